Context: an optimization exercise on an open-source flow, tuned for small area, a short achievable clock period and few clock cycles per item. The choices shown serve that exercise and are no tape-out recipe.
Function was checked by simulation only, so behaviour that the tests miss may differ from the original.
Runs are listed by start time; runs that overlapped did not see each other's results, and the first one shown may already differ from the original design.
Some runs may be left out. An edit can pass the tests and still lose a function that they never use.
Power is estimated from default activity; no workload was simulated.

File: design/flow/design.v
module sw_cell (
    input  wire [1:0] letter1,
    input  wire [1:0] letter2,
    input  wire [7:0] up_val,
    input  wire [7:0] left_val,
    input  wire [7:0] diagonal_val,
    output reg  [1:0] arrow,
    output reg  [7:0] val
);
reg [7:0] result_down, result_right, result_diag;
always @* begin
    if (up_val > 1)
        result_down = up_val - 8'd1;
    else
        result_down = 8'd0;
    if (left_val > 1)
        result_right = left_val - 8'd1;
    else
        result_right = 8'd0;
    if (letter1 == letter2)
        result_diag = diagonal_val + 8'd2;
    else if (diagonal_val > 1)
        result_diag = diagonal_val - 8'd1;
    else
        result_diag = 8'd0;
    if (result_down == 0 && result_right == 0 && result_diag == 0) begin
        val   = 8'd0;
        arrow = 2'b00;
    end else if (result_down > result_right) begin
        if (result_down > result_diag) begin
            val   = result_down;
            arrow = 2'b01;
        end else begin
            val   = result_diag;
            arrow = 2'b11;
        end
    end else begin
        if (result_right > result_diag) begin
            val   = result_right;
            arrow = 2'b10;
        end else begin
            val   = result_diag;
            arrow = 2'b11;
        end
    end
end
endmodule
module sw_tile16 (
    input  wire         clk,
    input  wire         rst,
    input  wire         start,
    input  wire [31:0]  seqA,           
    input  wire [31:0]  seqB,           
    input  wire [127:0] firstRow,       
    input  wire [127:0] firstCol,       
    input  wire [7:0]   diagonalCell,   
    output reg          done,
    output wire [7:0]   max_score,
    output wire [3:0]   max_row,
    output wire [3:0]   max_col,
    output wire [511:0] traceback,      
    output wire [127:0] lastRow,        
    output wire [127:0] lastCol         
);
    localparam N = 16;
    reg        busy;
    reg  [4:0] t;
    reg  [7:0]  v    [0:N-1];    
    reg  [7:0]  d    [0:N-1];    
    reg  [1:0]  b    [0:N-1];    
    reg  [31:0] arw  [0:N-1];    
    reg  [7:0]  rmax [0:N-1];    
    reg  [3:0]  rcol [0:N-1];    
    reg  [3:0]  rrow [0:N-1];    
    reg  [127:0] lrow;
    wire [7:0] cval [0:N-1];
    wire [1:0] carw [0:N-1];
    wire [7:0] up0 = firstRow[t[3:0]*8 +: 8];
    genvar g;
    generate
        for (g = 0; g < N; g = g + 1) begin : pe
            sw_cell u_cell (
                .letter1     (seqA[2*g +: 2]),
                .letter2     (b[g]),
                .up_val      ((g == 0) ? up0 : v[(g == 0) ? 0 : g - 1]),
                .left_val    (v[g]),
                .diagonal_val(d[g]),
                .arrow       (carw[g]),
                .val         (cval[g])
            );
            assign lastCol[8*g +: 8] = v[g];
            assign traceback[32*g +: 32] = arw[g];
        end
    endgenerate
    assign lastRow   = lrow;
    assign max_score = rmax[N-1];
    assign max_row   = rrow[N-1];
    assign max_col   = rcol[N-1];
    integer i;
    always @(posedge clk) begin
        if (rst) begin
            busy <= 1'b0;
            done <= 1'b0;
            t    <= 5'd0;
        end else if (start && !busy) begin
            busy <= 1'b1;
            done <= 1'b0;
            t    <= 5'd0;
            for (i = 0; i < N; i = i + 1) begin
                v[i]    <= firstCol[8*i +: 8];
                rmax[i] <= 8'd0;
                rcol[i] <= 4'd0;
                rrow[i] <= i[3:0];
            end
            d[0] <= diagonalCell;
            b[0] <= seqB[1:0];
        end else if (busy) begin
            t <= t + 5'd1;
            if (t == 5'd31) begin
                busy <= 1'b0;
                done <= 1'b1;
            end
            d[0] <= up0;
            b[0] <= seqB[(t[3:0] + 4'd1)*2 +: 2];
            for (i = 1; i < N; i = i + 1) begin
                d[i] <= v[i-1];
                b[i] <= b[i-1];
            end
            for (i = 0; i < N; i = i + 1) begin
                if ({27'd0, t} >= i && {27'd0, t} <= i + 15) begin
                    v[i]   <= cval[i];
                    arw[i] <= {carw[i], arw[i][31:2]};
                    if (cval[i] > rmax[i]) begin
                        rmax[i] <= cval[i];
                        rcol[i] <= t[3:0] - i[3:0];
                    end
                end else if (i > 0 && {27'd0, t} == i + 16) begin
                    if (rmax[i-1] >= rmax[i]) begin
                        rmax[i] <= rmax[i-1];
                        rrow[i] <= rrow[i-1];
                        rcol[i] <= rcol[i-1];
                    end
                end
            end
            if (t >= 5'd15 && t <= 5'd30)
                lrow <= {cval[N-1], lrow[127:8]};
        end
    end
endmodule
File: design/flow/run.sh
#!/bin/bash
# synth_recipe.tcl (not shown) runs the flow's synth.tcl, then flattens the netlist and writes it again
# the make line also repeats each setting of config.mk as NAME=value (left out here)
make -C /OpenROAD-flow-scripts/flow DESIGN_CONFIG=/design/flow/config.mk WORK_HOME=/design/flow/orfs CLKGATE_MAP_FILE= SYNTH_SCRIPT=/design/flow/synth_recipe.tcl finish
File: design/flow/config.mk
export PLATFORM = sky130hd
export DESIGN_NAME = sw_tile16
export DESIGN_NICKNAME = sw_tile16
export VERILOG_FILES = /design/flow/design.v
export SDC_FILE = /design/flow/constraint.sdc
export NUM_CORES = 4
export LEC_CHECK = 0
export CAP_MARGIN = 20
export CORE_MARGIN = 2
export CORE_UTILIZATION = 40
export SLEW_MARGIN = 20
File: design/flow/constraint.sdc
create_clock -name core_clock -period 6.5 [get_ports {clk}]
set_input_delay 1.3000 -clock core_clock [delete_from_list [all_inputs] [get_ports {clk}]]
set_output_delay 1.3000 -clock core_clock [all_outputs]
set_load 0.01 [all_outputs]
==> results.py, run 1 <==
metrics = {
    "route": {
        "drc": 0,
        "wirelength_um": 239000,
        "first_pass_iters": 8,
        "vias": 56534,
        "ant_nets": 0,
        "wl_per_cell_um": 23.4,
        "drt_iter0_markers": 4385,
        "vias_per_cell": 5.54,
    },
    "final_layout": {
        "drive_gt1_share_pct": 11.0,
        "utilization_pct": 53.1,
        "nNetsFinal": 8871,
        "fillCellCount": 15158,
        "area_growth_pct": 31.6,
    },
    "setup_path": {
        "slowest_stage": "mux4_2",
        "endpoint_kind": "flop",
        "cp_data_arrival_time_ps": 6840,
        "critPathKind": "input port to flop",
        "ff2ff_setup_slack_ps": 410,
        "worst-path-max-fanout": 12,
        "crit_path_max_incr_delay_ps": 480,
        "worstReg2RegEnd": "rcol[0][3]",
        "crit_start": "firstRow[124]",
        "r2r-start": "t[0]",
        "worst_r2r_path_depth": 27,
        "critPathLaunchType": "input port",
        "cp.required_ps": 7070,
        "worstSetupEndpoint": "rcol[0][3]",
    },
    "clock_tree": {
        "cts_root_buffer": "clkbuf_16",
        "clock-sinks": 1176,
        "cts-buffers-inserted": 140,
        "clkLatencyLatePin_ps": 820,
        "clk_path_buf_depth": 3,
        "cts_hold_buf": 0,
        "clk_pin_slew_ps": 60,
        "cts_tree": "done",
        "cts_max_level": 4,
    },
    "grt": {
        "antenna_found_initial": 11,
        "grt_max_degree": 151,
        "grt_busiest_layer": "met2",
        "grtUsageMet3_pct": 4.88,
        "grt.overflow.total": 0,
        "grt_util_met2_pct": 44.5,
        "track_usage_pct": 26.1,
        "grt_pass1_vias": 55724,
        "grt_pass1_wl_um": 349000,
        "use_met1_pct": 31.8,
    },
    "floorplanning": {
        "std_cell_rows": 152,
        "ios": 1116,
        "die_h_um": 420,
        "die_w_um": 420,
        "fp.coreArea_um2": 172000,
        "start_util_pct": 40.3,
        "die_area_um2": 177000,
    },
    "yosys": {
        "syn-instance-count": 6251,
        "async_reset_ff_share_pct": 0,
        "synth_edf_count": 1169,
        "synth_fp_nets": 7343,
        "yosys_warnings": 16,
        "avgSynthCellArea_um2": 11.1,
        "yosys.cell_types.count": 88,
        "synth_flop_cell": "edfxtp_1",
        "seq_area_frac_synth_pct": 50.8,
        "synthesis.area_um2": 69400,
        "synth-seq-cells": 1176,
    },
    "timing": {
        "hold_viol": 0,
        "setup_violations": 0,
        "fin_crit_ps": 6270,
        "setup_tns_ps": 0,
        "fmax_mhz": 160,
        "rsz0062_at_grt": "no",
        "drv_slew": 0,
        "skew_ps": 40.1,
        "relSlewSlack_pct": 28.3,
        "post-route-worst-setup-slack_ps": 233,
        "worstMarginPinSlew_ps": 1080,
        "finalCritPeriodShare_pct": 96.4,
    },
    "power": {
        "switching_power_w": 0.00688,
        "p_sw_share_pct": 30.2,
        "comb_power_share_pct": 25.5,
        "peakVddDrop_mv": 0.236,
        "p_leak_nw": 36.6,
        "p_seq_share_pct": 39.0,
        "p_clk_share_pct": 35.5,
        "powerDensity_nw_per_um2": 250,
        "intPower_w": 0.0159,
    },
    "status": {
        "status": "timing/DRC/antenna clean",
    },
    "place": {
        "place_ws_ps": -924,
        "dp_hpwl_um": 187000,
        "gp_congestion": 0.937,
        "numPortBuffers": 1115,
    },
    "min_path": {
        "hp-class": "flop to flop",
    },
    "flow_run": {
        "maxCapViolCount": 0,
    },
}
-- sequential cells by signal (all words and copies together) (netlist names), 5 cells and up --
signal  cells
b          32
t           5
rmax      128
lrow      128
d         128
rcol       64
v         128
rrow       49
arw       512
-- cells in the mapped netlist (all sizes together) (18+ instances only) --
library cell / n / share of area, %
o221ai: 31 / 0.39
mux2: 59 / 0.96
xor2: 45 / 0.57
nand4: 116 / 1.0
nor3b: 18 / 0.19
a21oi: 396 / 2.9
a221oi: 45 / 0.57
a22oi: 46 / 0.51
nand2: 456 / 2.5
a21o: 177 / 1.9
xnor2: 65 / 0.82
and2: 66 / 0.60
nor3: 155 / 1.1
nor2b: 109 / 0.98
or3: 25 / 0.23
a31oi: 20 / 0.18
o21ai: 296 / 2.1
and3: 81 / 0.73
clkbuf: 159 / 0.86
or2: 28 / 0.25
edfxtp: 1169 / 51
o21bai: 21 / 0.23
a211oi: 69 / 0.75
o211ai: 18 / 0.19
mux2i: 50 / 0.72
nand2b: 91 / 0.82
nor4: 49 / 0.45
mux4: 40 / 1.3
o211a: 31 / 0.45
nand3: 100 / 0.72
o22ai: 42 / 0.38
buf: 23 / 0.16
o21a: 99 / 1.1
nor2: 556 / 3.0
inv: 470 / 2.5
ha: 761 / 14
o31ai: 29 / 0.31
-- kinds of logic (layout without fill, tap and decap cells) --
logic type                 count (synthesis)  after routing  synth area share [%]
AOI/OAI and AO/OA                       1509           1509                  14.4
xor gates and xnor gates                 110            110                  1.39
adders and majority gates                761            761                  13.7
buffers and inverters                    653           2293                  3.57
DFF                                     1176           1176                  50.8
muxes                                    149            149                  2.98
other                                      0              8                     0
and+or+nand+nor                         1893           1893                  13.1
-- per-layer routing --
layer,up-vias,part of all wire (%)
met5,-,0.0054
met4,2,4.6
met3,450,6.1
met2,1912,49
met1,27578,40
li1,26592,-
-- worst min-delay path by stage --
stage	startpoint	to	depth (start not counted)
detailed placement	arw[5][6]	arw[5][4]	0
CTS	arw[5][6]	arw[5][4]	0
global route	arw[6][20]	arw[6][18]	0
global placement	arw[13][25]	arw[13][23]	0
floorplan	b[11][0]	b[12][0]	0
finish	arw[5][6]	arw[5][4]	0
-- power by group through the flow --
stage	Clock, W	Sequential [W]	Combinational [W]
after floorplan	0	0.00898	0.00327
after global placement	0	0.00905	0.00559
after detailed placement	0	0.00905	0.00573
after CTS	0.00830	0.00890	0.00577
after global routing	0.00856	0.00893	0.00642
final	0.00810	0.00890	0.00583
-- area by class of cell --
cell class | count | area (µm²) | share of cell area [%]
flip-flops and latches | 1176 | 35200 | 38.6
well taps | 2310 | 2890 | 3.17
inverters | 471 | 1780 | 1.95
repair buffers | 1568 | 14700 | 16.1
clock inverters | 96 | 1130 | 1.24
diodes | 8 | 20.0 | 0.0219
multi-input cells | 4422 | 31900 | 35.0
clock buffers | 158 | 3590 | 3.94
-- cell usage in the layout (no fill, tap or decap), drive strengths merged, types with 91 or more instances in the layout --
cell / n
edfxtp: 1169
nand4: 116
ha: 761
o21a: 99
clkdlybuf4s50: 1115
buf: 451
nor3: 155
a21oi: 396
nor2: 556
nand2b: 91
o21ai: 296
nor2b: 109
nand3: 100
a21o: 177
clkbuf: 160
nand2: 456
inv: 484
-- per-stage QoR --
stage          total power, W  std cells  hold slack, ps  instance area, µm²
6_report               0.0228      10209             428               91300
5_1_grt                0.0239      10203             434               91300
4_1_cts                0.0230      10197             424               91200
3_5_place_dp           0.0148       9943             431               86400
3_3_place_gp           0.0146       9943             427               86400
2_1_floorplan          0.0123       6251             448               69400
-- repair_timing --
action	CTS	global route
buffers inserted	0	2
setup endpoints to repair	12	12
gates cloned	0	0
pin swaps	0	3
gates resized for setup	1	14
-- worst max-delay path, delay by kind of cell --
kind	cells	cell delay, ps
buffers and inverters	3	760
AOI/OAI and AO/OA	11	1820
adders and majority gates	2	650
and+or+nand+nor	9	1410
muxes	2	920
Testbench counts, summed over its fixed seeds: cycles 12,672, jobs 384.
==> run 2, diff against run 1 <==
==> design/flow/design.v (replaced) <==
module sw_cell (
    input  wire [7:0] u,
    input  wire [7:0] l,
    input  wire [8:0] dg1,         
    output wire [7:0] val,
    output wire [1:0] arrow
);
    wire gUL = u > l;
    wire gUD = ~dg1[8] & (u > dg1[7:0]);
    wire gLD = ~dg1[8] & (l > dg1[7:0]);
    wire selU =  gUL & gUD;
    wire selL = ~gUL & gLD;
    wire [7:0] mx = selU ? u : (selL ? l : dg1[7:0]);
    assign val = mx - 8'd1;
    wire z = (u[7:1] == 7'd0) & (l[7:1] == 7'd0) & (dg1 == 9'd1);
    assign arrow = z ? 2'b00 : (selU ? 2'b01 : (selL ? 2'b10 : 2'b11));
endmodule
module sw_diag1 (
    input  wire [7:0] d,
    input  wire       m,
    output wire [8:0] dg1
);
    wire [8:0] p3 = {1'b0, d} + 9'd3;
    wire       w  = d[7] & d[6] & d[5] & d[4] & d[3] & d[2] & d[1];   
    assign dg1 = m ? {p3[8] & ~w, p3[7:0]} : {1'b0, d[7:1], d[0] | (d[7:1] == 7'd0)};
endmodule
module sw_tile16 (
    input  wire         clk,
    input  wire         rst,
    input  wire         start,
    input  wire [31:0]  seqA,           
    input  wire [31:0]  seqB,           
    input  wire [127:0] firstRow,       
    input  wire [127:0] firstCol,       
    input  wire [7:0]   diagonalCell,   
    output reg          done,
    output wire [7:0]   max_score,
    output wire [3:0]   max_row,
    output wire [3:0]   max_col,
    output wire [511:0] traceback,      
    output wire [127:0] lastRow,        
    output wire [127:0] lastCol         
);
    localparam N = 16;
    reg        busy;
    reg  [4:0] s;
    wire       go = start & ~busy;
    always @(posedge clk) begin
        if (rst) begin
            busy <= 1'b0;
            done <= 1'b0;
            s    <= 5'd0;
        end else if (go) begin
            busy <= 1'b1;
            done <= 1'b0;
            s    <= 5'd0;
        end else if (busy) begin
            s <= s + 5'd1;
            if (s == 5'd31) begin
                busy <= 1'b0;
                done <= 1'b1;
            end
        end
    end
    wire [3:0] nxt = go ? 4'd0 : s[3:0] + 4'd1;
    wire [1:0] bn0 = seqB[{nxt, 1'b0} +: 2];
    reg  [7:0] fru;
    always @(posedge clk) begin
        fru <= firstRow[{nxt, 3'd0} +: 8];
    end
    reg  [7:0]  v    [0:N-1];    
    reg  [8:0]  dx1  [0:N-1];    
    reg  [1:0]  b    [0:N-1];    
    reg  [31:0] tb   [0:N-1];
    reg  [7:0]  rm   [0:N-1];    
    reg  [3:0]  rc   [0:N-1];
    reg  [3:0]  rr   [0:N-1];
    reg  [127:0] lr;
    wire [7:0]  cval [0:N-1];
    wire [1:0]  carw [0:N-1];
    genvar g;
    generate
        for (g = 0; g < N; g = g + 1) begin : pe
            wire [1:0] a  = seqA[2*g +: 2];
            wire [7:0] up = (g == 0) ? fru : v[(g == 0) ? 0 : g - 1];
            wire [1:0] bc = (g == 0) ? bn0 : b[(g == 0) ? 0 : g - 1];
            sw_cell u_cell (.u(up), .l(v[g]), .dg1(dx1[g]), .val(cval[g]), .arrow(carw[g]));
            wire [7:0] dn = (g == 0) ? (go ? diagonalCell : fru) : v[(g == 0) ? 0 : g - 1];
            wire [1:0] bn = (g == 0) ? bn0 : b[(g == 0) ? 0 : g - 1];
            wire [8:0] dnx1;
            sw_diag1 dgp (.d(dn), .m(a == bn), .dg1(dnx1));
            wire act = busy && (s >= g) && (s <= g + 15);
            always @(posedge clk) begin
                dx1[g] <= dnx1;
                b[g]   <= bc;
                if (go)
                    v[g] <= firstCol[8*g +: 8];
                else if (act)
                    v[g] <= cval[g];
                if (act)
                    tb[g] <= {carw[g], tb[g][31:2]};
            end
            wire       tv  = busy && (s >= g + 1) && (s <= g + 16);
            wire       fin = busy && (s == g + 16);
            wire [3:0] col = s[3:0] - 4'd1 - g;
            wire       gt  = tv && (v[g] > rm[g]);
            wire [7:0] t_v = gt ? v[g] : rm[g];
            wire [3:0] t_c = gt ? col  : rc[g];
            always @(posedge clk) begin
                if (go) begin
                    rm[g] <= 8'd0;
                    rc[g] <= 4'd0;
                end else if (fin && g > 0 && !(t_v > rm[(g == 0) ? 0 : g - 1])) begin
                    rm[g] <= rm[(g == 0) ? 0 : g - 1];
                    rc[g] <= rc[(g == 0) ? 0 : g - 1];
                    rr[g] <= rr[(g == 0) ? 0 : g - 1];
                end else begin
                    rm[g] <= t_v;
                    rc[g] <= t_c;
                    if (fin) rr[g] <= g;
                end
            end
            assign traceback[32*g +: 32] = tb[g];
            assign lastCol[8*g +: 8] = v[g];
        end
    endgenerate
    always @(posedge clk)
        if (busy && s >= 5'd16)
            lr <= {v[N-1], lr[127:8]};
    assign lastRow = lr;
    assign max_score = rm[N-1];
    assign max_row   = rr[N-1];
    assign max_col   = rc[N-1];
endmodule
==> results.py, run 2 <==
metrics = {
    "yosys": {
        "synthSimpleGateAreaFrac_pct": 12.8,
        "yosys.cell_types.count": 92,
        "yosysMostFrequentCell": "edfxtp_1",
        "seq_area_frac_synth_pct": 49.6,
        "synth_compound_area_share_pct": 14.2,
        "yosys_warnings": 15,
        "synth_commonest_cells": "edfxtp_1, ha_1, nor2_1",
        "synth_fp_nets": 7062,
        "synthAdderAreaFrac_pct": 13.1,
        "synth.largest_area_cell": "edfxtp_1",
        "avgSynthCellArea_um2": 10.7,
        "async_reset_ff_share_pct": 0,
        "synth_edf_count": 817,
        "synth_flop_cell": "edfxtp_1",
        "synth.top_cell.area_share_pct": 37.8,
        "synth-seq-cells": 1198,
        "synthesis.area_um2": 64900,
        "synth_top_family_by_area": "compound AO/OA/AOI/OAI gates",
        "synth_area_leaders": "edfxtp_1, ha_1, dfxtp_1",
        "syn-instance-count": 6051,
        "yosys.area_share.xor_xnor_pct": 2.55,
        "synthMuxAreaShare_pct": 3.87,
    },
    "setup_path": {
        "endpoint_kind": "flop",
        "slowest_stage": "dfxtp_1",
        "critPathKind": "flop to flop",
        "cp.required_ps": 7110,
        "path_buf_inv": 2,
        "path_cells": "clkinv_1, nor3_1, o21ai_0, a221oi_2, buf_4, nand2_1, o21ai_0, ha_1, nor2b_1, o21a_1, o21a_1, o21ai_0, a21oi_1, o31ai_2, nand2_1, mux2i_1, nor2_1",
        "cp_top_family": "compound AO/OA/AOI/OAI gates",
        "cp_data_arrival_time_ps": 6090,
        "crit_path_max_incr_delay_ps": 900,
        "worst-path-max-fanout": 26,
        "critPathLaunchType": "flop",
        "crit_path_frequent_cell": "o21ai_0",
    },
    "timing": {
        "post-route-worst-setup-slack_ps": 1010,
        "fin_hold_ws_ps": 367,
        "finalCritPeriodShare_pct": 84.4,
        "skew_ps": 37.8,
        "fin_crit_ps": 5490,
        "worstMarginPinSlew_ps": 1160,
        "drv_slew": 0,
        "relSlewSlack_pct": 22.3,
        "setup_tns_ps": 0,
        "setup_violations": 0,
        "fmax_mhz": 182,
        "hold_viol": 0,
        "rsz0062_at_grt": "no",
    },
    "route": {
        "wl_per_cell_um": 23.8,
        "drc": 0,
        "ant_nets": 0,
        "drt_iter0_markers": 4067,
        "first_pass_iters": 6,
        "wirelength_um": 226000,
        "vias_per_cell": 5.59,
        "vias": 53022,
    },
    "grt": {
        "grt_pass1_vias": 51679,
        "antenna_found_initial": 17,
        "grt.overflow.total": 0,
        "track_usage_pct": 26.2,
        "grt_max_degree": 126,
        "grt_pass1_wl_um": 329000,
    },
    "final_layout": {
        "layout_common_cells": "clkdlybuf4s50_1, edfxtp_1, ha_1, nor2_1, inv_1",
        "largest_registers": "tb (512), dx1 (144)",
        "area_growth_pct": 28.5,
        "drive_gt1_share_pct": 6.34,
        "nNetsFinal": 8203,
        "largest_reg_flops": 512,
        "largest-register": "tb",
        "layout_commonest_cell": "clkdlybuf4s50_1",
    },
    "clock_tree": {
        "cts-buffers-inserted": 139,
        "cts_tree": "done",
        "clock-sinks": 1198,
        "clk_pin_slew_ps": 60,
        "post_cts_buffers": 0,
        "cts_hold_buf": 0,
        "clkLatencyLatePin_ps": 780,
        "cts_root_buffer": "clkbuf_16",
        "cts_max_level": 4,
        "clk_path_buf_depth": 3,
        "cts-resized-gates": 0,
    },
    "power": {
        "p_leak_nw": 31.9,
        "peakVddDrop_mv": 0.303,
        "intPower_w": 0.0211,
        "p_sw_share_pct": 42.3,
        "finalPower_w": 0.0365,
        "switching_power_w": 0.0155,
        "powerDensity_nw_per_um2": 438,
        "p_seq_share_pct": 31.5,
        "p_clk_share_pct": 21.5,
        "comb_power_share_pct": 46.9,
    },
    "place": {
        "gp_congestion": 0.951,
        "dp_hpwl_um": 170000,
        "place_ws_ps": 1100,
        "numPortBuffers": 1115,
    },
    "floorplanning": {
        "die_h_um": 407,
        "die_area_um2": 165000,
        "std_cell_rows": 147,
        "ios": 1116,
        "fp.coreArea_um2": 161000,
        "die_w_um": 407,
        "start_util_pct": 40.4,
    },
    "status": {
        "status": "timing/DRC/antenna clean",
    },
    "flow_run": {
        "maxCapViolCount": 0,
    },
    "min_path": {
        "hp-class": "flop to flop",
    },
}
==> run 2: cell families after synthesis <==
logic type	after synthesis
xor+xnor	188
fa+ha+maj	680
compound gates	1421
simple gates	1684
flops	1198
buf+inv	653
mux	227
==> run 2: final timing paths <==
check	slack [ps]	to	cells after the start	startpoint
max	1010	rc[7][1]	17	s[4]
min	370	b[11][0]	0	b[10][0]
max reg2reg	1010	rc[7][1]	17	s[4]
min reg2reg	370	b[11][0]	0	b[10][0]
==> run 2: per-layer routing <==
layer | global-route usage, % | wire length, µm
met1 | 33.0 | 93200
met2 | 44.1 | 108000
met3 | 6.43 | 17900
met4 | 8.45 | 6480
met5 | 0 | 55
==> run 2: area by class of cell <==
cell class	instances	area (µm²)
Clock inverter	75	773
Multi-Input combinational cell	4200	30400
Inverter	455	1710
Clock buffer	181	3790
Antenna cell	15	37.5
Tap cell	2160	2700
Fill cell	14396	77400
Sequential cell	1198	32200
Timing Repair Buffer	1198	11800
==> run 2: stage by stage <==
step | util, % | cells | instance area, µm²
2_1_floorplan | - | 6051 | 64900
4_1_cts | 51.8 | 9465 | 83300
3_5_place_dp | 49.0 | 9209 | 78700
6_report | 51.9 | 9482 | 83400
3_3_place_gp | 49.0 | 9209 | 78700
5_1_grt | 51.8 | 9472 | 83300
==> run 2: power by group through the flow <==
stage / combinational (W) / clock, W / sequential [W]
after detailed placement: 0.0169 / 0 / 0.0116
after floorplan: 0.0120 / 0 / 0.0107
final: 0.0171 / 0.00787 / 0.0115
after global routing: 0.0192 / 0.00834 / 0.0116
after global placement: 0.0164 / 0 / 0.0116
after CTS: 0.0170 / 0.00806 / 0.0115
Testbench counts for the RTL of run 2, summed over its fixed seeds: cycles 12,672, jobs 384.
==> run 3, diff against run 2 <==
--- a/design/flow/design.v
+++ b/design/flow/design.v
@@ -7,5 +7,8 @@
 );
-    wire gUL = u > l;
-    wire gUD = ~dg1[8] & (u > dg1[7:0]);
-    wire gLD = ~dg1[8] & (l > dg1[7:0]);
+    wire gUL, gUD0, gLD0;
+    sw_gt8 c0 (.a(u), .b(l),          .y(gUL));
+    sw_gt8 c1 (.a(u), .b(dg1[7:0]),   .y(gUD0));
+    sw_gt8 c2 (.a(l), .b(dg1[7:0]),   .y(gLD0));
+    wire gUD = ~dg1[8] & gUD0;
+    wire gLD = ~dg1[8] & gLD0;
     wire selU =  gUL & gUD;
@@ -25,2 +28,22 @@
     assign dg1 = m ? {p3[8] & ~w, p3[7:0]} : {1'b0, d[7:1], d[0] | (d[7:1] == 7'd0)};
+endmodule
+module sw_gt8 (
+    input  wire [7:0] a,
+    input  wire [7:0] b,
+    output wire       y
+);
+    wire [7:0] g = a & ~b;
+    wire [7:0] l = ~a & b;
+    wire [3:0] g1, l1;
+    genvar k;
+    generate
+        for (k = 0; k < 4; k = k + 1) begin : q
+            assign g1[k] = g[2*k+1] | (~l[2*k+1] & g[2*k]);
+            assign l1[k] = l[2*k+1] | (~g[2*k+1] & l[2*k]);
+        end
+    endgenerate
+    wire g2h = g1[3] | (~l1[3] & g1[2]);
+    wire l2h = l1[3] | (~g1[3] & l1[2]);
+    wire g2l = g1[1] | (~l1[1] & g1[0]);
+    assign y = g2h | (~l2h & g2l);
 endmodule
@@ -70,2 +93,12 @@
     end
+    reg  [N-1:0] act, tvl;
+    always @(posedge clk) begin
+        if (rst) begin
+            act <= {N{1'b0}};
+            tvl <= {N{1'b0}};
+        end else begin
+            act <= {act[N-2:0], go | (act[0] & (s[3:0] != 4'd15))};
+            tvl <= act;
+        end
+    end
     reg  [7:0]  v    [0:N-1];    
@@ -91,3 +124,2 @@
             sw_diag1 dgp (.d(dn), .m(a == bn), .dg1(dnx1));
-            wire act = busy && (s >= g) && (s <= g + 15);
             always @(posedge clk) begin
@@ -97,13 +129,16 @@
                     v[g] <= firstCol[8*g +: 8];
-                else if (act)
+                else if (act[g])
                     v[g] <= cval[g];
-                if (act)
+                if (act[g])
                     tb[g] <= {carw[g], tb[g][31:2]};
             end
-            wire       tv  = busy && (s >= g + 1) && (s <= g + 16);
-            wire       fin = busy && (s == g + 16);
+            wire       tv  = tvl[g];
+            wire       fin = tvl[g] & ~act[g];
             wire [3:0] col = s[3:0] - 4'd1 - g;
-            wire       gt  = tv && (v[g] > rm[g]);
+            wire       gt0, gtc;
+            sw_gt8 ct0 (.a(v[g]), .b(rm[g]), .y(gt0));
+            wire       gt  = tv && gt0;
             wire [7:0] t_v = gt ? v[g] : rm[g];
             wire [3:0] t_c = gt ? col  : rc[g];
+            sw_gt8 ct1 (.a(t_v), .b(rm[(g == 0) ? 0 : g - 1]), .y(gtc));
             always @(posedge clk) begin
@@ -112,3 +147,3 @@
                     rc[g] <= 4'd0;
-                end else if (fin && g > 0 && !(t_v > rm[(g == 0) ? 0 : g - 1])) begin
+                end else if (fin && g > 0 && !gtc) begin
                     rm[g] <= rm[(g == 0) ? 0 : g - 1];
--- a/design/flow/config.mk
+++ b/design/flow/config.mk
@@ -9,3 +9,5 @@
 export CORE_MARGIN = 2
-export CORE_UTILIZATION = 40
+export CORE_UTILIZATION = 55
+export PLACE_DENSITY = 0.65
+export SETUP_SLACK_MARGIN = 3.5
 export SLEW_MARGIN = 20
==> results.py, run 3 <==
metrics = {
    "status": {
        "status": "timing/DRC/antenna clean",
    },
    "final_layout": {
        "layout_commonest_cell": "edfxtp_1",
        "largest-register": "tb",
        "area_growth_pct": 58.3,
        "utilization_pct": 87.5,
        "largest_reg_flops": 512,
        "layout_common_cells": "edfxtp_1, buf_4, clkdlybuf4s50_1, nor2_1, buf_6",
        "largest_registers": "tb (512), dx1 (144)",
        "nNetsFinal": 8216,
        "drive_gt1_share_pct": 34.8,
    },
    "flow_run": {
        "maxCapViolCount": 0,
    },
    "place": {
        "gp_congestion": 0.951,
        "dp_hpwl_um": 148000,
        "numPortBuffers": 1115,
    },
    "route": {
        "wl_per_cell_um": 28.7,
        "vias": 61851,
        "ant_nets": 0,
        "wirelength_um": 269000,
        "drt_iter0_markers": 8989,
        "vias_per_cell": 6.59,
        "drc": 0,
        "first_pass_iters": 10,
    },
    "yosys": {
        "syn-instance-count": 5711,
        "synth_commonest_cells": "edfxtp_1, nor2_1, dfxtp_1, nand2_1, a21oi_1",
        "synth_edf_count": 817,
        "yosysMostFrequentCell": "edfxtp_1",
        "avgSynthCellArea_um2": 10.5,
        "synth.largest_area_cell": "edfxtp_1",
        "synth_area_leaders": "edfxtp_1, dfxtp_1, mux2i_1",
        "synth_fp_nets": 6083,
        "synth-seq-cells": 1215,
        "synthesis.area_um2": 60100,
        "seq_area_frac_synth_pct": 54.1,
        "yosys_warnings": 15,
        "async_reset_ff_share_pct": 0,
        "synth_flop_cell": "edfxtp_1",
        "synth.top_cell.area_share_pct": 40.8,
        "yosys.cell_types.count": 102,
    },
    "timing": {
        "fin_crit_ps": 4150,
        "relSlewSlack_pct": 21.8,
        "hold_viol": 0,
        "finalCritPeriodShare_pct": 63.9,
        "worstMarginPinSlew_ps": 1160,
        "setup_tns_ps": 0,
        "drv_slew": 0,
        "skew_ps": 26.0,
        "setup_violations": 0,
        "rsz0062_at_grt": "yes",
        "fmax_mhz": 241,
    },
    "floorplanning": {
        "die_area_um2": 112000,
        "ios": 1116,
        "die_w_um": 335,
        "die_h_um": 335,
        "std_cell_rows": 121,
        "fp.coreArea_um2": 109000,
        "start_util_pct": 55.3,
    },
    "grt": {
        "grt_max_degree": 91,
        "grt.overflow.total": 0,
        "track_usage_pct": 41.2,
        "grt_pass1_vias": 56266,
        "grt_pass1_wl_um": 353000,
        "antenna_found_initial": 19,
    },
    "power": {
        "powerDensity_nw_per_um2": 479,
        "p_leak_nw": 37.0,
        "peakVddDrop_mv": 0.303,
        "finalPower_w": 0.0456,
    },
    "clock_tree": {
        "clk_pin_slew_ps": 70,
        "clk_path_buf_depth": 3,
        "cts_tree": "done",
        "clock-sinks": 1215,
        "cts_root_buffer": "clkbuf_16",
        "cts-buffers-inserted": 132,
        "cts_hold_buf": 0,
        "cts_max_level": 4,
        "clkLatencyLatePin_ps": 790,
    },
    "setup_path": {
        "ff2ff_setup_slack_ps": 2350,
        "worst-path-max-fanout": 6,
        "critPathKind": "flop to flop",
        "critPathLaunchType": "flop",
        "endpoint_kind": "flop",
        "cp_data_arrival_time_ps": 4640,
        "cp.required_ps": 6980,
    },
    "min_path": {
        "hp-class": "flop to flop",
    },
}
==> run 3: cell count changes after synthesis, sizes merged, moves of 103 or more <==
cell    change
nand4     -130
maj3      +201
inv       -183
clkbuf    +103
ha        -639
nand2     +112
==> run 3: critical path, stage by stage (launching register included) <==
cell and delay (ps):
edfxtp_1 440, buf_6 150, buf_6 120, buf_6 120, buf_6 110, nor2b_4 120, maj3_2 460, o21ai_4 270
a31oi_4 120, nor3_2 220, o221ai_1 140, and3_4 230, buf_4 160, a21oi_2 700, nor3_2 130, xor2_1 230
o21ai_1 110
==> run 3: what timing repair did <==
item	CTS	global route
buffers inserted	836	273
gates cloned	33	2
gates resized for setup	1612	914
pin swaps	361	378
endpoints found under the setup margin	878	633
==> run 3: layer usage <==
metal,vias up,track usage (%),wire length (µm)
li1,25483,-,-
met4,12,19.4,21300
met1,29771,50.1,90900
met2,4972,68.8,125000
met5,-,0,75
met3,1613,10.3,31800
==> run 3: logic make-up (layout without fill, tap and decap cells) <==
kind of cell | Yosys count | count (layout) | share of synthesized area [%]
AO/OA/AOI/OAI | 1297 | 1311 | 14.3
XOR/XNOR | 233 | 233 | 3.39
adder cells (fa/ha/maj) | 242 | 243 | 4.21
buffers and inverters | 599 | 2815 | 3.84
flip-flops | 1215 | 1215 | 54.1
multiplexers | 309 | 309 | 5.61
other | 0 | 12 | 0
AND/OR/NAND/NOR | 1816 | 1827 | 14.6
==> run 3: through the flow <==
step | setup WS, ps | cells | hold slack [ps] | instance area, µm²
final | 2350 | 9379 | 365 | 95200
after global routing | 2170 | 9377 | 369 | 95200
after CTS | 2730 | 9092 | 356 | 89500
after detailed placement | 1770 | 7980 | 357 | 74400
after global placement | 1940 | 7980 | 355 | 74400
after floorplan | 2750 | 5711 | 349 | 63100
==> run 3: path summary, 6_finish.rpt <==
kind	depth (start not counted)	startpoint	to
worst max-delay path	16	v[7][0]	v[8][7]
worst min-delay path	0	b[5][0]	b[6][0]
worst max register to register	16	v[7][0]	v[8][7]
worst min register to register	0	b[5][0]	b[6][0]
==> run 3: where the power goes <==
group / internal (W) / leakage, nW / switching [W]
clock: 0.00465 / 2.20 / 0.00344
combinational: 0.0129 / 24.1 / 0.0139
sequential: 0.00940 / 10.7 / 0.00133
==> run 3: area by class of cell <==
cell class,instances,area (µm²)
timing repair buffer,2275,22000
tap,1414,1770
clock inverter,81,1040
multi-input combinational,3923,33000
inverter,297,1290
fill,5010,13500
clock buffer,162,3530
sequential,1215,32500
antenna,12,30.0
Testbench counts for the RTL of run 3, summed over its fixed seeds: cycles 12,672, jobs 384.
==> run 4, diff against run 3 <==
--- a/design/flow/design.v
+++ b/design/flow/design.v
@@ -15,4 +15,6 @@
     wire selL = ~gUL & gLD;
-    wire [7:0] mx = selU ? u : (selL ? l : dg1[7:0]);
-    assign val = mx - 8'd1;
+    wire [7:0] um1 = u - 8'd1;
+    wire [7:0] lm1 = l - 8'd1;
+    wire [7:0] dg  = dg1[8] ? 8'd255 : dg1[7:0] - 8'd1;
+    assign val = selU ? um1 : (selL ? lm1 : dg);
     wire z = (u[7:1] == 7'd0) & (l[7:1] == 7'd0) & (dg1 == 9'd1);
@@ -109,3 +111,4 @@
     reg  [3:0]  rc   [0:N-1];
-    reg  [3:0]  rr   [0:N-1];
+    wire [N-1:0] win;            
+    reg  [3:0]  mrow;
     reg  [127:0] lr;
@@ -137,16 +140,17 @@
             wire [3:0] col = s[3:0] - 4'd1 - g;
-            wire       gt0, gtc;
-            sw_gt8 ct0 (.a(v[g]), .b(rm[g]), .y(gt0));
-            wire       gt  = tv && gt0;
+            wire [7:0] cm = rm[(g == 0) ? 0 : g - 1];
+            wire       gvr, gvc, grc;
+            sw_gt8 ct0 (.a(v[g]),  .b(rm[g]), .y(gvr));
+            sw_gt8 ct1 (.a(v[g]),  .b(cm),    .y(gvc));
+            sw_gt8 ct2 (.a(rm[g]), .b(cm),    .y(grc));
+            wire       gt  = tv && (gvr || col == 4'd0);
             wire [7:0] t_v = gt ? v[g] : rm[g];
             wire [3:0] t_c = gt ? col  : rc[g];
-            sw_gt8 ct1 (.a(t_v), .b(rm[(g == 0) ? 0 : g - 1]), .y(gtc));
+            wire       gtc = gt ? gvc : grc;
+            wire       keep = (g > 0) && fin && !gtc;
+            assign win[g] = fin && !keep;
             always @(posedge clk) begin
-                if (go) begin
-                    rm[g] <= 8'd0;
-                    rc[g] <= 4'd0;
-                end else if (fin && g > 0 && !gtc) begin
+                if (keep) begin
                     rm[g] <= rm[(g == 0) ? 0 : g - 1];
                     rc[g] <= rc[(g == 0) ? 0 : g - 1];
-                    rr[g] <= rr[(g == 0) ? 0 : g - 1];
                 end else begin
@@ -154,3 +158,2 @@
                     rc[g] <= t_c;
-                    if (fin) rr[g] <= g;
                 end
@@ -165,4 +168,7 @@
     assign lastRow = lr;
+    always @(posedge clk)
+        if (|win)
+            mrow <= s[3:0];
     assign max_score = rm[N-1];
-    assign max_row   = rr[N-1];
+    assign max_row   = mrow;
     assign max_col   = rc[N-1];
==> results.py, run 4 <==
metrics = {
    "min_path": {
        "min_path_cells": 0,
        "whs_endpoint": "b[13][1]",
        "worstHoldStart": "b[12][1]",
        "hp-class": "flop to flop",
    },
    "final_layout": {
        "drive_gt1_share_pct": 23.3,
        "area_growth_pct": 43.5,
        "largest_reg_flops": 512,
        "largest-register": "tb",
        "largest_registers": "tb (512), dx1 (144)",
        "layout_commonest_cell": "edfxtp_1",
        "fillCellCount": 6789,
        "nNetsFinal": 7501,
        "utilization_pct": 79.3,
        "ff_latch_area_um2": 33100,
        "stdcell_count": 8641,
        "layout_common_cells": "edfxtp_1, clkdlybuf4s50_1, buf_4, dlygate4sd2_1, nand2_1",
        "multiInputGateArea_um2": 27700,
    },
    "route": {
        "vias": 54700,
        "drt_iter0_markers": 6870,
        "wirelength_um": 235000,
        "first_pass_iters": 9,
        "vias_per_cell": 6.33,
        "wl_per_cell_um": 27.2,
        "drc": 0,
        "ant_nets": 0,
    },
    "clock_tree": {
        "cts-buffers-inserted": 131,
        "clkLatencyLatePin_ps": 770,
        "clock-sinks": 1170,
        "cts_tree": "done",
        "cts_root_buffer": "clkbuf_16",
        "cts_max_level": 4,
        "clk_path_buf_depth": 3,
        "clk_pin_slew_ps": 60,
    },
    "timing": {
        "fin_crit_ps": 3620,
        "skew_ps": 22.7,
        "rsz0062_at_grt": "yes",
        "worstMarginPinSlew_ps": 1080,
        "fin_hold_ws_ps": 365,
        "setup_tns_ps": 0,
        "setup_violations": 0,
        "fmax_mhz": 277,
        "hold_viol": 0,
        "drv_slew": 0,
        "relSlewSlack_pct": 27.7,
        "finalCritPeriodShare_pct": 55.6,
    },
    "setup_path": {
        "path_buf_inv": 2,
        "cp.required_ps": 7020,
        "worst_r2r_path_depth": 12,
        "critPathLaunchType": "flop",
        "r2r-start": "v[11][0]",
        "crit_path_max_incr_delay_ps": 390,
        "cp_top_family": "adder cells",
        "slowest_stage": "edfxtp_1",
        "endpoint_kind": "flop",
        "critPathKind": "flop to flop",
        "worst-path-max-fanout": 4,
        "worstReg2RegEnd": "rc[11][3]",
        "path_cells": "buf_6, nand2b_4, maj3_2, maj3_2, maj3_2, maj3_2, maj3_2, a211oi_4, a21oi_2, a2111oi_4, buf_4, mux2_4",
        "crit_path_frequent_cell": "maj3_2",
        "ff2ff_setup_slack_ps": 2880,
        "cp_data_arrival_time_ps": 4130,
    },
    "power": {
        "powerDensity_nw_per_um2": 367,
        "peakVddDrop_mv": 0.279,
        "finalPower_w": 0.0315,
        "p_leak_nw": 33.1,
    },
    "place": {
        "gp_congestion": 0.955,
        "dp_hpwl_um": 153000,
        "numPortBuffers": 1115,
        "post-place-cells": 7686,
    },
    "floorplanning": {
        "ios": 1116,
        "start_util_pct": 55.2,
        "fp.coreArea_um2": 108000,
        "die_area_um2": 112000,
        "std_cell_rows": 121,
        "die_h_um": 334,
        "die_w_um": 334,
    },
    "yosys": {
        "synth_commonest_cells": "edfxtp_1, nand2_1, nor2_1",
        "synth_area_leaders": "edfxtp_1, dfxtp_1, xnor2_1",
        "avgSynthCellArea_um2": 11.0,
        "synth_flop_cell": "edfxtp_1",
        "seq_area_frac_synth_pct": 55.2,
        "synth_fp_nets": 5810,
        "async_reset_ff_share_pct": 0,
        "yosys.cell_types.count": 89,
        "synth.largest_area_cell": "edfxtp_1",
        "yosys_warnings": 13,
        "synth-seq-cells": 1170,
        "synth.top_cell.area_share_pct": 48.3,
        "syn-instance-count": 5422,
        "synth_edf_count": 964,
        "yosysMostFrequentCell": "edfxtp_1",
        "synthesis.area_um2": 59900,
    },
    "grt": {
        "track_usage_pct": 39.0,
        "antenna_found_initial": 19,
        "grt_pass1_wl_um": 330000,
        "grt_pass1_vias": 50686,
        "grt_max_degree": 84,
        "grt.overflow.total": 0,
    },
    "flow_run": {
        "maxCapViolCount": 0,
    },
    "status": {
        "status": "timing/DRC/antenna clean",
    },
}
run 4: cell count changes after synthesis, moves of 65 or more:
cell / change
edfxtp_1: +147
dfxtp_1: -192
o22ai_1: +78
nor2_1: -165
a211oi_1: -65
mux2i_1: -89
inv_1: +67
xnor2_1: +113
a21oi_1: -118
run 4: cell families after synthesis:
group,Yosys count,share of synthesized area (%)
AND/OR/NAND/NOR,1550,12.4
flip-flops,1170,55.2
AO/OA/AOI/OAI,1120,12.6
XOR/XNOR,346,5.06
buffers and inverters,663,4.24
adder cells (fa/ha/maj),290,5.11
multiplexers,283,5.34
run 4: how the worst max path moves through the flow:
stage | startpoint | to | cells after the start
6_report | v[11][0] | rc[11][3] | 12
3_3_place_gp | start | dx1[0][5] | 9
3_5_place_dp | s[1] | rc[6][1] | 10
2_1_floorplan | v[11][1] | rm[11][0] | 12
4_1_cts | v[11][0] | rc[11][3] | 12
5_1_grt | v[11][0] | rc[11][3] | 12
run 4: what timing repair did:
| action | in CTS | in global routing |
|---|---|---|
| cloned | 31 | 10 |
| setup endpoints to repair | 1011 | 613 |
| hold buffers | 0 | 0 |
| buffers inserted | 502 | 165 |
| gates resized for setup | 898 | 581 |
| pin swaps | 140 | 223 |
run 4: stage by stage:
stage                     instance area, µm²  worst slack [ps]
after CTS                              82400              2980
after detailed placement               72600              2050
after global placement                 72600              2140
after floorplan                        60800              2940
after global routing                   85900              2790
final                                  85900              2880
run 4: worst register-to-register path: cells and delay by family, from the launching register on:
kind | cells | cell delay, ps
adder cells (fa/ha/maj) | 5 | 1570
AO/OA/AOI/OAI | 3 | 680
flip-flops | 1 | 390
buffers and inverters | 2 | 360
multiplexers | 1 | 310
AND/OR/NAND/NOR | 1 | 50
run 4: report_power, final:
| part | leakage [nW] | total (W) | switching (W) | internal [W] |
|---|---|---|---|---|
| Clock | 2.16 | 0.00773 | 0.00322 | 0.00451 |
| Combinational | 20.5 | 0.0137 | 0.00752 | 0.00620 |
| Sequential | 10.5 | 0.0100 | 0.000978 | 0.00906 |
| Total | 33.1 | 0.0315 | 0.0117 | 0.0198 |
run 4: final cells by class:
| type | instances | share of cell area (%) |
|---|---|---|
| inverters | 366 | 1.83 |
| well taps | 1414 | 2.06 |
| repair inverters | 1 | 0.0102 |
| flip-flops and latches | 1170 | 38.5 |
| multi-input cells | 3615 | 32.2 |
| repair buffers | 1828 | 20.2 |
| clock buffers | 183 | 4.25 |
| clock inverters | 57 | 0.920 |
| diodes | 7 | 0.0204 |
run 4: metal layers:
layer  vias to the layer above  routed length, µm  GRT usage, %
met4                        10              12000          16.1
met1                     26761              87400          50.5
met2                      3685             109000          63.1
met5                         -                 71             0
li1                      23531                  -             -
met3                       713              25800          9.50
Testbench counts for the RTL of run 4, summed over its fixed seeds: cycles 12,672, jobs 384.
==> run 5, diff against run 4 <==
==> design/flow/flow/run.sh (new file) <==
#!/bin/bash
set -euo pipefail
bash standard.sh "BUFFER_PORTS_ARGS=-buffer_cell sky130_fd_sc_hd__buf_1" finish > flow_make.log 2>&1
==> design/flow/standard.sh (new file) <==
#!/bin/bash
# synth_recipe.tcl (not shown) runs the flow's synth.tcl, then flattens the netlist and writes it again
# the make line also repeats each setting of config.mk as NAME=value (left out here)
make -C /OpenROAD-flow-scripts/flow DESIGN_CONFIG=/design/flow/config.mk WORK_HOME=/design/flow/orfs CLKGATE_MAP_FILE= SYNTH_SCRIPT=/design/flow/synth_recipe.tcl "${@:-finish}"
--- a/design/flow/config.mk
+++ b/design/flow/config.mk
@@ -13 +13,2 @@
 export SLEW_MARGIN = 20
+export TNS_END_PERCENT = 5
removed: design/flow/run.sh
==> results.py, run 5 <==
metrics = {
    "timing": {
        "worstMarginPinSlew_ps": 1150,
        "rsz0062_at_grt": "yes",
        "finalCritPeriodShare_pct": 54.5,
        "fin_crit_ps": 3540,
        "fin_hold_ws_ps": 366,
        "setup_tns_ps": 0,
        "skew_ps": 30.9,
        "hold_viol": 0,
        "fmax_mhz": 282,
        "relSlewSlack_pct": 23.6,
        "setup_violations": 0,
        "drv_slew": 0,
    },
    "status": {
        "status": "timing/DRC/antenna clean",
    },
    "setup_path": {
        "ff2ff_setup_slack_ps": 2960,
        "worst_r2r_path_depth": 11,
        "crit_start": "rm[4][0]",
        "cp_data_arrival_time_ps": 4050,
        "critPathLaunchType": "flop",
        "endpoint_kind": "flop",
        "r2r-start": "rm[4][0]",
        "critPathKind": "flop to flop",
        "cp.required_ps": 7010,
        "worstSetupEndpoint": "rc[5][0]",
        "worst-path-max-fanout": 6,
        "worstReg2RegEnd": "rc[5][0]",
    },
    "final_layout": {
        "layout_commonest_cell": "buf_1",
        "largest_registers": "tb (512), dx1 (144)",
        "fillCellCount": 8480,
        "largest-register": "tb",
        "nNetsFinal": 7178,
        "largest_reg_flops": 512,
        "drive_gt1_share_pct": 15.0,
        "area_growth_pct": 23.9,
        "layout_common_cells": "buf_1, edfxtp_1, nand2_1, nor2_1, buf_4",
    },
    "floorplanning": {
        "die_h_um": 334,
        "std_cell_rows": 121,
        "fp.coreArea_um2": 108000,
        "start_util_pct": 55.2,
        "ios": 1116,
        "die_w_um": 334,
        "die_area_um2": 112000,
    },
    "grt": {
        "grt_util_met2_pct": 57.7,
        "grt_pass1_vias": 46709,
        "grtUsageMet3_pct": 7.98,
        "track_usage_pct": 35.9,
        "grt_pass1_wl_um": 304000,
        "grt_max_degree": 69,
        "grt.overflow.total": 0,
        "grt_busiest_layer": "met2",
        "use_met1_pct": 48.6,
        "antenna_found_initial": 14,
    },
    "clock_tree": {
        "cts_tree": "done",
        "cts_root_buffer": "clkbuf_16",
        "cts-buffers-inserted": 131,
        "clock-sinks": 1170,
        "cts_max_level": 4,
        "clk_pin_slew_ps": 60,
        "clkLatencyLatePin_ps": 770,
        "clk_path_buf_depth": 3,
        "cts_hold_buf": 0,
    },
    "yosys": {
        "synthesis.area_um2": 59900,
        "synth_area_leaders": "edfxtp_1, dfxtp_1, xnor2_1",
        "async_reset_ff_share_pct": 0,
        "synth_commonest_cells": "edfxtp_1, nand2_1, nor2_1",
        "synth_fp_nets": 5810,
        "synth-seq-cells": 1170,
        "yosysMostFrequentCell": "edfxtp_1",
        "yosys_warnings": 13,
        "synth.top_cell.area_share_pct": 48.3,
        "seq_area_frac_synth_pct": 55.2,
        "synth_edf_count": 964,
        "syn-instance-count": 5422,
        "avgSynthCellArea_um2": 11.0,
        "synth.largest_area_cell": "edfxtp_1",
        "yosys.cell_types.count": 89,
        "synth_flop_cell": "edfxtp_1",
    },
    "route": {
        "wl_per_cell_um": 25.8,
        "wirelength_um": 215000,
        "vias": 51325,
        "drt_iter0_markers": 5879,
        "drc": 0,
        "ant_nets": 0,
        "first_pass_iters": 8,
        "vias_per_cell": 6.17,
    },
    "place": {
        "numPortBuffers": 1115,
        "dp_hpwl_um": 151000,
        "gp_congestion": 0.967,
    },
    "power": {
        "powerDensity_nw_per_um2": 386,
        "p_leak_nw": 26.2,
        "finalPower_w": 0.0287,
        "peakVddDrop_mv": 0.326,
    },
    "min_path": {
        "hp-class": "flop to flop",
    },
    "flow_run": {
        "maxCapViolCount": 0,
    },
}
==> run 5: cell counts after synthesis <==
No cell type changed its count.
==> run 5: stage by stage <==
step,setup WS (ps),util (%),cells,instance area [µm²]
floorplan,2490,-,5422,60100
global placement,1510,60.1,7697,65200
detailed placement,1490,60.1,7697,65200
CTS,3020,65.9,8094,71500
global route,2890,68.4,8315,74200
finish,2960,68.5,8318,74200
==> run 5: worst max-delay path: stages (launching register included) <==
cell	delay, ps
edfxtp_1	410
nand2b_4	160
maj3_2	310
maj3_2	300
maj3_2	300
maj3_2	300
maj3_2	300
maj3_2	350
a211oi_2	280
a311oi_4	90
buf_6	170
or2_4	300
==> run 5: worst min-delay path by stage <==
stage                         from       end  cells after the start
after floorplan           b[11][0]  b[12][0]                      0
after global placement     b[7][0]   b[8][0]                      0
after detailed placement   b[7][0]   b[8][0]                      0
after CTS                  b[7][0]   b[8][0]                      0
after global routing       b[7][0]   b[8][0]                      0
final                      b[1][0]   b[2][0]                      0
==> run 5: logic make-up (layout without fill, tap and decap cells) <==
group / count (synthesis) / in the layout / share of synthesized area [%]
and+or+nand+nor: 1550 / 1562 / 12.4
DFF: 1170 / 1170 / 55.2
AOI/OAI and AO/OA: 1120 / 1122 / 12.6
buffers and inverters: 663 / 2126 / 4.24
xor gates and xnor gates: 346 / 346 / 5.06
adders and majority gates: 290 / 290 / 5.11
muxes: 283 / 283 / 5.34
other: 0 / 5 / 0
==> run 5: metal layers <==
layer  part of all wire, %  vias up
met5                 0.027        -
met2                    47     2758
met4                   3.2        8
met1                    40    25268
li1                      -    22865
met3                   9.5      426
==> run 5: power breakdown <==
group / switching [W] / internal, W / leakage (nW)
combinational: 0.00606 / 0.00452 / 13.5
sequential: 0.00139 / 0.00907 / 10.5
clock: 0.00324 / 0.00440 / 2.18
==> run 5: timing repair <==
action | 4_1_cts | 5_1_grt
setup endpoints to repair | 634 | 601
resized for setup | 147 | 215
cloned | 6 | 17
pin swaps | 36 | 70
buffers inserted | 149 | 202
==> run 5: area by class of cell <==
cell class,count,area [µm²],share of cell area [%]
diodes,5,12.5,0.0169
clock buffers,164,3520,4.75
clock inverters,78,943,1.27
inverters,366,1480,1.99
multi-input cells,3603,25600,34.6
flip-flops and latches,1170,33100,44.6
well taps,1414,1770,2.38
repair buffers,1518,7730,10.4
==> run 6, diff against run 5 <==
--- a/design/flow/config.mk
+++ b/design/flow/config.mk
@@ -10,2 +10,4 @@
 export CORE_UTILIZATION = 55
+export CTS_CLUSTER_DIAMETER = 100
+export CTS_CLUSTER_SIZE = 30
 export PLACE_DENSITY = 0.65
==> results.py, run 6 <==
metrics = {
    "clock_tree": {
        "clk_path_buf_depth": 3,
        "cts_max_level": 2,
        "clock-sinks": 1170,
        "clk_pin_slew_ps": 120,
        "cts_tree": "done",
        "cts-buffers-inserted": 49,
        "cts_root_buffer": "clkbuf_16",
        "clkLatencyLatePin_ps": 710,
    },
    "yosys": {
        "synth_edf_count": 964,
        "avgSynthCellArea_um2": 11.0,
        "yosysMostFrequentCell": "edfxtp_1",
        "yosys.cell_types.count": 89,
        "synth.largest_area_cell": "edfxtp_1",
        "synthesis.area_um2": 59900,
        "synth_flop_cell": "edfxtp_1",
        "syn-instance-count": 5422,
        "synth-seq-cells": 1170,
        "seq_area_frac_synth_pct": 55.2,
        "synth_fp_nets": 5810,
        "synth_area_leaders": "edfxtp_1, dfxtp_1, xnor2_1",
        "yosys_warnings": 13,
        "async_reset_ff_share_pct": 0,
        "synth.top_cell.area_share_pct": 48.3,
        "synth_commonest_cells": "edfxtp_1, nand2_1, nor2_1",
    },
    "power": {
        "switching_power_w": 0.0100,
        "p_seq_share_pct": 40.9,
        "comb_power_share_pct": 42.8,
        "p_leak_nw": 25.0,
        "peakVddDrop_mv": 0.261,
        "p_sw_share_pct": 39.5,
        "p_clk_share_pct": 16.2,
        "intPower_w": 0.0153,
        "powerDensity_nw_per_um2": 354,
        "finalPower_w": 0.0253,
    },
    "setup_path": {
        "ff2ff_setup_slack_ps": 2970,
        "worst-path-max-fanout": 4,
        "critPathKind": "flop to flop",
        "r2r-start": "rm[4][0]",
        "endpoint_kind": "flop",
        "critPathLaunchType": "flop",
        "worst_r2r_path_depth": 11,
        "crit_start": "rm[4][0]",
        "cp_data_arrival_time_ps": 4000,
        "cp.required_ps": 6970,
    },
    "place": {
        "gp_congestion": 0.967,
        "dp_hpwl_um": 151000,
        "numPortBuffers": 1115,
        "post-place-cells": 7697,
        "place_ws_ps": 1490,
    },
    "floorplanning": {
        "die_h_um": 334,
        "ios": 1116,
        "die_w_um": 334,
        "start_util_pct": 55.2,
        "std_cell_rows": 121,
        "fp.coreArea_um2": 108000,
        "die_area_um2": 112000,
    },
    "timing": {
        "drv_slew": 0,
        "fmax_mhz": 283,
        "rsz0062_at_grt": "yes",
        "finalCritPeriodShare_pct": 54.4,
        "skew_ps": 32.2,
        "setup_violations": 0,
        "fin_crit_ps": 3530,
        "worstMarginPinSlew_ps": 1080,
        "setup_tns_ps": 0,
        "hold_viol": 0,
        "relSlewSlack_pct": 28.0,
        "post-route-worst-setup-slack_ps": 2970,
    },
    "min_path": {
        "worstHoldStart": "b[7][0]",
        "min_path_cells": 0,
        "hp-class": "flop to flop",
    },
    "status": {
        "status": "timing/DRC/antenna clean",
    },
    "final_layout": {
        "largest_reg_flops": 512,
        "largest_registers": "tb (512), dx1 (144)",
        "layout_common_cells": "buf_1, edfxtp_1, nand2_1, nor2_1, buf_4",
        "nNetsFinal": 7132,
        "area_growth_pct": 19.6,
        "stdcell_count": 8204,
        "drive_gt1_share_pct": 14.2,
        "layout_commonest_cell": "buf_1",
        "fillCellCount": 8862,
        "largest-register": "tb",
    },
    "route": {
        "vias": 50808,
        "drt_iter0_markers": 5464,
        "drc": 0,
        "vias_per_cell": 6.19,
        "first_pass_iters": 6,
        "ant_nets": 0,
        "wirelength_um": 213000,
        "wl_per_cell_um": 26.0,
    },
    "grt": {
        "grt.overflow.total": 0,
        "grt_pass1_wl_um": 301000,
        "grt_max_degree": 69,
        "track_usage_pct": 35.4,
        "antenna_found_initial": 10,
        "grt_pass1_vias": 45904,
    },
    "flow_run": {
        "maxCapViolCount": 0,
    },
}
run 6: cell counts after synthesis:
No cell type changed its count.
run 6: repair_timing:
| action | 4_1_cts | 5_1_grt |
|---|---|---|
| buffers inserted | 162 | 227 |
| gates resized for setup | 152 | 233 |
| hold endpoints to repair | 0 | 0 |
| hold buffers | 0 | 0 |
| gates cloned | 6 | 14 |
| pin swaps | 35 | 81 |
| setup endpoints to repair | 618 | 579 |
run 6: worst max-delay path, stage by stage, from the launching register on:
cell	delay, ps
edfxtp_1	430
nand2b_4	160
maj3_2	310
maj3_2	300
maj3_2	300
maj3_2	300
maj3_2	300
maj3_2	370
a211oi_4	290
a311oi_4	80
buf_6	160
mux2_4	290
run 6: cell families (layout without fill, tap and decap cells):
group,count (synthesis),count (layout),synth area share (%)
buf+inv,663,2016,4.24
flops,1170,1170,55.2
compound gates,1120,1122,12.6
xor+xnor,346,346,5.06
other cells,0,5,0
mux,283,283,5.34
simple gates,1550,1558,12.4
fa+ha+maj,290,290,5.11
run 6: cell type report:
class	instances	area, µm²	area share [%]
Timing Repair Buffer	1558	7990	11.2
Tap cell	1414	1770	2.47
Sequential cell	1170	33100	46.2
Multi-Input combinational cell	3599	25600	35.8
Clock buffer	74	1370	1.92
Antenna cell	5	12.5	0.0175
Inverter	366	1470	2.05
Clock inverter	18	246	0.344
run 6: power by group through the flow:
stage	logic, W	clock network (W)	registers (W)
6_report	0.0108	0.00411	0.0104
5_1_grt	0.0116	0.00437	0.0104
4_1_cts	0.00943	0.00415	0.0104
3_5_place_dp	0.00846	0	0.0110
3_3_place_gp	0.00835	0	0.0109
2_1_floorplan	0.00676	0	0.00989
run 6: path summary, 6_finish.rpt:
| path | to |
|---|---|
| worst min register to register | b[8][0] |
| worst min-delay path | b[8][0] |
| worst max-delay path | rc[5][2] |
| worst max register to register | rc[5][2] |
run 6: metal layers:
layer / vias up / global-route usage, % / wire length [µm]
met4: 10 / 11.1 / 8250
met2: 2650 / 57.0 / 99600
met3: 424 / 7.08 / 20200
li1: 22685 / - / -
met1: 25039 / 48.6 / 85000
met5: - / 0 / 69
run 6: stage by stage:
step | hold slack [ps] | area, µm² | util (%)
floorplan | 349 | 60100 | -
global placement | 356 | 65200 | 60.1
detailed placement | 357 | 65200 | 60.1
CTS | 368 | 68700 | 63.4
global route | 375 | 71600 | 66.1
finish | 373 | 71600 | 66.1
==> run 7, diff against run 6 <==
--- a/design/flow/config.mk
+++ b/design/flow/config.mk
@@ -7,2 +7,3 @@
 export LEC_CHECK = 0
+export ABC_AREA = 1
 export CAP_MARGIN = 20
@@ -10,4 +11,2 @@
 export CORE_UTILIZATION = 55
-export CTS_CLUSTER_DIAMETER = 100
-export CTS_CLUSTER_SIZE = 30
 export PLACE_DENSITY = 0.65
==> results.py, run 7 <==
metrics = {
    "setup_path": {
        "crit_start": "v[14][5]",
        "slowest_stage": "edfxtp_1",
        "crit_path_max_incr_delay_ps": 940,
        "r2r-start": "v[14][5]",
        "path_buf_inv": 1,
        "path_cells": "buf_1",
        "worstReg2RegEnd": "tb[15][31]",
        "endpoint_kind": "output pin",
        "critPathKind": "flop to output pin",
        "critPathLaunchType": "flop",
        "worst_r2r_path_depth": 11,
        "cp_top_family": "flip-flops",
        "cp_data_arrival_time_ps": 1970,
        "cp.required_ps": 5200,
        "worst-path-max-fanout": 12,
        "ff2ff_setup_slack_ps": 3250,
    },
    "timing": {
        "finalCritPeriodShare_pct": 50.3,
        "setup_tns_ps": 0,
        "skew_ps": 26.2,
        "rsz0062_at_grt": "yes",
        "fmax_mhz": 306,
        "hold_viol": 0,
        "worstMarginPinSlew_ps": 1170,
        "fin_crit_ps": 3270,
        "post-route-worst-setup-slack_ps": 3230,
        "setup_violations": 0,
        "relSlewSlack_pct": 22.1,
        "drv_slew": 0,
    },
    "clock_tree": {
        "cts_hold_buf": 0,
        "cts-buffers-inserted": 130,
        "cts_max_level": 4,
        "clk_path_buf_depth": 3,
        "cts_root_buffer": "clkbuf_16",
        "clk_pin_slew_ps": 70,
        "clock-sinks": 1170,
        "cts_tree": "done",
        "clkLatencyLatePin_ps": 770,
    },
    "yosys": {
        "synth.largest_area_cell": "edfxtp_1",
        "synthesis.area_um2": 62800,
        "synth_edf_count": 964,
        "synth_fp_nets": 7907,
        "synth-seq-cells": 1170,
        "synth.top_cell.area_share_pct": 46.1,
        "syn-instance-count": 7519,
        "async_reset_ff_share_pct": 0,
        "yosys_warnings": 13,
        "synth_commonest_cells": "nand2_1, edfxtp_1, inv_1",
        "yosys.cell_types.count": 65,
        "synth_flop_cell": "edfxtp_1",
        "seq_area_frac_synth_pct": 52.6,
        "avgSynthCellArea_um2": 8.36,
        "synth_area_leaders": "edfxtp_1, nand2_1, dfxtp_1",
        "yosysMostFrequentCell": "nand2_1",
    },
    "power": {
        "finalPower_w": 0.0340,
        "switching_power_w": 0.0156,
        "powerDensity_nw_per_um2": 469,
        "p_sw_share_pct": 46.0,
        "comb_power_share_pct": 43.6,
        "peakVddDrop_mv": 0.377,
        "p_clk_share_pct": 21.7,
        "p_seq_share_pct": 34.7,
        "p_leak_nw": 29.9,
        "intPower_w": 0.0184,
    },
    "route": {
        "vias": 59749,
        "wirelength_um": 229000,
        "drc": 0,
        "first_pass_iters": 9,
        "wl_per_cell_um": 22.5,
        "vias_per_cell": 5.87,
        "ant_nets": 0,
        "drt_iter0_markers": 6888,
    },
    "grt": {
        "antenna_found_initial": 17,
        "track_usage_pct": 37.3,
        "grt_max_degree": 79,
        "grt.overflow.total": 0,
        "grt_pass1_wl_um": 335000,
        "grt_pass1_vias": 54551,
    },
    "min_path": {
        "hp-class": "flop to flop",
        "min_path_cells": 0,
        "worstHoldStart": "b[7][1]",
        "whs_endpoint": "b[8][1]",
    },
    "place": {
        "place_ws_ps": 2240,
        "dp_hpwl_um": 171000,
        "gp_congestion": 0.988,
        "numPortBuffers": 1115,
    },
    "floorplanning": {
        "die_area_um2": 117000,
        "fp.coreArea_um2": 113000,
        "std_cell_rows": 123,
        "die_w_um": 342,
        "die_h_um": 342,
        "ios": 1116,
        "start_util_pct": 55.6,
    },
    "final_layout": {
        "area_growth_pct": 15.3,
        "ff_latch_area_um2": 33100,
        "nNetsFinal": 8943,
        "multiInputGateArea_um2": 25500,
        "layout_common_cells": "nand2_1, buf_1, edfxtp_1, nor2_1, inv_1",
        "largest-register": "tb",
        "largest_reg_flops": 512,
        "drive_gt1_share_pct": 5.35,
        "layout_commonest_cell": "nand2_1",
        "largest_registers": "tb (512), dx1 (144)",
        "fillCellCount": 9958,
    },
    "flow_run": {
        "maxCapViolCount": 0,
    },
    "status": {
        "status": "timing/DRC/antenna clean",
    },
}
run 7: changes by cell type after synthesis, sizes merged, moves of 116 or more:
| cell | delta |
|---|---|
| nand2 | +1757 |
| nand3 | +514 |
| inv | +425 |
| nor2 | +325 |
| o21ai | +317 |
| xnor2 | -248 |
| maj3 | -233 |
| clkbuf | -192 |
| buf | +172 |
| mux2i | -158 |
| nand2b | -116 |
run 7: repair_timing:
| action | 4_1_cts | 5_1_grt |
|---|---|---|
| gates cloned | 0 | 2 |
| setup endpoints to repair | 462 | 611 |
| setup buffers | 7 | 34 |
| gates resized for setup | 33 | 36 |
| pin swaps | 1 | 1 |
run 7: cell families (layout without fill, tap and decap cells):
logic type               Yosys count  count (layout)  share of synthesized area, %
AO/OA/AOI/OAI                   1219            1219                          11.0
XOR/XNOR                         189             189                          2.65
AND/OR/NAND/NOR                 3828            3830                          25.5
adder cells (fa/ha/maj)           57              57                          1.14
buffers and inverters           1056            2196                          7.06
flip-flops                      1170            1170                          52.6
other                              0              12                             0
run 7: area by class of cell:
cell class	instances	share of cell area, %
clock buffers	167	4.81
multi-input cells	5295	35.2
repair buffers	1179	6.49
clock inverters	71	1.04
diodes	12	0.0414
well taps	1500	2.59
flip-flops and latches	1170	45.7
inverters	779	4.11
run 7: per-stage QoR:
stage / area, µm² / util, % / instances / hold WS [ps]
finish: 72500 / 64.1 / 10173 / 364
global route: 72400 / 64.1 / 10172 / 368
CTS: 72000 / 63.7 / 10125 / 362
detailed placement: 67600 / 59.8 / 9880 / 358
global placement: 67600 / 59.8 / 9880 / 356
floorplan: 62800 / - / 7519 / 350
run 7: how the worst max path moves through the flow:
stage,end,slack [ps],cells after the start
floorplan,rc[8][0],3330,19
global route,rm[4][7],3240,11
detailed placement,dx1[0][1],2240,13
CTS,lastCol[89],3270,1
finish,lastCol[117],3230,1
global placement,dx1[0][0],2260,13
run 7: metal layers:
| metal | up-vias | track usage (%) | wire length [µm] | share of wire (%) |
|---|---|---|---|---|
| met1 | 28344 | 48.6 | 88300 | 39 |
| met4 | 6 | 16.7 | 10400 | 4.5 |
| met3 | 475 | 7.78 | 23500 | 10 |
| met2 | 3352 | 60.3 | 107000 | 47 |
| li1 | 27572 | - | - | - |
| met5 | - | 0 | 34 | 0.015 |
run 7: power groups by stage:
stage	registers, W	logic (W)	clock network [W]
after floorplan	0.0104	0.0110	0
after global routing	0.0118	0.0165	0.00769
after detailed placement	0.0119	0.0141	0
final	0.0118	0.0148	0.00736
after global placement	0.0119	0.0139	0
after CTS	0.0117	0.0143	0.00741
==> run 8, diff against run 7 <==
--- a/design/flow/config.mk
+++ b/design/flow/config.mk
@@ -11,2 +11,4 @@
 export CORE_UTILIZATION = 55
+export CTS_CLUSTER_DIAMETER = 80
+export CTS_CLUSTER_SIZE = 20
 export PLACE_DENSITY = 0.65
==> results.py, run 8 <==
metrics = {
    "status": {
        "status": "timing/DRC/antenna clean",
    },
    "route": {
        "vias": 59146,
        "wirelength_um": 227000,
        "wl_per_cell_um": 22.5,
        "vias_per_cell": 5.87,
        "drc": 0,
        "drt_iter0_markers": 6493,
        "ant_nets": 0,
        "first_pass_iters": 8,
    },
    "timing": {
        "relSlewSlack_pct": 29.7,
        "hold_viol": 0,
        "worstMarginPinSlew_ps": 1060,
        "skew_ps": 38.3,
        "fin_hold_ws_ps": 372,
        "rsz0062_at_grt": "yes",
        "fmax_mhz": 307,
        "fin_crit_ps": 3260,
        "finalCritPeriodShare_pct": 50.1,
        "setup_tns_ps": 0,
        "drv_slew": 0,
        "setup_violations": 0,
    },
    "grt": {
        "grt_busiest_layer": "met2",
        "grt_pass1_wl_um": 331000,
        "use_met1_pct": 48.2,
        "grt_max_degree": 79,
        "grtUsageMet3_pct": 7.54,
        "grt.overflow.total": 0,
        "track_usage_pct": 36.8,
        "antenna_found_initial": 17,
        "grt_util_met2_pct": 60.1,
        "grt_pass1_vias": 53652,
    },
    "flow_run": {
        "maxCapViolCount": 0,
    },
    "place": {
        "gp_congestion": 0.988,
        "dp_hpwl_um": 171000,
        "numPortBuffers": 1115,
        "placed_area_um2": 67600,
        "post-place-cells": 9880,
    },
    "setup_path": {
        "endpoint_kind": "flop",
        "worst-path-max-fanout": 13,
        "critPathLaunchType": "flop",
        "critPathKind": "flop to flop",
        "cp_data_arrival_time_ps": 3670,
        "cp.required_ps": 6910,
    },
    "clock_tree": {
        "cts-buffers-inserted": 74,
        "clkLatencyLatePin_ps": 700,
        "clk_path_buf_depth": 3,
        "cts_max_level": 3,
        "cts_root_buffer": "clkbuf_16",
        "cts_tree": "done",
        "clock-sinks": 1170,
        "clk_pin_slew_ps": 80,
    },
    "yosys": {
        "yosys.cell_types.count": 65,
        "synthesis.area_um2": 62800,
        "synth_flop_cell": "edfxtp_1",
        "syn-instance-count": 7519,
        "synth.top_cell.area_share_pct": 46.1,
        "seq_area_frac_synth_pct": 52.6,
        "synth_commonest_cells": "nand2_1, edfxtp_1, inv_1",
        "yosysMostFrequentCell": "nand2_1",
        "yosys_warnings": 13,
        "synth_fp_nets": 7907,
        "avgSynthCellArea_um2": 8.36,
        "synth-seq-cells": 1170,
        "synth.largest_area_cell": "edfxtp_1",
        "async_reset_ff_share_pct": 0,
        "synth_edf_count": 964,
        "synth_area_leaders": "edfxtp_1, nand2_1, dfxtp_1",
    },
    "final_layout": {
        "largest_reg_flops": 512,
        "stdcell_area_um2": 70600,
        "layout_commonest_cell": "nand2_1",
        "layout_common_cells": "nand2_1, buf_1, edfxtp_1, nor2_1, inv_1",
        "nNetsFinal": 8895,
        "area_growth_pct": 12.4,
        "stdcell_count": 10083,
        "largest_registers": "tb (512), dx1 (144)",
        "drive_gt1_share_pct": 4.38,
        "largest-register": "tb",
    },
    "power": {
        "p_leak_nw": 29.0,
        "finalPower_w": 0.0317,
        "powerDensity_nw_per_um2": 448,
        "peakVddDrop_mv": 0.339,
    },
    "floorplanning": {
        "std_cell_rows": 123,
        "start_util_pct": 55.6,
        "die_area_um2": 117000,
        "die_h_um": 342,
        "ios": 1116,
        "die_w_um": 342,
        "fp.coreArea_um2": 113000,
    },
    "min_path": {
        "hp-class": "flop to flop",
    },
}
run 8: cell counts after synthesis:
No cell type changed its count.
run 8: cell type report:
type / count / area (µm²)
Antenna cell: 14 / 35.0
Clock buffer: 115 / 2090
Clock inverter: 23 / 265
Fill cell: 10140 / 42300
Inverter: 779 / 2980
Multi-Input combinational cell: 5294 / 25500
Sequential cell: 1170 / 33100
Tap cell: 1500 / 1880
Timing Repair Buffer: 1188 / 4770
run 8: path summary, 6_finish.rpt:
| path | end | depth (start not counted) | slack [ps] | startpoint |
|---|---|---|---|---|
| setup / recovery | tb[15][31] | 10 | 3240 | v[15][2] |
| hold / removal | b[13][0] | 0 | 370 | b[12][0] |
| hold reg to reg | b[13][0] | 0 | 370 | b[12][0] |
| setup reg to reg | tb[15][31] | 10 | 3240 | v[15][2] |
run 8: power by group:
| part | switching, W | internal, W | total [W] |
|---|---|---|---|
| logic | 0.0101 | 0.00476 | 0.0149 |
| registers | 0.00230 | 0.00944 | 0.0117 |
| clock network | 0.00268 | 0.00237 | 0.00505 |
| total | 0.0151 | 0.0166 | 0.0317 |
run 8: logic make-up (layout without fill, tap and decap cells):
logic type / count (synthesis) / after routing / synth area share (%)
AND/OR/NAND/NOR: 3828 / 3829 / 25.5
AO/OA/AOI/OAI: 1219 / 1219 / 11.0
flip-flops: 1170 / 1170 / 52.6
buffers and inverters: 1056 / 2105 / 7.06
XOR/XNOR: 189 / 189 / 2.65
adder cells (fa/ha/maj): 57 / 57 / 1.14
other: 0 / 14 / 0
run 8: worst max-delay path: stages (launching register included):
cell and delay [ps]:
edfxtp_1 800, inv_1 360, o22ai_1 220, a21oi_1 50, o21ai_0 160, nand2_1 120, inv_1 100, nor2_1 40
nand2_1 350, inv_1 240, nor2_1 520
run 8: metal layers:
| layer | share of wire (%) | vias up |
|---|---|---|
| li1 | - | 27411 |
| met1 | 39 | 28011 |
| met2 | 47 | 3269 |
| met3 | 10 | 449 |
| met4 | 4.0 | 6 |
| met5 | 0.018 | - |
run 8: metrics by stage:
step | setup WS, ps | util, %
after floorplan | 3330 | -
after global placement | 2260 | 59.8
after detailed placement | 2240 | 59.8
after CTS | 3320 | 62.1
after global routing | 3270 | 62.5
final | 3240 | 62.5
run 8: what timing repair did:
action | in CTS | in global routing
cloned | 0 | 1
setup buffers | 10 | 40
hold buffers | 0 | 0
gates resized for setup | 37 | 32
pin swaps | 1 | 1
endpoints found under the setup margin | 422 | 483
==> run 9, diff against run 8 <==
--- a/design/flow/config.mk
+++ b/design/flow/config.mk
@@ -14,3 +14,3 @@
 export PLACE_DENSITY = 0.65
-export SETUP_SLACK_MARGIN = 3.5
+export SETUP_SLACK_MARGIN = 4.0
 export SLEW_MARGIN = 20
==> results.py, run 9 <==
metrics = {
    "route": {
        "vias": 60731,
        "ant_nets": 0,
        "wirelength_um": 238000,
        "vias_per_cell": 5.88,
        "wl_per_cell_um": 23.0,
        "drc": 0,
        "first_pass_iters": 7,
        "drt_iter0_markers": 7804,
    },
    "clock_tree": {
        "cts_tree": "done",
        "cts_max_level": 3,
        "cts-buffers-inserted": 75,
        "clock-sinks": 1170,
        "clkLatencyLatePin_ps": 710,
        "clk_path_buf_depth": 3,
        "cts_hold_buf": 0,
        "cts_root_buffer": "clkbuf_16",
        "clk_pin_slew_ps": 90,
    },
    "yosys": {
        "syn-instance-count": 7519,
        "yosys_warnings": 13,
        "yosysMostFrequentCell": "nand2_1",
        "synth_commonest_cells": "nand2_1, edfxtp_1, inv_1",
        "avgSynthCellArea_um2": 8.36,
        "synth.largest_area_cell": "edfxtp_1",
        "synth_fp_nets": 7907,
        "seq_area_frac_synth_pct": 52.6,
        "yosys.cell_types.count": 65,
        "synth_area_leaders": "edfxtp_1, nand2_1, dfxtp_1",
        "synth-seq-cells": 1170,
        "synth.top_cell.area_share_pct": 46.1,
        "synthesis.area_um2": 62800,
        "synth_edf_count": 964,
        "synth_flop_cell": "edfxtp_1",
        "async_reset_ff_share_pct": 0,
    },
    "setup_path": {
        "critPathLaunchType": "flop",
        "worst_r2r_path_depth": 11,
        "worst-path-max-fanout": 1,
        "slowest_stage": "edfxtp_1",
        "path_cells": "buf_6",
        "cp.required_ps": 5200,
        "crit_path_max_incr_delay_ps": 610,
        "endpoint_kind": "output pin",
        "cp_top_family": "flip-flops",
        "cp_data_arrival_time_ps": 1550,
        "worstSetupPathDepth": 1,
        "path_buf_inv": 1,
        "critPathKind": "flop to output pin",
    },
    "floorplanning": {
        "start_util_pct": 55.6,
        "std_cell_rows": 123,
        "ios": 1116,
        "die_h_um": 342,
        "die_area_um2": 117000,
        "fp.coreArea_um2": 113000,
        "die_w_um": 342,
    },
    "grt": {
        "grt_max_degree": 78,
        "antenna_found_initial": 5,
        "track_usage_pct": 38.4,
        "grt_pass1_wl_um": 343000,
        "grt.overflow.total": 0,
        "grt_pass1_vias": 55277,
    },
    "timing": {
        "rsz0062_at_grt": "yes",
        "setup_violations": 0,
        "setup_tns_ps": 0,
        "finalCritPeriodShare_pct": 43.9,
        "worstMarginPinSlew_ps": 1030,
        "relSlewSlack_pct": 31.3,
        "drv_slew": 0,
        "hold_viol": 0,
        "post-route-worst-setup-slack_ps": 3650,
        "fin_crit_ps": 2850,
        "skew_ps": 35.1,
        "fmax_mhz": 351,
    },
    "final_layout": {
        "layout_commonest_cell": "nand2_1",
        "largest_registers": "tb (512), dx1 (144)",
        "layout_common_cells": "nand2_1, buf_1, edfxtp_1, nor2_1, inv_1",
        "largest-register": "tb",
        "largest_reg_flops": 512,
        "area_growth_pct": 17.5,
        "drive_gt1_share_pct": 8.51,
        "nNetsFinal": 9158,
    },
    "flow_run": {
        "maxCapViolCount": 0,
    },
    "status": {
        "status": "timing/DRC/antenna clean",
    },
    "place": {
        "numPortBuffers": 1115,
        "gp_congestion": 0.972,
        "place_ws_ps": 2000,
        "dp_hpwl_um": 170000,
    },
    "power": {
        "powerDensity_nw_per_um2": 447,
        "p_leak_nw": 30.6,
        "peakVddDrop_mv": 0.282,
    },
    "min_path": {
        "min_path_cells": 0,
        "hp-class": "flop to flop",
    },
}
run 9: what timing repair did:
action,in CTS,in global routing
pin swaps,21,24
gates cloned,24,13
endpoints found under the hold margin,0,0
setup endpoints to repair,1502,1440
setup buffers,216,63
gates resized for setup,135,155
run 9: final timing paths:
check,slack [ps],endpoint,start
worst min-delay path,360,b[5][1],b[4][1]
worst min register to register,360,b[5][1],b[4][1]
worst max-delay path,3650,max_col[1],rc[15][1]
worst max register to register,3770,tb[15][30],v[14][6]
run 9: final cells by class:
cell class | instances | area, µm²
Inverter | 779 | 3070
Fill cell | 9739 | 39200
Multi-Input combinational cell | 5327 | 26700
Antenna cell | 2 | 5.00
Timing Repair inverter | 2 | 17.5
Timing Repair Buffer | 1415 | 6580
Clock buffer | 113 | 2070
Clock inverter | 27 | 380
Sequential cell | 1170 | 33100
Tap cell | 1500 | 1880
run 9: cell families after synthesis:
family | share of synthesized area, %
simple gates | 25.5
compound gates | 11.0
flops | 52.6
buf+inv | 7.06
xor+xnor | 2.65
fa+ha+maj | 1.14
run 9: power breakdown:
part | switching [W] | internal [W]
registers | 0.00113 | 0.00942
logic | 0.0117 | 0.00558
clock network | 0.00278 | 0.00242
run 9: metal layers:
layer	wire [µm]	track usage [%]
met1	90200	49.9
met2	110000	62.8
met3	25400	7.80
met4	11500	16.2
met5	13	0
run 9: metrics by stage:
stage / total power [W] / hold WS [ps] / utilization [%] / instances / instance area [µm²]
finish: 0.0330 / 364 / 65.3 / 10335 / 73800
global route: 0.0351 / 376 / 65.3 / 10335 / 73800
CTS: 0.0320 / 367 / 64.2 / 10256 / 72500
detailed placement: 0.0259 / 357 / 59.8 / 9876 / 67600
global placement: 0.0257 / 355 / 59.8 / 9876 / 67600
floorplan: 0.0214 / 350 / - / 7519 / 62900
==> run 10, diff against run 9 <==
--- a/design/flow/design.v
+++ b/design/flow/design.v
@@ -130,6 +130,5 @@
                 b[g]   <= bc;
-                if (go)
-                    v[g] <= firstCol[8*g +: 8];
-                else if (act[g])
-                    v[g] <= cval[g];
+                v[g] <= ({8{go}} & firstCol[8*g +: 8])
+                      | ({8{~go &  act[g]}} & cval[g])
+                      | ({8{~go & ~act[g]}} & v[g]);
                 if (act[g])
==> results.py, run 10 <==
metrics = {
    "status": {
        "status": "timing/DRC/antenna clean",
    },
    "yosys": {
        "synthAdderAreaFrac_pct": 1.13,
        "avgSynthCellArea_um2": 8.16,
        "synth_flop_cell": "edfxtp_1",
        "yosys.area_share.xor_xnor_pct": 3.66,
        "yosysMostFrequentCell": "nand2_1",
        "syn-instance-count": 7705,
        "synth.top_cell.area_share_pct": 39.9,
        "synthMuxAreaShare_pct": 0,
        "synth_commonest_cells": "nand2_1, inv_1, edfxtp_1",
        "synth_fp_nets": 8093,
        "synth_top_family_by_area": "simple AND/OR/NAND/NOR gates",
        "synth_area_leaders": "edfxtp_1, nand2_1, dfxtp_1",
        "synth.largest_area_cell": "edfxtp_1",
        "yosys.cell_types.count": 62,
        "seq_area_frac_synth_pct": 50.5,
        "synth_compound_area_share_pct": 12.6,
        "synth_edf_count": 836,
        "synthesis.area_um2": 62900,
        "synth-seq-cells": 1170,
        "synthSimpleGateAreaFrac_pct": 23.8,
        "yosys_warnings": 13,
        "async_reset_ff_share_pct": 0,
    },
    "route": {
        "drc": 0,
        "first_pass_iters": 6,
        "wirelength_um": 220000,
        "drt_iter0_markers": 5890,
        "ant_nets": 0,
        "vias_per_cell": 5.73,
        "wl_per_cell_um": 21.3,
        "vias": 59318,
    },
    "timing": {
        "fmax_mhz": 356,
        "relSlewSlack_pct": 29.1,
        "finalCritPeriodShare_pct": 43.2,
        "worstMarginPinSlew_ps": 1060,
        "skew_ps": 23.7,
        "setup_violations": 0,
        "fin_crit_ps": 2810,
        "drv_slew": 0,
        "rsz0062_at_grt": "yes",
        "setup_tns_ps": 0,
        "hold_viol": 0,
        "fin_hold_ws_ps": 366,
    },
    "flow_run": {
        "maxCapViolCount": 0,
    },
    "grt": {
        "grt.overflow.total": 0,
        "antenna_found_initial": 13,
        "grt_pass1_wl_um": 325000,
        "grt_max_degree": 162,
        "track_usage_pct": 35.7,
        "grt_pass1_vias": 54613,
    },
    "final_layout": {
        "largest_reg_flops": 512,
        "stdcell_area_um2": 72600,
        "area_growth_pct": 15.5,
        "layout_common_cells": "nand2_1, buf_1, inv_1, edfxtp_1, nor2_1",
        "largest-register": "tb",
        "drive_gt1_share_pct": 7.84,
        "largest_registers": "tb (512), dx1 (144)",
        "layout_commonest_cell": "nand2_1",
        "fillCellCount": 10168,
        "nNetsFinal": 9159,
    },
    "min_path": {
        "min_path_cells": 0,
        "worstHoldStart": "b[8][0]",
        "hp-class": "flop to flop",
        "whs_endpoint": "b[9][0]",
    },
    "setup_path": {
        "endpoint_kind": "output pin",
        "crit_path_max_incr_delay_ps": 590,
        "critPathLaunchType": "flop",
        "r2r-start": "v[8][2]",
        "worstReg2RegEnd": "rm[8][1]",
        "worst_r2r_path_depth": 11,
        "path_buf_inv": 1,
        "cp_top_family": "flip-flops",
        "worst-path-max-fanout": 1,
        "path_cells": "buf_6",
        "slowest_stage": "edfxtp_1",
        "ff2ff_setup_slack_ps": 3800,
        "cp_data_arrival_time_ps": 1510,
        "critPathKind": "flop to output pin",
        "cp.required_ps": 5200,
    },
    "clock_tree": {
        "clk_path_buf_depth": 3,
        "cts_tree": "done",
        "cts-buffers-inserted": 75,
        "cts_hold_buf": 0,
        "clkLatencyLatePin_ps": 700,
        "clk_pin_slew_ps": 90,
        "cts_max_level": 3,
        "cts_root_buffer": "clkbuf_16",
        "clock-sinks": 1170,
    },
    "place": {
        "numPortBuffers": 1115,
        "dp_hpwl_um": 160000,
        "placed_area_um2": 67800,
        "gp_congestion": 0.960,
    },
    "power": {
        "p_seq_share_pct": 43.9,
        "intPower_w": 0.0133,
        "p_clk_share_pct": 23.9,
        "p_sw_share_pct": 38.6,
        "powerDensity_nw_per_um2": 299,
        "switching_power_w": 0.00838,
        "peakVddDrop_mv": 0.325,
        "p_leak_nw": 30.5,
        "comb_power_share_pct": 32.3,
    },
    "floorplanning": {
        "die_w_um": 342,
        "die_h_um": 342,
        "fp.coreArea_um2": 114000,
        "ios": 1116,
        "start_util_pct": 55.2,
        "die_area_um2": 117000,
        "std_cell_rows": 124,
    },
}
run 10: cell types whose count changed after synthesis, sizes merged, moves of 20 or more:
cell / change
edfxtp: -128
o21bai: +23
a22o: +24
clkbuf: -20
o22ai: +25
dfxtp: +128
o21ai: +118
inv: +177
nand3: -179
a31oi: +28
a21oi: -57
xor2: +64
run 10: what timing repair did:
| action | 4_1_cts | 5_1_grt |
|---|---|---|
| pin swaps | 22 | 10 |
| endpoints found under the hold margin | 0 | 0 |
| gates cloned | 17 | 9 |
| resized for setup | 276 | 207 |
| buffers inserted | 23 | 62 |
| endpoints found under the setup margin | 1415 | 1384 |
run 10: final cells by class:
| class | count | area, µm² | share of cell area, % |
|---|---|---|---|
| repair inverters | 2 | 17.5 | 0.0241 |
| repair buffers | 1232 | 5500 | 7.57 |
| multi-input cells | 5325 | 26900 | 37.1 |
| well taps | 1512 | 1890 | 2.61 |
| flip-flops and latches | 1170 | 32100 | 44.2 |
| clock inverters | 23 | 332 | 0.457 |
| clock buffers | 117 | 2120 | 2.92 |
| diodes | 6 | 15.0 | 0.0207 |
| inverters | 965 | 3710 | 5.11 |
run 10: how the worst max path moves through the flow:
stage | depth (start not counted) | startpoint | end | slack, ps
floorplan | 3 | busy | lr[0] | 3750
global placement | 15 | start | dx1[0][4] | 2200
detailed placement | 15 | start | dx1[0][4] | 2140
CTS | 1 | rc[15][1] | max_col[1] | 3680
global route | 1 | v[4][7] | lastCol[39] | 3700
finish | 1 | rc[15][1] | max_col[1] | 3690
run 10: through the flow:
stage,total power [W],util [%],worst slack [ps],instances
2_1_floorplan,0.0142,-,3750,7705
3_3_place_gp,0.0161,59.5,2200,10095
3_5_place_dp,0.0161,59.5,2140,10095
4_1_cts,0.0214,62.7,3680,10275
5_1_grt,0.0228,63.8,3700,10351
6_report,0.0217,63.8,3690,10352
run 10: kinds of logic after synthesis:
logic type,Yosys count
simple gates,3613
xor+xnor,263
buf+inv,1234
fa+ha+maj,57
compound gates,1368
flops,1170
run 10: per-layer routing:
| metal | track usage (%) | wire (µm) | up-vias |
|---|---|---|---|
| met5 | 0 | 35 | - |
| li1 | - | - | 27912 |
| met4 | 13.1 | 8260 | 6 |
| met1 | 47.3 | 88100 | 28172 |
| met3 | 6.71 | 20500 | 419 |
| met2 | 58.5 | 103000 | 2809 |
run 10: power groups by stage:
stage               Combinational (W)  Clock, W  Sequential (W)
detailed placement            0.00649         0         0.00966
floorplan                     0.00510         0         0.00910
CTS                           0.00660   0.00522         0.00953
global placement              0.00641         0         0.00967
finish                        0.00701   0.00518         0.00952
global route                  0.00782   0.00547         0.00956
Testbench counts for the RTL of run 10, summed over its fixed seeds: cycles 12,672, jobs 384.
==> run 11, diff against run 10 <==
--- a/design/flow/config.mk
+++ b/design/flow/config.mk
@@ -10,6 +10,6 @@
 export CORE_MARGIN = 2
-export CORE_UTILIZATION = 55
+export CORE_UTILIZATION = 62
 export CTS_CLUSTER_DIAMETER = 80
 export CTS_CLUSTER_SIZE = 20
-export PLACE_DENSITY = 0.65
+export PLACE_DENSITY = 0.72
 export SETUP_SLACK_MARGIN = 4.0
==> results.py, run 11 <==
metrics = {
    "floorplanning": {
        "start_util_pct": 62.7,
        "die_w_um": 323,
        "ios": 1116,
        "fp.coreArea_um2": 100000,
        "std_cell_rows": 116,
        "die_area_um2": 104000,
        "die_h_um": 323,
    },
    "final_layout": {
        "utilization_pct": 71.5,
        "layout_commonest_cell": "nand2_1",
        "stdcell_count": 10138,
        "drive_gt1_share_pct": 7.40,
        "largest-register": "tb",
        "nNetsFinal": 9104,
        "area_growth_pct": 14.0,
        "layout_common_cells": "nand2_1, buf_1, inv_1, edfxtp_1, nor2_1",
        "largest_reg_flops": 512,
        "largest_registers": "tb (512), dx1 (144)",
    },
    "yosys": {
        "yosysMostFrequentCell": "nand2_1",
        "synth.largest_area_cell": "edfxtp_1",
        "synth_fp_nets": 8093,
        "avgSynthCellArea_um2": 8.16,
        "async_reset_ff_share_pct": 0,
        "synth.top_cell.area_share_pct": 39.9,
        "synthesis.area_um2": 62900,
        "synth_edf_count": 836,
        "seq_area_frac_synth_pct": 50.5,
        "synth_commonest_cells": "nand2_1, inv_1, edfxtp_1",
        "synth_area_leaders": "edfxtp_1, nand2_1, dfxtp_1",
        "yosys.cell_types.count": 62,
        "synth-seq-cells": 1170,
        "yosys_warnings": 13,
        "syn-instance-count": 7705,
        "synth_flop_cell": "edfxtp_1",
    },
    "power": {
        "switching_power_w": 0.00832,
        "comb_power_share_pct": 32.0,
        "finalPower_w": 0.0214,
        "powerDensity_nw_per_um2": 298,
        "p_clk_share_pct": 22.9,
        "peakVddDrop_mv": 0.266,
        "p_leak_nw": 30.1,
        "p_seq_share_pct": 45.1,
        "p_sw_share_pct": 38.9,
        "intPower_w": 0.0131,
    },
    "timing": {
        "skew_ps": 29.4,
        "setup_violations": 0,
        "setup_tns_ps": 0,
        "finalCritPeriodShare_pct": 42.7,
        "fmax_mhz": 360,
        "post-route-worst-setup-slack_ps": 3720,
        "hold_viol": 0,
        "worstMarginPinSlew_ps": 1020,
        "drv_slew": 0,
        "fin_crit_ps": 2780,
        "relSlewSlack_pct": 32.3,
        "rsz0062_at_grt": "yes",
    },
    "setup_path": {
        "critPathLaunchType": "flop",
        "crit_path_max_incr_delay_ps": 600,
        "worstReg2RegEnd": "tb[15][31]",
        "cp.required_ps": 5200,
        "cp_top_family": "flip-flops",
        "worst_r2r_path_depth": 7,
        "slowest_stage": "edfxtp_1",
        "ff2ff_setup_slack_ps": 3860,
        "endpoint_kind": "output pin",
        "cp_data_arrival_time_ps": 1480,
        "path_buf_inv": 1,
        "path_cells": "buf_1",
        "worstSetupPathDepth": 1,
        "crit_start": "tb[9][30]",
        "r2r-start": "v[14][3]",
        "worstSetupEndpoint": "traceback[318]",
        "critPathKind": "flop to output pin",
        "worst-path-max-fanout": 2,
    },
    "route": {
        "ant_nets": 0,
        "first_pass_iters": 10,
        "vias_per_cell": 6.00,
        "drt_iter0_markers": 7774,
        "vias": 60829,
        "wl_per_cell_um": 21.7,
        "wirelength_um": 220000,
        "drc": 0,
    },
    "clock_tree": {
        "clkLatencyLatePin_ps": 700,
        "cts_hold_buf": 0,
        "cts_root_buffer": "clkbuf_16",
        "cts_tree": "done",
        "cts_max_level": 3,
        "clk_path_buf_depth": 3,
        "cts-buffers-inserted": 72,
        "clk_pin_slew_ps": 90,
        "clock-sinks": 1170,
    },
    "grt": {
        "grt_max_degree": 162,
        "antenna_found_initial": 13,
        "grt_pass1_wl_um": 322000,
        "track_usage_pct": 40.0,
        "grt.overflow.total": 0,
        "grt_pass1_vias": 55424,
    },
    "place": {
        "numPortBuffers": 1115,
        "gp_congestion": 0.975,
        "dp_hpwl_um": 159000,
        "place_ws_ps": 2140,
        "post-place-cells": 9936,
    },
    "flow_run": {
        "maxCapViolCount": 0,
    },
    "status": {
        "status": "timing/DRC/antenna clean",
    },
    "min_path": {
        "hp-class": "flop to flop",
    },
}
run 11: cell counts after synthesis:
Identical to the previous run, type by type.
run 11: worst min path at each step:
stage / slack [ps] / cells past startpoint / end / from
after floorplan: 350 / 0 / b[10][0] / b[9][0]
after global placement: 350 / 0 / b[5][1] / b[4][1]
after detailed placement: 360 / 0 / b[9][0] / b[8][0]
after CTS: 370 / 0 / b[9][0] / b[8][0]
after global routing: 370 / 0 / b[8][1] / b[7][1]
final: 370 / 0 / b[9][0] / b[8][0]
run 11: final cells by class:
| class | instances | area (µm²) |
|---|---|---|
| flip-flops and latches | 1170 | 32100 |
| fillers | 8001 | 28600 |
| multi-input cells | 5321 | 26900 |
| repair buffers | 1183 | 4890 |
| inverters | 965 | 3720 |
| clock buffers | 111 | 1980 |
| well taps | 1357 | 1700 |
| clock inverters | 21 | 280 |
| repair inverters | 3 | 26.3 |
| diodes | 7 | 17.5 |
run 11: logic make-up (layout without fill, tap and decap cells):
| logic type | Yosys count | after routing | synth area share (%) |
|---|---|---|---|
| simple gates | 3613 | 3633 | 23.8 |
| flops | 1170 | 1170 | 50.5 |
| xor+xnor | 263 | 263 | 3.66 |
| compound gates | 1368 | 1368 | 12.6 |
| buf+inv | 1234 | 2283 | 8.24 |
| fa+ha+maj | 57 | 57 | 1.13 |
| other cells | 0 | 7 | 0 |
run 11: repair_timing:
item                        CTS  global route
cloned                       17             8
resized for setup           310           114
setup buffers                28            10
setup endpoints to repair  1385          1366
pin swaps                    13            19
run 11: per-stage QoR:
step / hold slack (ps) / area [µm²]
floorplan: 350 / 63000
global placement: 353 / 67600
detailed placement: 356 / 67600
CTS: 367 / 71000
global route: 372 / 71700
finish: 366 / 71700
run 11: routing by layer:
layer | GRT usage (%) | share of wire (%) | vias to the layer above
met1 | 51.2 | 37 | 28378
met3 | 9.05 | 12 | 689
met4 | 18.5 | 5.3 | 6
li1 | - | - | 27774
met5 | 0 | 0.017 | -
met2 | 64.7 | 46 | 3982
run 11: power by group through the flow:
stage	Sequential, W	Combinational (W)	Clock, W
global placement	0.00969	0.00635	0
floorplan	0.00910	0.00510	0
CTS	0.00956	0.00660	0.00492
finish	0.00964	0.00684	0.00490
detailed placement	0.00969	0.00647	0
global route	0.00967	0.00756	0.00515
==> run 12, diff against run 11 <==
--- a/design/flow/config.mk
+++ b/design/flow/config.mk
@@ -10,7 +10,7 @@
 export CORE_MARGIN = 2
-export CORE_UTILIZATION = 62
+export CORE_UTILIZATION = 55
 export CTS_CLUSTER_DIAMETER = 80
 export CTS_CLUSTER_SIZE = 20
-export PLACE_DENSITY = 0.72
-export SETUP_SLACK_MARGIN = 4.0
+export PLACE_DENSITY = 0.65
+export SETUP_SLACK_MARGIN = 3.75
 export SLEW_MARGIN = 20
==> results.py, run 12 <==
metrics = {
    "yosys": {
        "yosys.area_share.xor_xnor_pct": 3.66,
        "synth_flop_cell": "edfxtp_1",
        "synth_fp_nets": 8093,
        "yosys_warnings": 13,
        "synth_compound_area_share_pct": 12.6,
        "syn-instance-count": 7705,
        "synth_edf_count": 836,
        "async_reset_ff_share_pct": 0,
        "seq_area_frac_synth_pct": 50.5,
        "synth-seq-cells": 1170,
        "synthesis.area_um2": 62900,
        "synth_area_leaders": "edfxtp_1, nand2_1, dfxtp_1",
        "synthAdderAreaFrac_pct": 1.13,
        "yosys.cell_types.count": 62,
        "yosysMostFrequentCell": "nand2_1",
        "avgSynthCellArea_um2": 8.16,
        "synthSimpleGateAreaFrac_pct": 23.8,
        "synthMuxAreaShare_pct": 0,
        "synth_top_family_by_area": "simple AND/OR/NAND/NOR gates",
        "synth.top_cell.area_share_pct": 39.9,
        "synth.largest_area_cell": "edfxtp_1",
        "synth_commonest_cells": "nand2_1, inv_1, edfxtp_1",
    },
    "grt": {
        "grt_max_degree": 162,
        "grt_pass1_wl_um": 321000,
        "grt.overflow.total": 0,
        "grt_pass1_vias": 53779,
        "antenna_found_initial": 9,
        "track_usage_pct": 35.1,
    },
    "power": {
        "peakVddDrop_mv": 0.222,
        "finalPower_w": 0.0213,
        "p_leak_nw": 29.7,
        "powerDensity_nw_per_um2": 300,
    },
    "floorplanning": {
        "die_area_um2": 117000,
        "start_util_pct": 55.2,
        "std_cell_rows": 124,
        "die_w_um": 342,
        "ios": 1116,
        "fp.coreArea_um2": 114000,
        "die_h_um": 342,
    },
    "final_layout": {
        "largest-register": "tb",
        "stdcell_count": 10261,
        "nNetsFinal": 9071,
        "largest_registers": "tb (512), dx1 (144)",
        "area_growth_pct": 12.9,
        "multiInputGateArea_um2": 26400,
        "largest_reg_flops": 512,
        "ff_latch_area_um2": 31900,
        "fillCellCount": 10249,
        "drive_gt1_share_pct": 5.68,
        "layout_common_cells": "nand2_1, buf_1, inv_1, edfxtp_1, nor2_1",
        "layout_commonest_cell": "nand2_1",
    },
    "setup_path": {
        "cp.required_ps": 5200,
        "path_cells": "buf_1",
        "worst-path-max-fanout": 8,
        "path_buf_inv": 1,
        "cp_top_family": "flip-flops",
        "cp_data_arrival_time_ps": 1630,
        "endpoint_kind": "output pin",
        "critPathKind": "flop to output pin",
        "crit_path_max_incr_delay_ps": 660,
        "critPathLaunchType": "flop",
        "slowest_stage": "dfxtp_1",
    },
    "timing": {
        "relSlewSlack_pct": 28.6,
        "fin_hold_ws_ps": 365,
        "post-route-worst-setup-slack_ps": 3570,
        "drv_slew": 0,
        "setup_tns_ps": 0,
        "fmax_mhz": 341,
        "fin_crit_ps": 2930,
        "setup_violations": 0,
        "skew_ps": 45.8,
        "finalCritPeriodShare_pct": 45.1,
        "rsz0062_at_grt": "yes",
        "hold_viol": 0,
        "worstMarginPinSlew_ps": 1070,
    },
    "clock_tree": {
        "cts_hold_buf": 0,
        "clock-sinks": 1170,
        "clk_pin_slew_ps": 80,
        "cts_tree": "done",
        "cts_max_level": 3,
        "clkLatencyLatePin_ps": 720,
        "cts_root_buffer": "clkbuf_16",
        "clk_path_buf_depth": 3,
        "cts-buffers-inserted": 74,
    },
    "route": {
        "topRoutingLayerUsed": "met5",
        "vias_per_cell": 5.72,
        "wirelength_um": 216000,
        "wl_per_cell_um": 21.1,
        "ant_nets": 0,
        "drc": 0,
        "route.met2.wl_um": 102000,
        "vias": 58645,
        "drt_iter0_markers": 6289,
        "first_pass_iters": 9,
        "wl_met1_um": 87700,
        "route.met3.wl_um": 19700,
    },
    "place": {
        "place_ws_ps": 2060,
        "dp_hpwl_um": 160000,
        "post-place-cells": 10094,
        "gp_congestion": 0.979,
        "numPortBuffers": 1115,
    },
    "status": {
        "status": "timing/DRC/antenna clean",
    },
    "flow_run": {
        "maxCapViolCount": 0,
    },
    "min_path": {
        "hp-class": "flop to flop",
    },
}
==> run 12: cell counts after synthesis <==
Identical to the previous run, type by type.
==> run 12: logic make-up (layout without fill, tap and decap cells) <==
group / Yosys count / after routing
AND/OR/NAND/NOR: 3613 / 3619
AO/OA/AOI/OAI: 1368 / 1368
buffers and inverters: 1234 / 2266
flip-flops: 1170 / 1170
XOR/XNOR: 263 / 263
adder cells (fa/ha/maj): 57 / 57
other: 0 / 6
==> run 12: path summary, 6_finish.rpt <==
check,start,endpoint,slack [ps],cells past startpoint
max,v[13][0],lastCol[104],3570,1
min,b[8][0],b[9][0],370,0
max reg2reg,v[15][5],rm[15][1],3720,11
min reg2reg,b[8][0],b[9][0],370,0
==> run 12: power by group <==
part | switching, W | total [W] | internal (W)
combinational | 0.00444 | 0.00666 | 0.00222
clock | 0.00274 | 0.00509 | 0.00234
sequential | 0.00109 | 0.00958 | 0.00849
total | 0.00827 | 0.0213 | 0.0131
==> run 12: cell type report <==
class | count | area share [%]
Multi-Input combinational cell | 5307 | 37.2
Sequential cell | 1170 | 44.9
Tap cell | 1512 | 2.66
Inverter | 965 | 5.28
Clock inverter | 27 | 0.541
Timing Repair inverter | 1 | 0.0159
Antenna cell | 6 | 0.0211
Clock buffer | 109 | 2.86
Timing Repair Buffer | 1164 | 6.47
==> run 12: per-stage QoR <==
| stage | util [%] | cell area (µm²) |
|---|---|---|
| global placement | 59.5 | 67700 |
| CTS | 61.9 | 70500 |
| finish | 62.4 | 71000 |
| global route | 62.4 | 71000 |
| floorplan | - | 62900 |
| detailed placement | 59.5 | 67700 |
==> run 12: per-layer routing <==
metal  vias to the layer above  GRT usage, %
li1                      27655             -
met1                     27844          47.1
met2                      2778          58.0
met3                       364          6.36
met4                         4          10.8
met5                         -             0
==> run 12: what timing repair did <==
| action | CTS | global route |
|---|---|---|
| resized for setup | 105 | 92 |
| endpoints found under the setup margin | 639 | 694 |
| buffers inserted | 7 | 10 |
| pin swaps | 5 | 12 |
| cloned | 4 | 4 |
==> run 13, diff against run 12 <==
--- a/design/flow/config.mk
+++ b/design/flow/config.mk
@@ -10,6 +10,6 @@
 export CORE_MARGIN = 2
-export CORE_UTILIZATION = 55
+export CORE_UTILIZATION = 62
 export CTS_CLUSTER_DIAMETER = 80
 export CTS_CLUSTER_SIZE = 20
-export PLACE_DENSITY = 0.65
+export PLACE_DENSITY = 0.72
 export SETUP_SLACK_MARGIN = 3.75
==> results.py, run 13 <==
metrics = {
    "status": {
        "status": "timing/DRC/antenna clean",
    },
    "floorplanning": {
        "std_cell_rows": 116,
        "die_area_um2": 104000,
        "ios": 1116,
        "fp.coreArea_um2": 100000,
        "die_w_um": 323,
        "die_h_um": 323,
        "start_util_pct": 62.7,
    },
    "place": {
        "gp_congestion": 0.999,
        "post-place-cells": 9944,
        "place_ws_ps": 2090,
        "numPortBuffers": 1115,
        "dp_hpwl_um": 162000,
    },
    "yosys": {
        "syn-instance-count": 7705,
        "seq_area_frac_synth_pct": 50.5,
        "synth_commonest_cells": "nand2_1, inv_1, edfxtp_1",
        "yosys.cell_types.count": 62,
        "synth_edf_count": 836,
        "synth_area_leaders": "edfxtp_1, nand2_1, dfxtp_1",
        "synth-seq-cells": 1170,
        "avgSynthCellArea_um2": 8.16,
        "yosys_warnings": 13,
        "synth_fp_nets": 8093,
        "synth.largest_area_cell": "edfxtp_1",
        "yosysMostFrequentCell": "nand2_1",
        "async_reset_ff_share_pct": 0,
        "synthesis.area_um2": 62900,
        "synth.top_cell.area_share_pct": 39.9,
        "synth_flop_cell": "edfxtp_1",
    },
    "final_layout": {
        "layout_common_cells": "nand2_1, buf_1, inv_1, edfxtp_1, nor2_1",
        "largest_registers": "tb (512), dx1 (144)",
        "stdcell_count": 10109,
        "largest_reg_flops": 512,
        "nNetsFinal": 9075,
        "largest-register": "tb",
        "layout_commonest_cell": "nand2_1",
        "drive_gt1_share_pct": 5.54,
        "area_growth_pct": 12.3,
    },
    "route": {
        "wirelength_um": 220000,
        "route.met2.wl_um": 102000,
        "route.met3.wl_um": 25400,
        "drt_iter0_markers": 7098,
        "wl_per_cell_um": 21.7,
        "topRoutingLayerUsed": "met5",
        "first_pass_iters": 6,
        "drc": 0,
        "vias": 60225,
        "vias_per_cell": 5.96,
        "wl_met1_um": 80600,
        "ant_nets": 0,
    },
    "setup_path": {
        "r2r-start": "s[0]",
        "critPathKind": "flop to output pin",
        "cp_top_family": "flip-flops",
        "cp.required_ps": 5200,
        "path_cells": "buf_1",
        "path_buf_inv": 1,
        "endpoint_kind": "output pin",
        "worst-path-max-fanout": 2,
        "slowest_stage": "edfxtp_1",
        "crit_start": "tb[9][30]",
        "critPathLaunchType": "flop",
        "cp_data_arrival_time_ps": 1680,
        "crit_path_max_incr_delay_ps": 770,
    },
    "min_path": {
        "worstHoldStart": "b[6][1]",
        "hp-class": "flop to flop",
    },
    "clock_tree": {
        "cts_root_buffer": "clkbuf_16",
        "cts_max_level": 3,
        "cts_tree": "done",
        "clkLatencyLatePin_ps": 710,
        "clk_pin_slew_ps": 90,
        "cts-buffers-inserted": 72,
        "cts_hold_buf": 0,
        "clk_path_buf_depth": 3,
        "clock-sinks": 1170,
    },
    "timing": {
        "rsz0062_at_grt": "yes",
        "setup_violations": 0,
        "finalCritPeriodShare_pct": 45.8,
        "fin_crit_ps": 2980,
        "post-route-worst-setup-slack_ps": 3520,
        "setup_tns_ps": 0,
        "skew_ps": 33.5,
        "worstMarginPinSlew_ps": 1090,
        "hold_viol": 0,
        "relSlewSlack_pct": 27.5,
        "drv_slew": 0,
        "fmax_mhz": 336,
    },
    "grt": {
        "track_usage_pct": 40.0,
        "grt_pass1_wl_um": 321000,
        "grt_max_degree": 73,
        "grt.overflow.total": 0,
        "antenna_found_initial": 15,
        "grt_pass1_vias": 55407,
    },
    "power": {
        "powerDensity_nw_per_um2": 301,
        "peakVddDrop_mv": 0.324,
        "p_leak_nw": 29.6,
        "finalPower_w": 0.0213,
    },
    "flow_run": {
        "maxCapViolCount": 0,
    },
}
## run 13: cell count changes in the layout (fill, tap and decap cells not counted), sizes merged, moves of 3 or more
cell / previous run / this run
clkbuf: 110 / 122
clkinv: 46 / 35
clkinvlp: 13 / 10
buf: 1163 / 1166
inv: 932 / 936
## run 13: final timing paths
path / to / slack, ps / cells past startpoint
worst max-delay path: traceback[318] / 3520 / 1
worst min-delay path: b[7][1] / 360 / 0
worst max register to register: rm[12][1] / 3610 / 16
worst min register to register: b[7][1] / 360 / 0
## run 13: area by class of cell
type,instances,area (µm²)
fill,7988,29600
clock buffer,117,2020
timing repair buffer,1171,4660
inverter,965,3720
sequential,1170,31900
multi-input combinational,5307,26400
tap,1357,1700
clock inverter,17,211
antenna,5,12.5
## run 13: worst reg2reg max path: stages (launching register included)
cell       delay, ps
dfxtp_4          440
clkinv_16        150
ha_4             240
inv_2             80
nand2_1          110
nand2_1          160
ha_1             150
nand2_1           70
nand2_1           80
nor2_1            40
nand2_1           90
nand2_1          120
nand2_1          150
nand2_2          140
nor3_4           250
inv_1            130
nand2_4          180
## run 13: cells by family after synthesis
family | after synthesis | synth area share, %
flops | 1170 | 50.5
compound gates | 1368 | 12.6
xor+xnor | 263 | 3.66
buf+inv | 1234 | 8.24
fa+ha+maj | 57 | 1.13
simple gates | 3613 | 23.8
## run 13: power by group
| group | switching, W | internal [W] | total (W) |
|---|---|---|---|
| Combinational | 0.00460 | 0.00222 | 0.00682 |
| Clock | 0.00262 | 0.00224 | 0.00486 |
| Sequential | 0.00109 | 0.00849 | 0.00958 |
| Total | 0.00830 | 0.0130 | 0.0213 |
## run 13: per-layer routing
| layer | vias up | track usage [%] |
|---|---|---|
| li1 | 27664 | - |
| met1 | 28083 | 50.2 |
| met2 | 3823 | 64.6 |
| met3 | 643 | 9.40 |
| met4 | 12 | 20.5 |
| met5 | - | 0 |
## run 13: repair_timing
item	4_1_cts	5_1_grt
gates cloned	1	5
setup endpoints to repair	694	692
setup buffers	7	13
pin swaps	2	4
endpoints found under the hold margin	0	0
gates resized for setup	88	103
## run 13: stage by stage
stage / instance area, µm² / util, % / hold WS, ps
after detailed placement: 67600 / 67.4 / 356
after CTS: 70100 / 69.9 / 367
after floorplan: 62900 / - / 350
after global routing: 70700 / 70.4 / 376
final: 70700 / 70.5 / 365
after global placement: 67600 / 67.4 / 352
==> run 14, diff against run 13 <==
--- a/design/flow/config.mk
+++ b/design/flow/config.mk
@@ -10,7 +10,7 @@
 export CORE_MARGIN = 2
-export CORE_UTILIZATION = 62
+export CORE_UTILIZATION = 66
 export CTS_CLUSTER_DIAMETER = 80
 export CTS_CLUSTER_SIZE = 20
-export PLACE_DENSITY = 0.72
-export SETUP_SLACK_MARGIN = 3.75
+export PLACE_DENSITY = 0.75
+export SETUP_SLACK_MARGIN = 4.0
 export SLEW_MARGIN = 20
==> results.py, run 14 <==
metrics = {
    "timing": {
        "post-route-worst-setup-slack_ps": 3530,
        "skew_ps": 28.4,
        "drv_slew": 0,
        "relSlewSlack_pct": 19.5,
        "finalCritPeriodShare_pct": 45.8,
        "rsz0062_at_grt": "yes",
        "hold_viol": 0,
        "setup_tns_ps": 0,
        "setup_violations": 0,
        "fmax_mhz": 336,
        "worstMarginPinSlew_ps": 1200,
        "fin_crit_ps": 2970,
    },
    "power": {
        "powerDensity_nw_per_um2": 302,
        "p_sw_share_pct": 39.8,
        "switching_power_w": 0.00863,
        "intPower_w": 0.0130,
        "peakVddDrop_mv": 0.265,
        "finalPower_w": 0.0217,
        "p_leak_nw": 30.3,
        "comb_power_share_pct": 32.7,
        "p_seq_share_pct": 44.5,
        "p_clk_share_pct": 22.8,
    },
    "place": {
        "place_ws_ps": 2170,
        "gp_congestion": 1.01,
        "dp_hpwl_um": 172000,
        "numPortBuffers": 1115,
    },
    "floorplanning": {
        "ios": 1116,
        "fp.coreArea_um2": 94700,
        "die_w_um": 313,
        "start_util_pct": 66.4,
        "die_h_um": 313,
        "std_cell_rows": 113,
        "die_area_um2": 97800,
    },
    "grt": {
        "grt_pass1_wl_um": 343000,
        "grt_max_degree": 74,
        "grt_pass1_vias": 56814,
        "antenna_found_initial": 19,
        "track_usage_pct": 45.7,
        "grt.overflow.total": 0,
    },
    "yosys": {
        "synth_area_leaders": "edfxtp_1, nand2_1, dfxtp_1",
        "avgSynthCellArea_um2": 8.16,
        "yosys.cell_types.count": 62,
        "synth.top_cell.area_share_pct": 39.9,
        "synth-seq-cells": 1170,
        "synth_commonest_cells": "nand2_1, inv_1, edfxtp_1",
        "synth_fp_nets": 8093,
        "syn-instance-count": 7705,
        "synth_flop_cell": "edfxtp_1",
        "synthesis.area_um2": 62900,
        "yosys_warnings": 13,
        "synth_edf_count": 836,
        "seq_area_frac_synth_pct": 50.5,
        "yosysMostFrequentCell": "nand2_1",
        "async_reset_ff_share_pct": 0,
        "synth.largest_area_cell": "edfxtp_1",
    },
    "setup_path": {
        "endpoint_kind": "flop",
        "critPathKind": "flop to flop",
        "cp_data_arrival_time_ps": 3290,
        "worst-path-max-fanout": 10,
        "ff2ff_setup_slack_ps": 3530,
        "critPathLaunchType": "flop",
        "cp.required_ps": 6810,
    },
    "route": {
        "wl_per_cell_um": 23.6,
        "vias_per_cell": 6.25,
        "drt_iter0_markers": 9817,
        "vias": 63156,
        "first_pass_iters": 7,
        "wirelength_um": 238000,
        "ant_nets": 0,
        "drc": 0,
    },
    "final_layout": {
        "largest-register": "tb",
        "area_growth_pct": 14.3,
        "largest_reg_flops": 512,
        "nNetsFinal": 9149,
        "drive_gt1_share_pct": 7.89,
        "layout_commonest_cell": "nand2_1",
        "largest_registers": "tb (512), dx1 (144)",
        "layout_common_cells": "nand2_1, buf_1, inv_1, edfxtp_1, nor2_1",
    },
    "clock_tree": {
        "clk_pin_slew_ps": 90,
        "cts-buffers-inserted": 73,
        "cts_max_level": 3,
        "clock-sinks": 1170,
        "cts_root_buffer": "clkbuf_16",
        "clk_path_buf_depth": 3,
        "cts_hold_buf": 0,
        "clkLatencyLatePin_ps": 700,
        "cts_tree": "done",
    },
    "flow_run": {
        "maxCapViolCount": 0,
    },
    "status": {
        "status": "timing/DRC/antenna clean",
    },
    "min_path": {
        "hp-class": "flop to flop",
    },
}
[run 14: cell counts after synthesis]
Identical to the previous run, type by type.
[run 14: power groups by stage]
stage	registers [W]	logic [W]	clock network [W]
after floorplan	0.00910	0.00510	0
after global placement	0.00969	0.00641	0
after detailed placement	0.00969	0.00655	0
after CTS	0.00956	0.00669	0.00488
after global routing	0.00967	0.00775	0.00512
final	0.00965	0.00709	0.00493
[run 14: worst paths after layout]
path | start | endpoint | depth (start not counted)
min | b[4][1] | b[5][1] | 0
min reg2reg | b[4][1] | b[5][1] | 0
max | v[12][0] | tb[13][30] | 8
max reg2reg | v[12][0] | tb[13][30] | 8
[run 14: stage by stage]
step           hold WS (ps)  util [%]  cell area, µm²  cells
2_1_floorplan           350         -           63000   7705
3_3_place_gp            354      71.2           67400   9846
3_5_place_dp            356      71.2           67400   9846
4_1_cts                 367      74.7           70800  10021
5_1_grt                 375      75.9           71900  10093
6_report                368      75.9           71900  10097
[run 14: layout make-up]
class                   instances  area (µm²)
flip-flops and latches       1170       32000
fillers                      6848       22900
repair inverters                4        36.3
diodes                         11        27.5
well taps                    1265        1580
inverters                     965        3780
multi-input cells            5320       26900
clock buffers                 115        2050
repair buffers               1227        5240
clock inverters                20         198
[run 14: cells by family (layout without fill, tap and decap cells)]
| logic type | after synthesis | count (layout) | share of synthesized area, % |
|---|---|---|---|
| simple gates | 3613 | 3632 | 23.8 |
| compound gates | 1368 | 1368 | 12.6 |
| fa+ha+maj | 57 | 57 | 1.13 |
| other cells | 0 | 11 | 0 |
| flops | 1170 | 1170 | 50.5 |
| buf+inv | 1234 | 2331 | 8.24 |
| xor+xnor | 263 | 263 | 3.66 |
[run 14: routing by layer]
metal  track usage, %  part of all wire [%]  vias to the layer above
li1                 -                     -                    27866
met1             57.6                    34                    29090
met2             72.2                    45                     5199
met3             10.3                    14                      991
met4             27.3                   7.0                       10
met5                0                 0.026                        -
[run 14: critical path, stage by stage (launching register included)]
cell	delay (ps)
dfxtp_1	630
inv_2	240
o22ai_1	200
inv_1	50
o21bai_1	140
nand4_1	150
nand2_1	140
nor2_1	110
a21boi_0	930
[run 14: what timing repair did]
| action | 4_1_cts | 5_1_grt |
|---|---|---|
| cloned | 9 | 15 |
| pin swaps | 25 | 17 |
| resized for setup | 261 | 125 |
| setup buffers | 31 | 50 |
| endpoints found under the setup margin | 1381 | 1375 |
==> run 15, diff against run 14 <==
--- a/design/flow/config.mk
+++ b/design/flow/config.mk
@@ -10,6 +10,6 @@
 export CORE_MARGIN = 2
-export CORE_UTILIZATION = 66
-export CTS_CLUSTER_DIAMETER = 80
-export CTS_CLUSTER_SIZE = 20
-export PLACE_DENSITY = 0.75
+export CORE_UTILIZATION = 62
+export CTS_CLUSTER_DIAMETER = 90
+export CTS_CLUSTER_SIZE = 25
+export PLACE_DENSITY = 0.72
 export SETUP_SLACK_MARGIN = 4.0
==> results.py, run 15 <==
metrics = {
    "clock_tree": {
        "cts_root_buffer": "clkbuf_16",
        "clock-sinks": 1170,
        "clkLatencyLatePin_ps": 740,
        "cts_max_level": 2,
        "clk_path_buf_depth": 3,
        "cts_tree": "done",
        "clk_pin_slew_ps": 110,
        "cts-buffers-inserted": 57,
    },
    "power": {
        "peakVddDrop_mv": 0.291,
        "p_leak_nw": 30.1,
        "powerDensity_nw_per_um2": 290,
        "comb_power_share_pct": 33.1,
        "p_seq_share_pct": 46.3,
        "p_sw_share_pct": 39.6,
        "intPower_w": 0.0126,
        "finalPower_w": 0.0208,
        "switching_power_w": 0.00825,
        "p_clk_share_pct": 20.6,
    },
    "yosys": {
        "synth_flop_cell": "edfxtp_1",
        "yosys.cell_types.count": 62,
        "async_reset_ff_share_pct": 0,
        "synth_commonest_cells": "nand2_1, inv_1, edfxtp_1",
        "synth-seq-cells": 1170,
        "avgSynthCellArea_um2": 8.16,
        "seq_area_frac_synth_pct": 50.5,
        "synth.top_cell.area_share_pct": 39.9,
        "yosysMostFrequentCell": "nand2_1",
        "yosys_warnings": 13,
        "synthesis.area_um2": 62900,
        "synth_edf_count": 836,
        "syn-instance-count": 7705,
        "synth.largest_area_cell": "edfxtp_1",
        "synth_area_leaders": "edfxtp_1, nand2_1, dfxtp_1",
        "synth_fp_nets": 8093,
    },
    "floorplanning": {
        "start_util_pct": 62.7,
        "ios": 1116,
        "die_area_um2": 104000,
        "die_h_um": 323,
        "die_w_um": 323,
        "fp.coreArea_um2": 100000,
        "std_cell_rows": 116,
    },
    "setup_path": {
        "endpoint_kind": "output pin",
        "crit_start": "mrow[1]",
        "worstSetupPathDepth": 1,
        "critPathKind": "flop to output pin",
        "worst_r2r_path_depth": 18,
        "cp_top_family": "flip-flops",
        "critPathLaunchType": "flop",
        "crit_path_max_incr_delay_ps": 580,
        "ff2ff_setup_slack_ps": 3800,
        "cp.required_ps": 5200,
        "path_cells": "clkbuf_2",
        "worstReg2RegEnd": "mrow[2]",
        "worst-path-max-fanout": 1,
        "worstSetupEndpoint": "max_row[1]",
        "cp_data_arrival_time_ps": 1510,
        "path_buf_inv": 1,
        "r2r-start": "s[0]",
        "slowest_stage": "edfxtp_1",
    },
    "grt": {
        "grt.overflow.total": 0,
        "track_usage_pct": 39.4,
        "grt_pass1_vias": 54656,
        "grt_pass1_wl_um": 318000,
        "grt_max_degree": 162,
        "antenna_found_initial": 14,
    },
    "final_layout": {
        "nNetsFinal": 9111,
        "largest_reg_flops": 512,
        "layout_commonest_cell": "nand2_1",
        "largest_registers": "tb (512), dx1 (144)",
        "drive_gt1_share_pct": 7.62,
        "area_growth_pct": 14.1,
        "largest-register": "tb",
        "layout_common_cells": "nand2_1, buf_1, inv_1, edfxtp_1, nor2_1",
    },
    "route": {
        "vias": 60447,
        "drt_iter0_markers": 7889,
        "first_pass_iters": 8,
        "wl_per_cell_um": 21.6,
        "drc": 0,
        "vias_per_cell": 5.96,
        "ant_nets": 0,
        "wirelength_um": 219000,
    },
    "place": {
        "numPortBuffers": 1115,
        "gp_congestion": 0.975,
        "dp_hpwl_um": 159000,
    },
    "timing": {
        "skew_ps": 29.5,
        "relSlewSlack_pct": 32.0,
        "worstMarginPinSlew_ps": 1020,
        "setup_violations": 0,
        "drv_slew": 0,
        "fin_crit_ps": 2810,
        "hold_viol": 0,
        "setup_tns_ps": 0,
        "finalCritPeriodShare_pct": 43.3,
        "rsz0062_at_grt": "yes",
        "fin_hold_ws_ps": 367,
        "fmax_mhz": 355,
    },
    "min_path": {
        "hp-class": "flop to flop",
    },
    "status": {
        "status": "timing/DRC/antenna clean",
    },
    "flow_run": {
        "maxCapViolCount": 0,
    },
}
[run 15: metal layers]
layer  up-vias  routed length [µm]  track usage (%)
met5         -                  73                0
met4        10               10300             17.1
li1      27780                   -                -
met1     28289               81400             50.9
met2      3758              102000             64.2
met3       610               24800             8.31
[run 15: power groups by stage]
stage	Clock [W]	Sequential, W	Combinational, W
floorplan	0	0.00910	0.00510
global placement	0	0.00969	0.00635
detailed placement	0	0.00969	0.00647
CTS	0.00430	0.00956	0.00657
global route	0.00451	0.00967	0.00761
finish	0.00430	0.00963	0.00688
[run 15: how the worst min path moves through the flow]
| stage | from | end | slack (ps) | depth (start not counted) |
|---|---|---|---|---|
| after detailed placement | b[8][0] | b[9][0] | 360 | 0 |
| after floorplan | b[9][0] | b[10][0] | 350 | 0 |
| after CTS | b[4][0] | b[5][0] | 370 | 0 |
| final | b[4][0] | b[5][0] | 370 | 0 |
| after global placement | b[4][1] | b[5][1] | 350 | 0 |
| after global routing | b[7][0] | b[8][0] | 380 | 0 |
[run 15: area by class of cell]
type | count | area, µm²
tap | 1357 | 1700
inverter | 965 | 3760
timing repair inverter | 1 | 11.3
clock buffer | 91 | 1560
multi-input combinational | 5323 | 27200
sequential | 1170 | 32200
fill | 7965 | 28500
timing repair buffer | 1205 | 5130
antenna | 10 | 25.0
clock inverter | 17 | 221
[run 15: what timing repair did]
item / in CTS / in global routing
gates resized for setup: 278 / 215
hold buffers: 0 / 0
setup endpoints to repair: 1397 / 1359
buffers inserted: 25 / 36
pin swaps: 12 / 43
gates cloned: 8 / 16
[run 15: cell families (layout without fill, tap and decap cells)]
group | after synthesis | count (layout) | synth area share (%)
AOI/OAI and AO/OA | 1368 | 1368 | 12.6
xor gates and xnor gates | 263 | 263 | 3.66
adders and majority gates | 57 | 57 | 1.13
buffers and inverters | 1234 | 2279 | 8.24
DFF | 1170 | 1170 | 50.5
other | 0 | 10 | 0
and+or+nand+nor | 3613 | 3635 | 23.8
[run 15: per-stage QoR]
step / cells / instance area (µm²) / setup slack (ps) / utilization [%]
after floorplan: 7705 / 63000 / 3750 / -
after global placement: 9936 / 67600 / 2190 / 67.4
after detailed placement: 9936 / 67600 / 2140 / 67.4
after CTS: 10077 / 70300 / 3690 / 70.1
after global routing: 10134 / 71800 / 3680 / 71.5
final: 10139 / 71800 / 3690 / 71.6

==> separate check: timing with driven ports <==
The results above use ideal ports. As a check the final layouts listed here were re-extracted and re-timed, cells and wires unchanged.
Step 1, drivers: a clkbuf_16 drives clk and a buf_2 each remaining input, both assumed.
Step 2 times the ports against the registers' clock, not the clock port: input delays grow and output delays shrink by t, the midpoint of the rising clock arrivals with the driver on.
Slacks: ideal / step 1 / step 2; pairs: ideal / step 1.
run	shift t [ns]	slack for setup (ns)	slew at the worst register clock pin (ns)	cell pins on the clock port's net
run 1	0.880	0.233 / 0.252 / -0.628	0.07 / 0.07	1
run 2	0.847	1.013 / 1.013 / 1.013	0.06 / 0.06	1
run 3	0.851	2.347 / 2.347 / 2.347	0.07 / 0.07	1
run 4	0.841	2.885 / 2.885 / 2.666	0.07 / 0.07	1
run 5	0.835	2.957 / 2.957 / 2.691	0.07 / 0.07	1
run 6	0.774	2.967 / 2.967 / 2.702	0.12 / 0.12	1
run 7	0.825	3.230 / 3.158 / 2.810	0.07 / 0.07	1
run 8	0.756	3.244 / 3.244 / 2.866	0.10 / 0.10	1
run 9	0.770	3.648 / 3.572 / 3.125	0.10 / 0.10	1
run 10	0.767	3.694 / 3.618 / 3.007	0.10 / 0.10	1
run 11	0.756	3.725 / 3.651 / 3.076	0.09 / 0.09	1
run 12	0.766	3.567 / 3.496 / 2.955	0.09 / 0.09	1
run 13	0.766	3.524 / 3.447 / 2.929	0.10 / 0.10	1
run 14	0.760	3.526 / 3.478 / 3.377	0.10 / 0.10	1
run 15	0.796	3.685 / 3.613 / 2.922	0.11 / 0.11	1
Met with ideal ports but missed after step 2: setup timing in run 1. The setup slack of run 1, which loses most, moves by +0.019 ns with the drivers and by -0.861 ns with both steps.
